From an optimization exercise on the open Yosys and OpenROAD flow, aimed at small area; shortcuts taken in it are not production practice. Where RTL was checked, it was by simulation tests only, not by an equivalence proof against the original. The runs stand in the order in which they began. Some may have run side by side, so a run need not build on the results above it, and the first need not be the original design. Some runs may be left out. An edit can pass the tests and still lose a function that they never use. Function not checked in runs 5, 6, 8 and 9: the RTL went through the layout flow alone. Power and IR drop assume default switching activity.

## design/flow/design.v

```verilog
module vga_controller
(
	input                clk,
	input                rst,
	input                pix_en,
	output       [10:0]  hcount,
	output       [10:0]  vcount,
	output reg           hs,
	output reg           vs,
	output reg           vblank
);
reg   [10:0] hcounter;
reg   [10:0] vcounter;
reg          video_enable;
reg          blanking;
assign hcount = hcounter;
assign vcount = vcounter;
always @(posedge clk) begin
	if (rst == 1'b1)
		vblank <= 1'b0;
	else if (pix_en == 1'b1)
		vblank <= blanking;
end
always @(posedge clk) begin
	if (rst == 1'b1)
		hcounter <= 11'b0;
	else if (pix_en == 1'b0)
		hcounter <= hcounter;
	else if (hcounter == 11'd800)
		hcounter <= 11'b0;
	else
		hcounter <= hcounter + 1;
end
always @(posedge clk) begin
	if (rst == 1'b1)
		vcounter <= 11'b0;
	else if (pix_en == 1'b1 && hcounter == 11'd800) begin
		if (vcounter == 11'd525)
			vcounter <= 11'b0;
		else
			vcounter <= vcounter + 1;
	end
end
always @(posedge clk) begin
	if (rst == 1'b1)
		hs <= ~1'b0;
	else if (pix_en == 1'b0)
		hs <= hs;
	else if (hcounter >= 11'd648 && hcounter < 11'd744)
		hs <= 1'b0;
	else
		hs <= ~1'b0;
end
always @(posedge clk) begin
	if (rst == 1'b1)
		vs <= ~1'b0;
	else if (pix_en == 1'b0)
		vs <= vs;
	else if (vcounter >= 11'd482 && vcounter < 11'd484)
		vs <= 1'b0;
	else
		vs <= ~1'b0;
end
always @(hcounter or vcounter) begin
	if (hcounter < 11'd640 && vcounter < 11'd480)
		video_enable = 1'b1;
	else
		video_enable = 1'b0;
	if (vcounter >= 11'd480)
		blanking = 1'b1;
	else
		blanking = 1'b0;
end
endmodule
module ball
(
	input               clk,
	input               rst,
	input       [10:0]  hcount,
	input       [10:0]  vcount,
	input       [3:0]   speed,
	input               frame_tick,
	input               change_dir,
	output reg          ball_h_dir,
	output reg  [10:0]  ball_h_init,
	output reg  [10:0]  ball_v_init,
	output reg          pixel_valid
);
reg    [4:0]   ball_speed;
reg            ball_v_dir;
always @(posedge clk) begin
	if (rst == 1'b1)
		ball_speed <= 5'd0;
	else
		ball_speed <= speed;
	if (rst == 1'b1)
		pixel_valid <= 1'b0;
	else if (hcount >= ball_h_init && hcount <= (ball_h_init + 11'd4) &&
	    vcount >= ball_v_init && vcount <= (ball_v_init + 11'd4))
		pixel_valid <= 1'b1;
	else
		pixel_valid <= 1'b0;
end
always @(posedge clk) begin
	if (rst == 1'b1) begin
		ball_h_init <= 11'd310;
		ball_v_init <= 11'd230;
		ball_h_dir <= 1'b0;
		ball_v_dir <= 1'b0;
	end else if (frame_tick == 1'b0) begin
		ball_h_init <= ball_h_init;
	end else if (change_dir == 1'b1) begin
		if (ball_h_dir == 1'b1)
			ball_h_dir <= 1'b0;
		else
			ball_h_dir <= 1'b1;
	end else begin
		if (ball_h_dir == 1'b0) begin
			if ((ball_h_init + 11'd4 + ball_speed) >= 11'd610)
				ball_h_dir <= 1'b1;
			else
				ball_h_init <= ball_h_init + ball_speed;
		end else begin
			if (ball_h_init < (11'd30 + ball_speed))
				ball_h_dir <= 1'b0;
			else
				ball_h_init <= ball_h_init - ball_speed;
		end
		if (ball_v_dir == 1'b0) begin
			if ((ball_v_init + 11'd4 + ball_speed) >= 11'd420)
				ball_v_dir <= 1'b1;
			else
				ball_v_init <= ball_v_init + ball_speed;
		end else begin
			if (ball_v_init < (11'd60 + ball_speed))
				ball_v_dir <= 1'b0;
			else
				ball_v_init <= ball_v_init - ball_speed;
		end
	end
end
endmodule
module background
(
	input               clk,
	input               rst,
	input       [10:0]  hcount,
	input       [10:0]  vcount,
	output              pixel_valid
);
reg   left_valid;
reg   right_valid;
reg   top_valid;
reg   bottom_valid;
always @(posedge clk) begin
	if (rst == 1'b1)
		left_valid <= 1'b0;
	else if (  hcount <= 11'd30 &&
	      hcount >= (11'd30 - 11'd5) &&
	      vcount >= (11'd60 - 11'd5) &&
	      vcount <= (11'd420 + 11'd5)
	   )
		left_valid <= 1'b1;
	else
		left_valid <= 1'b0;
end
always @(posedge clk) begin
	if (rst == 1'b1)
		right_valid <= 1'b0;
	else if (  hcount >= 11'd610 &&
	      hcount <= (11'd610 + 11'd5) &&
	      vcount >= (11'd60 - 11'd5) &&
	      vcount <= (11'd420 + 11'd5)
	   )
		right_valid <= 1'b1;
	else
		right_valid <= 1'b0;
end
always @(posedge clk) begin
	if (rst == 1'b1)
		top_valid <= 1'b0;
	else if (  vcount <= 11'd60 &&
	      vcount >= (11'd60 - 11'd5) &&
	      hcount >= (11'd30 - 11'd5) &&
	      hcount <= (11'd610 + 11'd5)
	   )
		top_valid <= 1'b1;
	else
		top_valid <= 1'b0;
end
always @(posedge clk) begin
	if (rst == 1'b1)
		bottom_valid <= 1'b0;
	else if (  vcount >= 11'd420 &&
	      vcount <= (11'd420 + 11'd5) &&
	      hcount >= (11'd30 - 11'd5) &&
	      hcount <= (11'd610 + 11'd5)
	   )
		bottom_valid <= 1'b1;
	else
		bottom_valid <= 1'b0;
end
assign pixel_valid = left_valid | right_valid | top_valid | bottom_valid;
endmodule
module paddle
(
	input               clk,
	input               rst,
	input       [10:0]  hcount,
	input       [10:0]  vcount,
	input       [10:0]  hpos,
	input               up,
	input               down,
	input               frame_tick,
	output reg  [10:0]  paddle_v_pos,
	output reg          pixel_valid
);
always @(posedge clk) begin
	if (rst == 1'b1)
		pixel_valid <= 1'b0;
	else if
	(
	      vcount >= paddle_v_pos &&
	      vcount <= (paddle_v_pos + 11'd20) &&
	      hcount >= hpos &&
	      hcount <= (hpos + 11'd5)
	)
		pixel_valid <= 1'b1;
	else
		pixel_valid <= 1'b0;
end
always @(posedge clk) begin
	if (rst == 1'b1)
		paddle_v_pos <= 11'd230;  
	else if (frame_tick == 1'b1) begin
	if
	(
	     up == 1'b1 &&
	     paddle_v_pos >= (11'd60 + 11'd5 + 4'd5)
	)
		paddle_v_pos <= paddle_v_pos - 4'd5;
	if
	(
	     down == 1'b1 &&
	     (paddle_v_pos + 11'd20) <= (11'd420 - 11'd5 - 4'd5)
	)
		paddle_v_pos <= paddle_v_pos + 4'd5;
	end
end
endmodule
module colldetect
(
	input               clk,
	input               rst,
	input       [10:0]  left_paddle_pos,
	input       [10:0]  right_paddle_pos,
	input               ball_dir,
	input       [10:0]  ball_h,
	input       [10:0]  ball_v,
	input        [3:0]  ball_speed,
	output reg   [6:0]  seg,
	output reg   [3:0]  an,
	output reg          coll_paddle,
	output reg          coll_wall
);
reg  [15:0]  counter;
reg          update_lcd;
reg  [3:0]   digit;
reg  [3:0]   player1_0;
reg  [3:0]   player1_1;
reg  [3:0]   player2_0;
reg  [3:0]   player2_1;
reg  [1:0]   cnt;
reg          coll_wall_d;
always @(posedge clk) begin
	if (rst == 1'b1) begin
		coll_wall <= 1'b0;
		coll_paddle <= 1'b0;
	end else if (ball_dir == 1'b1) begin
		if ((ball_h - ball_speed) <= 11'd30)
			coll_wall <= 1'b1;
		else begin
			coll_wall <= 1'b0;
			if ((ball_h - ball_speed) <= ((11'd30 + 11'd10) + 11'd5) &&
			    !(ball_v > (left_paddle_pos + 11'd20) ||
			     (ball_v + 11'd4) < left_paddle_pos))
				coll_paddle <= 1'b1;
			else
				coll_paddle <= 1'b0;
		end
	end else begin
		if ((ball_h + 11'd4 + ball_speed) >= 11'd610)
			coll_wall <= 1'b1;
		else begin
			coll_wall <= 1'b0;
			if ((ball_h + 11'd4 + ball_speed) >= (11'd610 - 11'd10 - 11'd5) &&
			    !(ball_v > (right_paddle_pos + 11'd20) ||
			     (ball_v + 11'd4) < right_paddle_pos))
				coll_paddle <= 1'b1;
			else
				coll_paddle <= 1'b0;
		end
	end
	if (rst == 1'b1) begin
		counter <= 16'd0;
		update_lcd <= 1'b0;
	end else begin
		counter <= counter + 16'd1;
		if (counter == 16'd50000) begin
			counter <= 16'd0;
			update_lcd <= 1'b1;
		end else
			update_lcd <= 1'b0;
	end
end
always @(posedge clk) begin
	if (rst == 1'b1) begin
		digit <= 4'd0;
		seg <= 7'b1111111;
		an <= 4'b1111;
		cnt <= 2'b00;
	end else if (update_lcd == 1'b1) begin
		case (cnt)
			2'b00:    digit <= player1_0;
			2'b01:    digit <= player2_1;
			2'b10:    digit <= player2_0;
			default:  digit <= player1_1;
		endcase
		case (digit)
			4'd0:    seg <= 7'b1000000;
			4'd1:    seg <= 7'b1111001;
			4'd2:    seg <= 7'b0100100;
			4'd3:    seg <= 7'b0110000;
			4'd4:    seg <= 7'b0011001;
			4'd5:    seg <= 7'b0010010;
			4'd6:    seg <= 7'b0000010;
			4'd7:    seg <= 7'b1111000;
			4'd8:    seg <= 7'b0000000;
			4'd9:    seg <= 7'b0010000;
			default: seg <= 7'b0001110;
		endcase
		case (cnt)
			2'b00:   an <= 4'b0111;
			2'b01:   an <= 4'b1011;
			2'b10:   an <= 4'b1101;
			default: an <= 4'b1110;
		endcase
		cnt <= cnt + 2'd1;
	end
end
always @(posedge clk) begin
	if (rst == 1'b1) begin
		coll_wall_d <= 1'b0;
		player1_0 <= 4'd0;
		player1_1 <= 4'd0;
		player2_0 <= 4'd0;
		player2_1 <= 4'd0;
	end else begin
		coll_wall_d <= coll_wall;
		if (coll_wall == 1'b1 && coll_wall_d == 1'b0) begin
			if (ball_dir == 1'b1) begin
				if (player1_0 == 4'd9) begin
					if (player1_1 == 4'd9)
						player1_1 <= 4'd0;
					else
						player1_1 <= player1_1 + 4'd1;
					player1_0 <= 4'd0;
				end else
					player1_0 <= player1_0 + 4'd1;
			end else begin
				if (player2_0 == 4'd9) begin
					if (player2_1 == 4'd9)
						player2_1 <= 4'd0;
					else
						player2_1 <= player2_1 + 4'd1;
					player2_0 <= 4'd0;
				end else
					player2_0 <= player2_0 + 4'd1;
			end
		end
	end
end
endmodule
module pong
(
	input             clk,
	input             rst,
	input      [3:0]  sw,
	input      [3:0]  btn,
	output     [2:0]  led,
	output            hs,
	output            vs,
	output     [7:0]  rgb,
	output     [6:0]  seg,
	output     [3:0]  an
);
wire   [10:0]  hcount;
wire   [10:0]  vcount;
reg            clk_2;
reg            color;
wire           vblank;
reg            blank;
reg            blank_d;
wire           frame_tick;
wire           coll_paddle;
wire           coll_wall;
wire           ball_dir;
wire   [10:0]  ball_h;
wire   [10:0]  ball_v;
wire           ball_valid;
wire           bg_valid;
wire   [10:0]  left_paddle_pos;
wire   [10:0]  right_paddle_pos;
wire           left_paddle_valid;
wire           right_paddle_valid;
assign led[0] = coll_paddle;
assign led[2] = 1'b0;
assign rgb[0] = color;
assign rgb[1] = color;
assign rgb[2] = color;
assign rgb[3] = color;
assign rgb[4] = color;
assign rgb[5] = color;
assign rgb[6] = color;
assign rgb[7] = color;
always @(posedge clk) begin
	if (rst == 1'b1)
		clk_2 <= 1'b0;
	else
		clk_2 <= ~clk_2;
end
always @(posedge clk) begin
	if (rst == 1'b1)
		blank_d <= 1'b0;
	else
		blank_d <= blank;
end
assign frame_tick = blank & ~blank_d;
vga_controller vga0
(
	.clk         ( clk     ),
	.rst         ( rst     ),
	.pix_en      ( ~clk_2  ),
	.hcount      ( hcount  ),
	.vcount      ( vcount  ),
	.hs          ( hs      ),
	.vs          ( vs      ),
	.vblank      ( vblank  )
);
ball ball0
(
	.clk          ( clk               ),
	.rst          ( rst               ),
	.hcount       ( hcount            ),
	.vcount       ( vcount            ),
	.speed        ( sw                ),
	.frame_tick   ( frame_tick        ),
	.change_dir   ( coll_paddle       ),
	.ball_h_dir   ( ball_dir          ),
	.ball_h_init  ( ball_h            ),
	.ball_v_init  ( ball_v            ),
	.pixel_valid  ( ball_valid        )
);
background background0
(
	.clk          ( clk              ),
	.rst          ( rst              ),
	.hcount       ( hcount           ),
	.vcount       ( vcount           ),
	.pixel_valid  ( bg_valid         )
);
paddle left_paddle
(
	.clk           ( clk                     ),
	.rst           ( rst                     ),
	.hcount        ( hcount                  ),
	.vcount        ( vcount                  ),
	.hpos          ( (11'd30 + 11'd10)            ),
	.up            ( btn[1]                  ),
	.down          ( btn[0]                  ),
	.frame_tick    ( frame_tick              ),
	.paddle_v_pos  ( left_paddle_pos         ),
	.pixel_valid   ( left_paddle_valid       )
);
paddle right_paddle
(
	.clk           ( clk                     ),
	.rst           ( rst                     ),
	.hcount        ( hcount                  ),
	.vcount        ( vcount                  ),
	.hpos          ( (11'd610 - 11'd10 - 11'd5)           ),
	.up            ( btn[3]                  ),
	.down          ( btn[2]                  ),
	.frame_tick    ( frame_tick              ),
	.paddle_v_pos  ( right_paddle_pos        ),
	.pixel_valid   ( right_paddle_valid      )
);
colldetect colldetect0
(
	.clk               ( clk                     ),
	.rst               ( rst                     ),
	.left_paddle_pos   ( left_paddle_pos         ),
	.right_paddle_pos  ( right_paddle_pos        ),
	.ball_dir          ( ball_dir                ),
	.ball_h            ( ball_h                  ),
	.ball_v            ( ball_v                  ),
	.ball_speed        ( sw                      ),
	.seg               ( seg                     ),
	.an                ( an                      ),
	.coll_paddle       ( coll_paddle             ),
	.coll_wall         ( led[1]                  )
);
always @(posedge clk) begin
	if (rst == 1'b1) begin
		blank <= 1'b0;
		color <= 1'b0;
	end else if (clk_2 == 1'b0) begin
	blank <= vblank;
	if (
	      ball_valid == 1'b1 ||
	      bg_valid == 1'b1 ||
	      left_paddle_valid == 1'b1 ||
	      right_paddle_valid == 1'b1
	   )
	begin
		color <= 1'b1;
	end else begin
		color <= 1'b0;
	end
	end
end
endmodule
```

## design/flow/run.sh

```bash
#!/bin/bash
# synth_recipe.tcl (not shown) runs the flow's synth.tcl, then flattens the netlist and writes it again
# the make line also repeats each setting of config.mk as NAME=value (left out here)
make -C /OpenROAD-flow-scripts/flow DESIGN_CONFIG=/design/flow/config.mk WORK_HOME=/design/flow/orfs CLKGATE_MAP_FILE= SYNTH_SCRIPT=/design/flow/synth_recipe.tcl finish
```

## design/flow/config.mk

```make
export PLATFORM = sky130hd
export DESIGN_NAME = pong
export DESIGN_NICKNAME = pong
export VERILOG_FILES = /design/flow/design.v
export SDC_FILE = /design/flow/constraint.sdc
export NUM_CORES = 4
export LEC_CHECK = 0
export CAP_MARGIN = 20
export CORE_MARGIN = 2
export CORE_UTILIZATION = 40
export SLEW_MARGIN = 20
```

## design/flow/constraint.sdc

```tcl
create_clock -name core_clock -period 10.0 [get_ports {clk}]
set_input_delay 2.0000 -clock core_clock [delete_from_list [all_inputs] [get_ports {clk}]]
set_output_delay 2.0000 -clock core_clock [all_outputs]
set_load 0.01 [all_outputs]
```

==> impl_metrics.env, run 1 <==
export IMPL_synth_distinct_cells=95
export IMPL_hold_viol_final=0
export IMPL_grt_max_degree=49
export IMPL_post_place_ws_ns=4.773
export IMPL_synth_async_reset_ratio_pct=0
export IMPL_startpoint_type="input port"
export IMPL_grt_antenna_before_repair=2
export IMPL_max_slew_margin_pct=46.07
export IMPL_cts_sinks=139
export IMPL_synth_largest_area_cell="dfxtp_1"
export IMPL_avgSynthCellArea_um2=8.093
export IMPL_max_cap_viol_count=0
export IMPL_setup_worst_path_end_class="flop"
export IMPL_num_vias=11508
export IMPL_first_iter_violations=722
export IMPL_drc=0
export IMPL_drive_gt1_share_pct=5.439
export IMPL_period_minus_slack_ns=4.730
export IMPL_fp_dieH_um=184.1
export IMPL_synth_seq_area_share_pct=21.45
export IMPL_final_max_slew_viol_count=0
export IMPL_synth_edff_count=0
export IMPL_vdd_drop_max_mv=0.1148
export IMPL_die_w_um=184.1
export IMPL_grt_overflow_total=0
export IMPL_placed_area_um2=13520
export IMPL_path_class="input port to flop"
export IMPL_dp_hpwl_um=25990
export IMPL_die_area_um2=33890
export IMPL_rows=65
export IMPL_ioPinCount=34
export IMPL_p_total_mw=1.385
export IMPL_via_per_inst=5.694
export IMPL_rrSetupSlack_ns=5.68
export IMPL_synth_flop_cell="dfxtp_1"
export IMPL_whs_path_depth=2
export IMPL_fin_nets=1836
export IMPL_clk_pin_slew_ns=0.07
export IMPL_finalSetupViolCount=0
export IMPL_synth_cells=1603
export IMPL_h_tree_depth=4
export IMPL_drt_first_pass_iters=5
export IMPL_wirelength_um=35390
export IMPL_critical_path_required_ns=10.30
export IMPL_cts_root_buffer="clkbuf_16"
export IMPL_cts_tree="yes"
export IMPL_mostFrequentLayoutCell="ha_1"
export IMPL_ant_nets=0
export IMPL_place_gp_congestion=0.9433
export IMPL_fin_cells=2021
export IMPL_timing_final_ws_setup_ns=5.270
export IMPL_syn2layout_area_growth_pct=8.776
export IMPL_wl_per_cell_um=17.51
export IMPL_hp_class="flop to flop"
export IMPL_p_per_area_nw_per_um2=98.12
export IMPL_placedCellCount=1988
export IMPL_netlist_area_leader_share_pct=21.45
export IMPL_final_core_util_pct=44.49
export IMPL_cts_resized_gates=0
export IMPL_grt_pass1_wl_um=57890
export IMPL_r2r_cells=16
export IMPL_cp_arrival_ns=5.03
export IMPL_hold_worst_slack_ns=0.4723
export IMPL_synth_seq_cells=139
export IMPL_start_util_pct=40.90
export IMPL_p_leak_nw=5.925
export IMPL_netlist_area_um2=12970
export IMPL_max_freq_mhz=211.4
export IMPL_grt_total_usage_pct=21.49
export IMPL_holdBufCountCts=0
export IMPL_worstMarginPinSlew_ns=0.8079
export IMPL_cts_buffers=17
export IMPL_clock_latency_ns=0.44
export IMPL_setup_tns_ns=0
export IMPL_grt_pass1_vias=11005
export IMPL_finalClockSkew_ns=0.01513
export IMPL_port_buffers=32
export IMPL_status="timing/DRC/antenna clean"
export IMPL_cp_max_fo=13
export IMPL_timing_final_crit_share_pct=47.30
export IMPL_final_cell_mix="ha_1, nor2_1, dfxtp_1"
export IMPL_design_area_um2=14110
export IMPL_clockBufferDepth=2
export IMPL_yosysWarnings=6
export IMPL_postCtsSetupRepairBufs=0
export IMPL_rsz0062_at_grt="false"
export IMPL_synth_area_leaders="dfxtp_1, ha_1, nor2_1"
export IMPL_core_area_um2=31720
==> where the power goes <==
part / leakage (nW) / internal (mW) / switching (mW)
clock network: 0.286 / 0.361 / 0.306
logic: 4.52 / 0.0664 / 0.0858
registers: 1.12 / 0.557 / 0.00879
total: 5.93 / 0.984 / 0.401
==> routing by layer <==
metal	vias up	wire length (um)	global-route usage [%]
li1	5801	-	-
met1	5413	17000	28.71
met2	240	16130	35.43
met3	54	1431	3.478
met4	0	829	6.720
met5	-	0	0
==> cell usage after synthesis (10+ instances only) <==
master and instances:
nand4_1 29, o21ai_0 94, and3_1 12, buf_4 12
inv_1 102, nand2_1 95, dfxtp_1 139, nand3b_1 13
ha_1 213, or3_1 17, a21o_1 33, nor4_1 22
a221oi_1 10, mux2i_1 14, a21oi_1 114, o21a_1 12
nor3_1 43, a31oi_1 11, nand3_1 38, nor2b_1 36
or2_2 15, nand2b_1 19, xor2_1 39, xnor2_1 69
nor2_1 161, o211ai_1 28, clkbuf_1 28
==> flip-flops by register name, summed over array words and instances (netlist names), 2 cells and up <==
name,count
colldetect0.player2_0,4
vga0.vcounter,11
colldetect0.an,4
colldetect0.counter,16
left_paddle.paddle_v_pos,11
colldetect0.player1_0,4
ball0.ball_speed,4
right_paddle.paddle_v_pos,11
colldetect0.player1_1,4
vga0.hcounter,11
ball0.ball_h_init,11
colldetect0.cnt,2
colldetect0.seg,7
colldetect0.player2_1,4
ball0.ball_v_init,11
colldetect0.digit,4
==> worst paths after layout <==
check / from / endpoint
max: btn[2] / right_paddle.paddle_v_pos[9]
min: colldetect0.seg[3] / colldetect0.seg[3]
max reg2reg: right_paddle.paddle_v_pos[2] / right_paddle.paddle_v_pos[9]
min reg2reg: colldetect0.seg[3] / colldetect0.seg[3]
==> worst max-delay path, cell delays in order <==
cell             delay, ns
clkdlybuf4s50_1       0.47
nand4_1               0.46
ha_1                  0.49
a21o_1                0.17
a21oi_1               0.20
o21ai_0               0.13
a2111o_1              0.41
o311ai_0              0.14
o21ai_0               0.20
xor2_1                0.17
a21oi_1               0.14
nor2_1                0.05
==> area by class of cell <==
class / count / area [um^2]
flip-flops and latches: 139 / 2783
inverters: 106 / 397.9
diodes: 1 / 2.502
well taps: 402 / 503.0
multi-input cells: 1301 / 9464
fillers: 3146 / 17610
repair buffers: 40 / 375.4
clock buffers: 18 / 439.2
clock inverters: 14 / 147.6
==> cell families (layout without fill, tap and decap cells) <==
logic type | Yosys count | after routing | share of synthesized area, %
DFF | 139 | 139 | 21.45
other | 1 | 2 | 0.02890
and+or+nand+nor | 548 | 548 | 21.55
buffers and inverters | 163 | 178 | 5.603
muxes | 15 | 15 | 1.167
xor gates and xnor gates | 113 | 113 | 8.005
AOI/OAI and AO/OA | 403 | 403 | 20.42
adders and majority gates | 221 | 221 | 21.78
==> inputs of run 2 (changes only) <==
==> design/flow/design.v (replaced) <==
module pong
(
	input             clk,
	input             rst,
	input      [3:0]  sw,
	input      [3:0]  btn,
	output     [2:0]  led,
	output            hs,
	output            vs,
	output     [7:0]  rgb,
	output     [6:0]  seg,
	output     [3:0]  an
);
function automatic lt10(input [9:0] a, input [9:0] b);
	integer i; reg r;
	begin
		r = 1'b0;
		for (i = 0; i < 10; i = i + 1)
			r = (~a[i] & b[i]) | (~(a[i] ^ b[i]) & r);
		lt10 = r;
	end
endfunction
function automatic lt4(input [3:0] a, input [3:0] b);
	integer i; reg r;
	begin
		r = 1'b0;
		for (i = 0; i < 4; i = i + 1)
			r = (~a[i] & b[i]) | (~(a[i] ^ b[i]) & r);
		lt4 = r;
	end
endfunction
function automatic [9:0] add10(input [9:0] a, input [9:0] b, input ci);
	integer i; reg c;
	begin
		c = ci;
		for (i = 0; i < 10; i = i + 1) begin
			add10[i] = a[i] ^ b[i] ^ c;
			c = (a[i] & b[i]) | (a[i] & c) | (b[i] & c);
		end
	end
endfunction
function automatic [10:0] inc11(input [10:0] a);
	integer i; reg c;
	begin
		c = 1'b1;
		for (i = 0; i < 11; i = i + 1) begin
			inc11[i] = a[i] ^ c;
			c = a[i] & c;
		end
	end
endfunction
reg  [10:0] X;
reg  [9:0]  V;
wire [9:0]  P = X[10:1];
wire        xend = X[10] & X[9] & X[6] & X[0];           
wire        vend = V[9] & V[3] & V[2] & V[0];            
wire        ft   = (X == 11'd2) & (V == 10'd480);        
always @(posedge clk) begin
	if (rst)
		X <= 11'd1601;
	else if (xend)
		X <= 11'd0;
	else
		X <= inc11(X);
	if (rst)
		V <= 10'd525;
	else if (xend)
		V <= vend ? 10'd0 : inc11({1'b0, V});
end
assign hs = ~(P >= 10'd648 && P <= 10'd743);
assign vs = ~(V == 10'd482 || V == 10'd483);
reg  [9:0]  bh;          
reg  [8:0]  bv;          
reg         hdir;        
reg         vdir;        
reg  [3:0]  spd;
reg  [8:0]  lp, rp;
reg         cw, cp, cwd;
always @(posedge clk) spd <= sw;
wire        h_r0 = hdir ? (bh <= 10'd45) : (bh >= 10'd591);
wire        h_r1 = hdir ? (bh >= 10'd46 && bh <= 10'd60) : (bh >= 10'd576 && bh <= 10'd590);
wire [3:0]  h_lo = hdir ? (bh[3:0] + 4'd2) : (4'd14 - bh[3:0]);
wire        v_r0 = vdir ? (bv <= 9'd75) : (bv >= 9'd401);
wire [3:0]  v_lo = vdir ? (bv[3:0] + 4'd4) : (4'd0 - bv[3:0]);
wire        w_lt = lt4(h_lo, sw);
wire        w_eq = (h_lo == sw);
wire        wall = h_r0 & (w_lt | w_eq);
wire        padh = h_r0 | (h_r1 & w_lt);
wire [8:0]  pp = hdir ? lp : rp;
wire [9:0]  du = add10({1'b0, bv}, ~{1'b0, pp}, 1'b1);    
wire        ovl = (&du[9:2]) | (du[9:5] == 5'd0 && du[4:0] <= 5'd20);
wire        hf = h_r0 & (lt4(h_lo, spd) | (~hdir & (h_lo == spd)));
wire        vf = v_r0 & (lt4(v_lo, spd) | (~vdir & (v_lo == spd)));
wire [9:0]  spx = hdir ? ~{6'd0, spd} : {6'd0, spd};
wire [9:0]  spy = vdir ? ~{6'd0, spd} : {6'd0, spd};
wire [9:0]  bh_n = add10(bh, spx, hdir);
wire [9:0]  bv_n = add10({1'b0, bv}, spy, vdir);
always @(posedge clk) begin
	if (rst) begin
		bh <= 10'd310;
		bv <= 9'd230;
		hdir <= 1'b0;
		vdir <= 1'b0;
	end else if (ft) begin
		if (cp)
			hdir <= ~hdir;
		else begin
			if (hf) hdir <= ~hdir; else bh <= bh_n;
			if (vf) vdir <= ~vdir; else bv <= bv_n[8:0];
		end
	end
end
always @(posedge clk) begin
	if (rst) begin
		lp <= 9'd230;
		rp <= 9'd230;
	end else if (ft) begin
		if (btn[0] && lp <= 9'd390) lp <= lp + 9'd5;
		else if (btn[1] && lp >= 9'd70) lp <= lp - 9'd5;
		if (btn[2] && rp <= 9'd390) rp <= rp + 9'd5;
		else if (btn[3] && rp >= 9'd70) rp <= rp - 9'd5;
	end
end
always @(posedge clk) begin
	if (rst) begin
		cw <= 1'b0;
		cp <= 1'b0;
	end else begin
		cw <= wall;
		if (!wall) cp <= padh & ovl;
	end
end
assign led = {1'b0, cw, cp};
wire [9:0] dh = add10(P, ~bh, 1'b1);            
wire [9:0] dv = add10(V, ~{1'b0, bv}, 1'b1);    
wire [9:0] dpd = add10(V, ~{1'b0, (P[9] ? rp : lp)}, 1'b1);
wire ball_on = (dh <= 10'd4) & (dv <= 10'd4);
wire lp_on = ((P >= 10'd40 && P <= 10'd45) | (P >= 10'd595 && P <= 10'd600)) & (dpd <= 10'd20);
wire rp_on = 1'b0;
wire bg_v = (V >= 10'd55 && V <= 10'd425);
wire bg_h = (P >= 10'd25 && P <= 10'd615);
wire bg_on = (bg_v & ((P <= 10'd30) | (P >= 10'd610)) & bg_h) |
             (bg_h & ((V <= 10'd60) | (V >= 10'd420)) & bg_v);
wire color = ball_on | lp_on | rp_on | bg_on;
assign rgb = {8{color}};
reg [3:0] p10, p11, p20, p21;
always @(posedge clk) begin
	if (rst) begin
		cwd <= 1'b0;
		p10 <= 4'd0; p11 <= 4'd0; p20 <= 4'd0; p21 <= 4'd0;
	end else begin
		cwd <= cw;
		if (cw & ~cwd) begin
			if (hdir) begin
				if (p10 == 4'd9) begin
					p11 <= (p11 == 4'd9) ? 4'd0 : p11 + 4'd1;
					p10 <= 4'd0;
				end else
					p10 <= p10 + 4'd1;
			end else begin
				if (p20 == 4'd9) begin
					p21 <= (p21 == 4'd9) ? 4'd0 : p21 + 4'd1;
					p20 <= 4'd0;
				end else
					p20 <= p20 + 4'd1;
			end
		end
	end
end
reg  [15:0] lf;
wire        upd = (lf == 16'h44da);
always @(posedge clk) begin
	if (rst)
		lf <= 16'd0;
	else if (upd)
		lf <= 16'd1;
	else
		lf <= {lf[14:0], ~(lf[15] ^ lf[8])};
end
reg [1:0] cnt;
reg [3:0] digit;
reg [3:0] sc;        
always @(posedge clk) begin
	if (rst) begin
		cnt <= 2'd0;
		digit <= 4'd0;
		sc <= 4'd15;
	end else if (upd) begin
		case (cnt)
			2'd0: digit <= p10;
			2'd1: digit <= p21;
			2'd2: digit <= p20;
			default: digit <= p11;
		endcase
		sc <= digit;
		cnt <= cnt + 2'd1;
	end
end
wire [3:0] q = sc;
wire [6:0] sg;
assign sg[0] = (q == 4'd1) | (q == 4'd4) | (q == 4'd15);
assign sg[1] = (q == 4'd5) | (q == 4'd6) | (q == 4'd15);
assign sg[2] = (q == 4'd2) | (q == 4'd15);
assign sg[3] = (q == 4'd1) | (q == 4'd4) | (q == 4'd7) | (q == 4'd15);
assign sg[4] = (q == 4'd1) | (q == 4'd3) | (q == 4'd4) | (q == 4'd5) | (q == 4'd7) | (q == 4'd9) | (q == 4'd15);
assign sg[5] = (q == 4'd1) | (q == 4'd2) | (q == 4'd3) | (q == 4'd7) | (q == 4'd15);
assign sg[6] = (q == 4'd0) | (q == 4'd1) | (q == 4'd7) | (q == 4'd15);
assign seg = sg;
wire blank = (sc == 4'd15);
assign an = blank ? 4'b1111 :
            (cnt == 2'd1) ? 4'b0111 :
            (cnt == 2'd2) ? 4'b1011 :
            (cnt == 2'd3) ? 4'b1101 : 4'b1110;
endmodule
==> run 2 against run 1 <==
Compared with the run above:
- still clean on timing, DRC and antenna
- cell area decreased by 38%
- first-iteration DRC count decreased by 61%
- count of clock-buffer cells in the layout decreased by 9
- synthesized area decreased by 39%
- utilization increased by 0.28 points
- highest routed layer unchanged
==> impl_metrics.env, run 2 <==
export IMPL_status="timing/DRC/antenna clean"
export IMPL_synth_largest_area_cell="dfxtp_1"
export IMPL_rsz0062_at_grt="false"
export IMPL_crit_path_frequent_cell="fa_1"
export IMPL_final_max_slew_viol_count=0
export IMPL_hold_viol_final=0
export IMPL_mostFrequentLayoutCell="dfxtp_1"
export IMPL_vdd_drop_max_mv=0.07406
export IMPL_fillerInstances=1938
export IMPL_clk_pin_slew_ns=0.08
export IMPL_h_tree_depth=3
export IMPL_ioPinCount=34
export IMPL_holdBufCountCts=0
export IMPL_critical_path_required_ns=8.00
export IMPL_timing_final_ws_setup_ns=1.654
export IMPL_die_w_um=144.5
export IMPL_max_freq_mhz=119.8
export IMPL_synth_distinct_cells=70
export IMPL_drc=0
export IMPL_crit_family="adder cells"
export IMPL_place_gp_congestion=0.8331
export IMPL_worstMarginPinSlew_ns=1.077
export IMPL_crit_chain="buf_4, mux2_2, ha_1, fa_1, inv_1, fa_1, fa_1, fa_1, fa_1, fa_1, inv_1, fa_1, inv_1, fa_1, or4b_2, nor3_1, o211ai_1, o21a_1, o221ai_1, clkdlybuf4s50_1"
export IMPL_r2r_cells=15
export IMPL_wirelength_um=16650
export IMPL_rows=51
export IMPL_max_slew_margin_pct=28.05
export IMPL_synth_seq_area_share_pct=27.62
export IMPL_grt_max_degree=50
export IMPL_timing_rr_start="hdir"
export IMPL_final_cell_mix="dfxtp_1, nor2_1, inv_1"
export IMPL_cts_sinks=109
export IMPL_grt_pass1_vias=5605
export IMPL_setup_tns_ns=0
export IMPL_path_class="flop to output pin"
export IMPL_clockBufferDepth=2
export IMPL_synth_flop_cell="dfxtp_1"
export IMPL_postCtsSetupRepairBufs=0
export IMPL_synth_async_reset_ratio_pct=0
export IMPL_finalClockSkew_ns=0.009470
export IMPL_placedCellCount=1130
export IMPL_fp_dieH_um=144.5
export IMPL_synthTopCellsByCount="dfxtp_1, nor2_1, inv_1"
export IMPL_cp_num_buf_inv=5
export IMPL_largestRegisters="lf (16), X (11)"
export IMPL_p_total_uw=994.0
export IMPL_cp_max_fo=18
export IMPL_whs_path_depth=1
export IMPL_post_place_ws_ns=2.048
export IMPL_max_cap_viol_count=0
export IMPL_ant_nets=0
export IMPL_first_iter_violations=285
export IMPL_syn2layout_area_growth_pct=9.930
export IMPL_period_minus_slack_ns=8.346
export IMPL_synth_area_leaders="dfxtp_1, fa_1, ha_1"
export IMPL_port_buffers=32
export IMPL_synth_most_common_cell="dfxtp_1"
export IMPL_hp_class="flop to flop"
export IMPL_fin_cells=1146
export IMPL_setup_worst_path_end_class="output pin"
export IMPL_core_area_um2=19400
export IMPL_regMostFlops="lf"
export IMPL_dp_hpwl_um=12170
export IMPL_cts_buffers=9
export IMPL_startpoint_type="flop"
export IMPL_final_core_util_pct=44.77
export IMPL_grt_overflow_total=0
export IMPL_synth_edff_count=0
export IMPL_worst_r2r_endpoint="cp"
export IMPL_p_leak_nw=3.536
export IMPL_hold_worst_slack_ns=0.4525
export IMPL_yosysWarnings=1
export IMPL_die_area_um2=20890
export IMPL_diodes=0
export IMPL_timing_final_crit_share_pct=83.46
export IMPL_worstHoldStart="X[0]"
export IMPL_clock_latency_ns=0.36
export IMPL_synth_seq_cells=109
export IMPL_cts_resized_gates=0
export IMPL_grt_total_usage_pct=17.05
export IMPL_drt_first_pass_iters=6
export IMPL_critPathSlowestCell="clkdlybuf4s50_1"
export IMPL_rrSetupSlack_ns=4.82
export IMPL_synth_cells=871
export IMPL_drive_gt1_share_pct=5.675
export IMPL_start_util_pct=40.72
export IMPL_wl_per_cell_um=14.53
export IMPL_cp_arrival_ns=6.35
export IMPL_netlist_area_um2=7900
export IMPL_largest_reg_flops=16
export IMPL_p_per_area_nw_per_um2=114.5
export IMPL_grt_antenna_before_repair=0
export IMPL_via_per_inst=5.182
export IMPL_num_vias=5938
export IMPL_placed_area_um2=8353
export IMPL_cts_root_buffer="clkbuf_16"
export IMPL_finalSetupViolCount=0
export IMPL_cts_tree="yes"
export IMPL_avgSynthCellArea_um2=9.070
export IMPL_whs_endpoint="X[0]"
export IMPL_max_stage_delay_ns=0.66
export IMPL_design_area_um2=8685
export IMPL_netlist_area_leader_share_pct=27.62
export IMPL_fin_nets=1003
export IMPL_grt_pass1_wl_um=28620
[run 2: cell types whose count changed after synthesis, moves of 30 or more]
cell and change:
a21oi_1 -52, ha_1 -145, dfxtp_1 -30, nor2_1 -85, xnor2_1 -41, o21ai_0 -55
fa_1 +41, nand2_1 -59
[run 2: where the power goes]
group	internal (mW)	switching [mW]	total (mW)
clock	0.224	0.177	0.400
sequential	0.444	0.0211	0.465
combinational	0.0566	0.0717	0.128
total	0.724	0.270	0.994
[run 2: worst max path at each step]
| stage | from | endpoint | slack (ns) | cells after the start |
|---|---|---|---|---|
| final | X[10] | rgb[6] | 1.65 | 20 |
| after global routing | X[10] | rgb[3] | 1.28 | 20 |
| after CTS | X[10] | rgb[4] | 1.61 | 20 |
| after detailed placement | X[10] | rgb[4] | 2.05 | 20 |
| after global placement | X[10] | rgb[4] | 2.18 | 20 |
| after floorplan | X[10] | rgb[0] | 2.51 | 21 |
[run 2: layout make-up]
class	instances	area [um^2]	area share [%]
clock buffer	9	225.2	2.593
tap	265	331.6	3.818
sequential	109	2182	25.13
timing repair buffer	36	345.3	3.976
inverter	73	274.0	3.155
clock inverter	7	102.6	1.181
multi-input combinational	647	5224	60.15
[run 2: per-layer routing]
metal	vias to the layer above	part of all wire, %	track usage, %
li1	3041	-	-
met2	83	44	26.39
met5	-	0	0
met1	2810	52	24.89
met4	0	0.48	3.015
met3	4	3.4	3.411
[run 2: cells by family (layout without fill, tap and decap cells)]
| family | count (synthesis) | in the layout | share of synthesized area [%] |
|---|---|---|---|
| buffers and inverters | 115 | 125 | 6.303 |
| AND/OR/NAND/NOR | 259 | 259 | 17.71 |
| other | 1 | 1 | 0.04747 |
| adder cells (fa/ha/maj) | 117 | 117 | 23.19 |
| multiplexers | 31 | 31 | 4.118 |
| AO/OA/AOI/OAI | 193 | 193 | 15.92 |
| XOR/XNOR | 46 | 46 | 5.100 |
| flip-flops | 109 | 109 | 27.62 |
==> inputs of run 3 (changes only) <==
==> design/flow/design.v (replaced) <==
function automatic [10:0] f_add(input [10:0] a, input [10:0] b, input ci);
	integer i; reg c;
	begin
		c = ci;
		for (i = 0; i < 11; i = i + 1) begin
			f_add[i] = a[i] ^ b[i] ^ c;
			c = (a[i] & b[i]) | (a[i] & c) | (b[i] & c);
		end
	end
endfunction
function automatic [10:0] f_sub(input [10:0] a, input [10:0] b);
	f_sub = f_add(a, ~b, 1'b1);
endfunction
function automatic f_lt(input [10:0] a, input [10:0] b);
	integer i; reg r;
	begin
		r = 1'b0;
		for (i = 0; i < 11; i = i + 1)
			r = (~a[i] & b[i]) | (~(a[i] ^ b[i]) & r);
		f_lt = r;
	end
endfunction
function automatic [10:0] f_inc(input [10:0] a);
	integer i; reg c;
	begin
		c = 1'b1;
		for (i = 0; i < 11; i = i + 1) begin
			f_inc[i] = a[i] ^ c;
			c = a[i] & c;
		end
	end
endfunction
function automatic f_cmp(input [10:0] a, input [10:0] b, input ci);
	integer i; reg r;
	begin
		r = ci;
		for (i = 0; i < 11; i = i + 1)
			r = (~a[i] & b[i]) | (~(a[i] ^ b[i]) & r);
		f_cmp = r;
	end
endfunction
module pong
(
	input             clk,
	input             rst,
	input      [3:0]  sw,
	input      [3:0]  btn,
	output     [2:0]  led,
	output            hs,
	output            vs,
	output     [7:0]  rgb,
	output     [6:0]  seg,
	output     [3:0]  an
);
function automatic [10:0] f_add(input [10:0] a, input [10:0] b, input ci);
	integer i; reg c;
	begin
		c = ci;
		for (i = 0; i < 11; i = i + 1) begin
			f_add[i] = a[i] ^ b[i] ^ c;
			c = (a[i] & b[i]) | (a[i] & c) | (b[i] & c);
		end
	end
endfunction
function automatic [10:0] f_sub(input [10:0] a, input [10:0] b);
	f_sub = f_add(a, ~b, 1'b1);
endfunction
function automatic f_lt(input [10:0] a, input [10:0] b);
	integer i; reg r;
	begin
		r = 1'b0;
		for (i = 0; i < 11; i = i + 1)
			r = (~a[i] & b[i]) | (~(a[i] ^ b[i]) & r);
		f_lt = r;
	end
endfunction
function automatic [10:0] f_inc(input [10:0] a);
	integer i; reg c;
	begin
		c = 1'b1;
		for (i = 0; i < 11; i = i + 1) begin
			f_inc[i] = a[i] ^ c;
			c = a[i] & c;
		end
	end
endfunction
function automatic f_cmp(input [10:0] a, input [10:0] b, input ci);
	integer i; reg r;
	begin
		r = ci;
		for (i = 0; i < 11; i = i + 1)
			r = (~a[i] & b[i]) | (~(a[i] ^ b[i]) & r);
		f_cmp = r;
	end
endfunction
reg  [10:0] X;
reg  [9:0]  V;
wire [9:0]  P    = X[10:1];
wire        xend = X[10] & X[9] & X[6] & X[0];           
wire        vend = V[9] & V[3] & V[2] & V[0];            
wire        ft   = (X == 11'd2) & (V == 10'd480);
always @(posedge clk) begin
	if (rst)
		X <= 11'd1601;
	else if (xend)
		X <= 11'd0;
	else
		X <= f_inc(X);
	if (rst)
		V <= 10'd525;
	else if (xend & vend)
		V <= 10'd0;
	else
		V <= f_add(V, 11'd0, xend);
end
assign hs = ~(~f_lt(P, 10'd648) & f_lt(P, 10'd744));
assign vs = ~(V[9:1] == 9'd241);                         
reg  [9:0] bh;           
reg  [8:0] bv;           
reg        hdir;         
reg        vdir;         
reg  [3:0] spd;
reg        cw, cp, ovl;
always @(posedge clk) spd <= sw;
wire       h_r0 = hdir ? f_lt(bh, 10'd46) : ~f_lt(bh, 10'd591);
wire       h_r1 = hdir ? (~f_lt(bh, 10'd46) & f_lt(bh, 10'd61)) : (~f_lt(bh, 10'd576) & f_lt(bh, 10'd591));
wire [3:0] h_lo = hdir ? f_add(bh[3:0], 4'd2, 1'b0) : f_sub(4'd14, bh[3:0]);
wire       v_r0 = vdir ? f_lt(bv, 9'd76) : ~f_lt(bv, 9'd401);
wire [3:0] v_lo = vdir ? f_add(bv[3:0], 4'd4, 1'b0) : f_sub(4'd0, bv[3:0]);
wire       hf = h_r0 & f_cmp(h_lo, spd, ~hdir);
wire       vf = v_r0 & f_cmp(v_lo, spd, ~vdir);
wire       mh = ft & ~cp & ~hf;
wire       mv = ft & ~cp & ~vf;
wire [9:0] oh = {{6{mh & hdir}}, {4{mh}} & (spd ^ {4{hdir}})};
wire [8:0] ov = {{5{mv & vdir}}, {4{mv}} & (spd ^ {4{vdir}})};
wire [9:0] bh_n = f_add(bh, oh, mh & hdir);
wire [8:0] bv_n = f_add(bv, ov, mv & vdir);
wire       hdir_n = hdir ^ (ft & (cp | hf));
always @(posedge clk) begin
	if (rst) begin
		bh <= 10'd310;
		bv <= 9'd230;
		hdir <= 1'b0;
		vdir <= 1'b0;
	end else begin
		bh <= bh_n;
		bv <= bv_n;
		hdir <= hdir_n;
		vdir <= vdir ^ (ft & ~cp & vf);
	end
end
reg  [8:0] lp, rp;
wire       l_dn = ft & btn[0] & ~(lp[8] & lp[7] & lp[3]);           
wire       l_up = ft & ~l_dn & btn[1] & (|{lp[8], lp[5:1]});        
wire       r_dn = ft & btn[2] & ~(rp[8] & rp[7] & rp[3]);
wire       r_up = ft & ~r_dn & btn[3] & (|{rp[8], rp[5:1]});
wire [8:0] lp_n = f_add(lp, {{6{l_up}}, l_dn, l_up, l_dn | l_up}, 1'b0);
wire [8:0] rp_n = f_add(rp, {{6{r_up}}, r_dn, r_up, r_dn | r_up}, 1'b0);
always @(posedge clk) begin
	if (rst) begin
		lp <= 9'd230;
		rp <= 9'd230;
	end else begin
		lp <= lp_n;
		rp <= rp_n;
	end
end
wire [8:0] pa = (ft ? ~hdir_n : P[9]) ? rp_n : lp_n;
wire [8:0] ra = ft ? bv_n : V[8:0];
wire [9:0] dd = f_sub(ra, pa);
wire       d_0_20 = (dd[9:5] == 5'd0) & f_lt(dd[4:0], 5'd21);
wire       d_m4_m1 = &dd[9:2];
wire       w_lt = f_lt(h_lo, sw);
wire       wall = h_r0 & f_cmp(h_lo, sw, 1'b1);
wire       padh = h_r0 | (h_r1 & w_lt);
always @(posedge clk) begin
	if (rst) begin
		cw <= 1'b0;
		cp <= 1'b0;
		ovl <= 1'b1;
	end else begin
		cw <= wall;
		if (!wall) cp <= padh & ovl;
		if (ft) ovl <= d_0_20 | d_m4_m1;
	end
end
assign led = {1'b0, cw, cp};
wire [9:0] dh = f_sub(P, bh);
wire [9:0] dv = f_sub(V[8:0], bv);
wire ball_on = f_lt(dh, 10'd5) & f_lt(dv, 10'd5);
wire pad_on = ((~f_lt(P, 10'd40) & f_lt(P, 10'd46)) | (~f_lt(P, 10'd595) & f_lt(P, 10'd601))) & d_0_20;
wire bg_v = ~f_lt(V, 10'd55) & f_lt(V, 10'd426);
wire bg_h = ~f_lt(P, 10'd25) & f_lt(P, 10'd616);
wire bg_on = bg_v & bg_h & (f_lt(P, 10'd31) | ~f_lt(P, 10'd610) | f_lt(V, 10'd61) | ~f_lt(V, 10'd420));
assign rgb = {8{ball_on | pad_on | bg_on}};
reg  [3:0] p10, p11, p20, p21;
reg        cwd;
wire       hit = cw & ~cwd;
wire       e10 = hit & hdir;
wire       e20 = hit & ~hdir;
wire       e11 = e10 & p10[3] & p10[0];        
wire       e21 = e20 & p20[3] & p20[0];
always @(posedge clk) begin
	if (rst) begin
		cwd <= 1'b0;
		p10 <= 4'd0; p11 <= 4'd0; p20 <= 4'd0; p21 <= 4'd0;
	end else begin
		cwd <= cw;
		p10 <= bcd_inc(p10, e10);
		p11 <= bcd_inc(p11, e11);
		p20 <= bcd_inc(p20, e20);
		p21 <= bcd_inc(p21, e21);
	end
end
function automatic [3:0] bcd_inc(input [3:0] d, input e);
	begin
		bcd_inc[0] = d[0] ^ e;
		bcd_inc[1] = d[1] ^ (e & d[0] & ~d[3]);
		bcd_inc[2] = d[2] ^ (e & d[0] & d[1]);
		bcd_inc[3] = d[3] ^ (e & d[0] & (d[3] | (d[1] & d[2])));
	end
endfunction
reg  [15:0] lf;
wire        upd = (lf == 16'h44da);
always @(posedge clk) begin
	if (rst)
		lf <= 16'd0;
	else if (upd)
		lf <= 16'd1;
	else
		lf <= {lf[14:0], ~(lf[15] ^ lf[8])};
end
reg [1:0] cnt;
reg [3:0] digit;
reg [3:0] sc;        
always @(posedge clk) begin
	if (rst) begin
		cnt <= 2'd0;
		digit <= 4'd0;
		sc <= 4'd15;
	end else if (upd) begin
		digit <= cnt[1] ? (cnt[0] ? p11 : p20) : (cnt[0] ? p21 : p10);
		sc <= digit;
		cnt <= {cnt[1] ^ cnt[0], ~cnt[0]};
	end
end
wire [3:0] q = sc;
assign seg[0] = (q == 4'd1) | (q == 4'd4) | (q == 4'd15);
assign seg[1] = (q == 4'd5) | (q == 4'd6) | (q == 4'd15);
assign seg[2] = (q == 4'd2) | (q == 4'd15);
assign seg[3] = (q == 4'd1) | (q == 4'd4) | (q == 4'd7) | (q == 4'd15);
assign seg[4] = (q == 4'd1) | (q == 4'd3) | (q == 4'd4) | (q == 4'd5) | (q == 4'd7) | (q == 4'd9) | (q == 4'd15);
assign seg[5] = (q == 4'd1) | (q == 4'd2) | (q == 4'd3) | (q == 4'd7) | (q == 4'd15);
assign seg[6] = (q == 4'd0) | (q == 4'd1) | (q == 4'd7) | (q == 4'd15);
wire blank = &sc;
assign an = {blank | (cnt != 2'd1), blank | (cnt != 2'd2), blank | (cnt != 2'd3), blank | (cnt != 2'd0)};
endmodule
==> run 3 against run 2 <==
Compared with the run above:
- flip-flop and latch count grew 1
- highest routed layer unchanged
- synthesized area shrank 13%
- total power shrank 0.34%
- wire length shrank 16%
- utilization grew 1.7 points
- largest cell class unchanged
- worst hold slack gained 0.011 ns
- count of clock-buffer cells in the layout grew 1
- first-iteration DRC count shrank 22%
- still clean
- sequential power grew 2%
- non-clock buffer count grew 6
==> impl_metrics.env, run 3 <==
export IMPL_drc=0
export IMPL_setup_worst_path_start="btn[1]"
export IMPL_synth_async_reset_ratio_pct=0
export IMPL_synth_largest_area_cell="dfxtp_1"
export IMPL_fin_cells=927
export IMPL_timing_rr_start="bv[0]"
export IMPL_fin_nets=820
export IMPL_max_freq_mhz=102.7
export IMPL_worstMarginPinSlew_ns=0.8672
export IMPL_grt_antenna_before_repair=0
export IMPL_synth_seq_cells=110
export IMPL_grt_pass1_wl_um=23790
export IMPL_synth_cells=682
export IMPL_hold_viol_final=0
export IMPL_diodes=0
export IMPL_clock_latency_ns=0.36
export IMPL_rsz0062_at_grt="false"
export IMPL_cts_buffers=9
export IMPL_route_met3_wl_um=514
export IMPL_synth_flop_cell="dfxtp_1"
export IMPL_wl_met1_um=6688
export IMPL_die_w_um=135.0
export IMPL_final_max_slew_viol_count=0
export IMPL_hold_worst_slack_ns=0.4633
export IMPL_startpoint_type="input port"
export IMPL_grt_pass1_vias=4830
export IMPL_r2r_cells=26
export IMPL_path_class="input port to output pin"
export IMPL_placedCellCount=911
export IMPL_die_area_um2=18240
export IMPL_cp_arrival_ns=7.73
export IMPL_wl_per_cell_um=15.04
export IMPL_fillerInstances=1547
export IMPL_synth_most_common_cell="dfxtp_1"
export IMPL_regMostFlops="lf"
export IMPL_h_tree_depth=3
export IMPL_wirelength_um=13940
export IMPL_vdd_drop_max_mv=0.1077
export IMPL_ant_nets=0
export IMPL_mostFrequentLayoutCell="dfxtp_1"
export IMPL_port_buffers=32
export IMPL_p_leak_nw=3.140
export IMPL_hp_class="flop to flop"
export IMPL_largestRegisters="lf (16), X (11)"
export IMPL_synth_area_leaders="dfxtp_1, fa_1, ha_1"
export IMPL_rows=47
export IMPL_netlist_area_um2=6869
export IMPL_rrSetupSlack_ns=2.74
export IMPL_place_gp_congestion=0.7905
export IMPL_max_slew_margin_pct=42.19
export IMPL_via_per_inst=5.101
export IMPL_netlist_area_leader_share_pct=32.06
export IMPL_synth_distinct_cells=66
export IMPL_clockBufferDepth=2
export IMPL_timing_final_crit_share_pct=97.34
export IMPL_start_util_pct=41.13
export IMPL_synth_seq_area_share_pct=32.06
export IMPL_worst_r2r_endpoint="ovl"
export IMPL_first_iter_violations=222
export IMPL_grt_total_usage_pct=16.30
export IMPL_wl_met2_um=6587
export IMPL_synthTopCellsByCount="dfxtp_1, fa_1, ha_1"
export IMPL_cp_endpoint="rgb[7]"
export IMPL_drive_gt1_share_pct=12.31
export IMPL_finalClockSkew_ns=0.007602
export IMPL_syn2layout_area_growth_pct=13.01
export IMPL_p_per_area_nw_per_um2=127.6
export IMPL_clk_pin_slew_ns=0.07
export IMPL_largest_reg_flops=16
export IMPL_setup_worst_path_end_class="output pin"
export IMPL_ioPinCount=34
export IMPL_yosysWarnings=1
export IMPL_cp_max_fo=8
export IMPL_finalSetupViolCount=0
export IMPL_num_vias=4729
export IMPL_status="timing/DRC/antenna clean"
export IMPL_synth_edff_count=0
export IMPL_core_area_um2=16700
export IMPL_max_cap_viol_count=0
export IMPL_cts_tree="yes"
export IMPL_final_cell_mix="dfxtp_1, ha_1, fa_1"
export IMPL_top_layer_used="met4"
export IMPL_avgSynthCellArea_um2=10.07
export IMPL_grt_max_degree=86
export IMPL_cts_sinks=110
export IMPL_critical_path_required_ns=8.00
export IMPL_cts_root_buffer="clkbuf_16"
export IMPL_grt_overflow_total=0
export IMPL_drt_first_pass_iters=4
export IMPL_holdBufCountCts=0
export IMPL_period_minus_slack_ns=9.734
export IMPL_fp_dieH_um=135.0
export IMPL_dp_hpwl_um=10610
==> run 3: power by group <==
group	internal (mW)	switching (mW)	total, mW
registers	0.450	0.0240	0.474
logic	0.0520	0.0627	0.115
clock network	0.225	0.177	0.402
==> run 3: cell type report <==
type	instances	area, um^2	area share (%)
well taps	220	275.3	3.546
flip-flops and latches	110	2207	28.43
multi-input cells	492	4370	56.30
clock inverters	6	103.9	1.338
clock buffers	10	229.0	2.950
inverters	47	176.4	2.273
repair buffers	42	400.4	5.158
==> run 3: logic make-up after synthesis <==
group	count (synthesis)	share of synthesized area, %
flops	110	32.06
fa+ha+maj	108	25.68
buf+inv	80	5.191
simple gates	238	19.89
xor+xnor	32	4.080
compound gates	89	8.634
other cells	1	0.05459
mux	24	4.408
==> run 3: what timing repair did <==
item,in CTS,in global routing
cloned,0,0
pin swaps,1,8
buffers inserted,0,0
endpoints found under the setup margin,8,8
resized for setup,14,40
==> run 3: worst min-delay path by stage <==
stage	start	to	cells after the start
2_1_floorplan	X[0]	X[0]	1
3_3_place_gp	X[0]	X[0]	1
3_5_place_dp	X[0]	X[0]	1
4_1_cts	X[0]	X[0]	1
5_1_grt	X[0]	X[0]	1
6_report	X[0]	X[0]	1
==> run 3: metal layers <==
| layer | track usage (%) | vias to the layer above |
|---|---|---|
| li1 | - | 2336 |
| met1 | 21.92 | 2308 |
| met2 | 26.82 | 72 |
| met3 | 3.866 | 13 |
| met4 | 3.588 | 0 |
| met5 | 0 | - |
==> run 3: worst max-delay path, cell delays in order <==
cell and delay [ns]:
clkdlybuf4s50_1 0.42, o31ai_1 0.12, a21oi_1 0.12, ha_1 0.21, fa_1 0.38, fa_1 0.40
fa_1 0.39, fa_1 0.39, fa_1 0.39, fa_1 0.39, fa_1 0.45, mux2_4 0.28
fa_2 0.36, fa_2 0.36, nor4b_2 0.27, o211ai_1 0.21, nor2_1 0.12, o21ai_0 0.11
nand3_2 0.22, buf_6 0.15
==> run 3: through the flow <==
step	total power [mW]	setup TNS [ns]	setup slack, ns	instance area (um^2)	util [%]
floorplan	0.5610	0	0.7594	6869	-
global placement	0.5958	-1.456	-0.1827	7361	44.07
detailed placement	0.5988	-3.072	-0.3902	7361	44.07
CTS	1.002	0	0.02777	7711	46.17
global route	1.039	0	0.008543	7762	46.48
finish	0.9906	0	0.2659	7762	46.48
==> inputs of run 4 (changes only) <==
--- a/design/flow/config.mk
+++ b/design/flow/config.mk
@@ -8,4 +8,5 @@
 export CAP_MARGIN = 20
 export CORE_MARGIN = 2
 export CORE_UTILIZATION = 40
+export CTS_BUF_LIST = sky130_fd_sc_hd__clkbuf_8
 export SLEW_MARGIN = 20
==> run 4 against run 3 <==
Compared with the run above:
- still clean on timing, DRC and antenna
- die area is the same
- maximum frequency up 0.39%
- register-to-register slack improved by 0.04 ns
- synthesized area stayed put
- wire length rose by 0.13%
- synthesized cell count did not move
- clock power down 22%
- critical path depth stayed put
- total power down 9.1%
- clock skew increased by 0.0052 ns
- first-iteration DRC count fell by 3.2%
- highest routed layer unchanged
==> impl_metrics.env, run 4 <==
export IMPL_largestRegisters="lf (16), X (11)"
export IMPL_port_buffers=32
export IMPL_fp_dieH_um=135.0
export IMPL_via_per_inst=5.099
export IMPL_synth_compound_area_share_pct=8.634
export IMPL_max_stage_delay_ns=0.45
export IMPL_die_w_um=135.0
export IMPL_syn2layout_area_growth_pct=11.57
export IMPL_first_iter_violations=215
export IMPL_cp_max_fo=8
export IMPL_drive_gt1_share_pct=12.45
export IMPL_muxShareOfSynthArea_pct=4.408
export IMPL_critPathSlowestCell="fa_1"
export IMPL_finalClockSkew_ns=0.01283
export IMPL_fin_nets=820
export IMPL_cts_tree="yes"
export IMPL_whs_path_depth=1
export IMPL_avgSynthCellArea_um2=10.07
export IMPL_hold_viol_final=0
export IMPL_crit_path_frequent_cell="fa_1"
export IMPL_cp_num_buf_inv=2
export IMPL_max_cap_viol_count=0
export IMPL_synth_async_reset_ratio_pct=0
export IMPL_yosys_area_share_simple_pct=19.89
export IMPL_mostFrequentLayoutCell="dfxtp_1"
export IMPL_synth_cells=682
export IMPL_synth_distinct_cells=66
export IMPL_rows=47
export IMPL_p_per_area_nw_per_um2=117.5
export IMPL_finalSetupViolCount=0
export IMPL_holdBufCountCts=0
export IMPL_clk_pin_slew_ns=0.10
export IMPL_cts_root_buffer="clkbuf_8"
export IMPL_max_freq_mhz=103.1
export IMPL_worstHoldStart="X[0]"
export IMPL_core_area_um2=16700
export IMPL_path_class="input port to output pin"
export IMPL_drc=0
export IMPL_synth_xor_area_share_pct=4.080
export IMPL_h_tree_depth=3
export IMPL_hold_worst_slack_ns=0.4709
export IMPL_wl_per_cell_um=15.06
export IMPL_grt_overflow_total=0
export IMPL_design_area_um2=7664
export IMPL_die_area_um2=18240
export IMPL_dp_hpwl_um=10610
export IMPL_num_vias=4727
export IMPL_postCtsSetupRepairBufs=0
export IMPL_worst_r2r_endpoint="ovl"
export IMPL_whs_endpoint="X[0]"
export IMPL_yosysWarnings=1
export IMPL_synth_area_leaders="dfxtp_1, fa_1, ha_1"
export IMPL_grt_pass1_wl_um=23880
export IMPL_r2r_cells=26
export IMPL_timing_rr_start="bv[0]"
export IMPL_wirelength_um=13960
export IMPL_grt_max_degree=86
export IMPL_clockBufferDepth=2
export IMPL_vdd_drop_max_mv=0.08905
export IMPL_netlist_area_leader_share_pct=32.06
export IMPL_final_cell_mix="dfxtp_1, ha_1, fa_1"
export IMPL_rrSetupSlack_ns=2.78
export IMPL_clock_latency_ns=0.40
export IMPL_grt_pass1_vias=4857
export IMPL_fillerInstances=1556
export IMPL_synth_top_family_by_area="adder cells"
export IMPL_synth_flop_cell="dfxtp_1"
export IMPL_start_util_pct=41.13
export IMPL_place_gp_congestion=0.7905
export IMPL_netlist_area_um2=6869
export IMPL_cts_buffers=9
export IMPL_critical_path_required_ns=8.00
export IMPL_grt_antenna_before_repair=0
export IMPL_synth_seq_cells=110
export IMPL_largest_reg_flops=16
export IMPL_status="timing/DRC/antenna clean"
export IMPL_regMostFlops="lf"
export IMPL_setup_worst_path_end_class="output pin"
export IMPL_final_max_slew_viol_count=0
export IMPL_crit_family="adder cells"
export IMPL_grt_total_usage_pct=16.44
export IMPL_worstMarginPinSlew_ns=0.8648
export IMPL_synthAdderAreaFrac_pct=25.68
export IMPL_crit_chain="clkdlybuf4s50_1, o31ai_1, a21oi_1, ha_1, fa_1, fa_1, fa_1, fa_1, fa_1, fa_1, fa_1, mux2_4, fa_2, fa_2, nor4b_2, o211ai_1, nor2_1, o21ai_0, nand3_2, buf_6"
export IMPL_synth_most_common_cell="dfxtp_1"
export IMPL_timing_final_crit_share_pct=96.96
export IMPL_ant_nets=0
export IMPL_diodes=0
export IMPL_synthTopCellsByCount="dfxtp_1, fa_1, ha_1"
export IMPL_placed_area_um2=7361
export IMPL_synth_edff_count=0
export IMPL_drt_first_pass_iters=5
export IMPL_period_minus_slack_ns=9.696
export IMPL_cts_sinks=110
export IMPL_cp_arrival_ns=7.70
export IMPL_max_slew_margin_pct=42.35
export IMPL_p_leak_nw=3.095
export IMPL_p_total_uw=900.6
export IMPL_synth_largest_area_cell="dfxtp_1"
export IMPL_startpoint_type="input port"
export IMPL_synth_seq_area_share_pct=32.06
export IMPL_ioPinCount=34
export IMPL_hp_class="flop to flop"
==> run 4: changes by cell type in the layout (fill, tap and decap cells not counted) <==
| cell | delta |
|---|---|
| clkbuf_8 | +9 |
| clkbuf_16 | -9 |
| clkbuf_1 | -1 |
| fa_2 | +1 |
| inv_1 | +1 |
| fa_1 | -1 |
==> run 4: per-stage QoR <==
stage | util, % | TNS (ns) | worst slack [ns] | std cells
detailed placement | 44.07 | -3.072 | -0.3902 | 911
finish | 45.89 | 0 | 0.3038 | 927
global route | 45.89 | -0.1554 | -0.02059 | 927
global placement | 44.07 | -1.456 | -0.1827 | 911
CTS | 45.56 | 0 | 0.02575 | 927
floorplan | - | 0 | 0.7594 | 682
==> run 4: repair_timing <==
action / CTS / global route
gates resized for setup: 14 / 41
setup endpoints to repair: 8 / 8
pin swaps: 3 / 7
==> run 4: layout make-up <==
| cell class | instances | area (um^2) | share of cell area (%) |
|---|---|---|---|
| Tap cell | 220 | 275.3 | 3.592 |
| Timing Repair Buffer | 42 | 400.4 | 5.224 |
| Clock buffer | 9 | 123.9 | 1.616 |
| Sequential cell | 110 | 2207 | 28.80 |
| Clock inverter | 7 | 107.6 | 1.404 |
| Inverter | 47 | 176.4 | 2.302 |
| Multi-Input combinational cell | 492 | 4373 | 57.06 |
==> run 4: logic make-up (layout without fill, tap and decap cells) <==
group,after synthesis,after routing
XOR/XNOR,32,32
adder cells (fa/ha/maj),108,108
AO/OA/AOI/OAI,89,89
multiplexers,24,24
AND/OR/NAND/NOR,238,238
buffers and inverters,80,105
flip-flops,110,110
other,1,1
==> run 4: power breakdown <==
part	total [mW]	switching (mW)	leakage (nW)	internal, mW
registers	0.474	0.0238	0.892	0.450
logic	0.115	0.0629	2.09	0.0520
clock network	0.312	0.167	0.116	0.145
==> run 4: worst max path at each step <==
stage                     startpoint  endpoint  cells after the start
final                         btn[1]    rgb[7]                     20
after global placement        btn[1]    rgb[0]                     20
after global routing           bv[1]    rgb[7]                     27
after detailed placement      btn[1]    rgb[6]                     20
after CTS                      bv[0]    rgb[6]                     27
after floorplan                bv[0]    rgb[1]                     27
==> run 4: per-layer routing <==
metal  track usage (%)  vias to the layer above  share of wire [%]
met5                 0                        -                  0
met4             4.398                        0                1.5
met3             3.754                       16                3.4
met2             27.04                       80                 48
met1             21.87                     2301                 48
li1                  -                     2330                  -
==> inputs of run 5 (changes only) <==
--- a/design/flow/design.v
+++ b/design/flow/design.v
@@ -99,6 +99,7 @@
 wire        xend = X[10] & X[9] & X[6] & X[0];           
 wire        vend = V[9] & V[3] & V[2] & V[0];            
 wire        ft   = (X == 11'd2) & (V == 10'd480);
+wire        ft1  = (X == 11'd3) & (V == 10'd480);         
 always @(posedge clk) begin
 	if (rst)
 		X <= 11'd1601;
@@ -165,14 +166,16 @@
 		rp <= rp_n;
 	end
 end
-wire [8:0] pa = (ft ? ~hdir_n : P[9]) ? rp_n : lp_n;
-wire [8:0] ra = ft ? bv_n : V[8:0];
+wire [8:0] pa = (ft1 ? ~hdir : P[9]) ? rp : lp;
+wire [8:0] ra = ft1 ? bv : V[8:0];
 wire [9:0] dd = f_sub(ra, pa);
 wire       d_0_20 = (dd[9:5] == 5'd0) & f_lt(dd[4:0], 5'd21);
 wire       d_m4_m1 = &dd[9:2];
 wire       w_lt = f_lt(h_lo, sw);
 wire       wall = h_r0 & f_cmp(h_lo, sw, 1'b1);
 wire       padh = h_r0 | (h_r1 & w_lt);
+wire       ovl_new = d_0_20 | d_m4_m1;
+wire       ovl_now = ft1 ? ovl_new : ovl;
 always @(posedge clk) begin
 	if (rst) begin
 		cw <= 1'b0;
@@ -180,8 +183,8 @@
 		ovl <= 1'b1;
 	end else begin
 		cw <= wall;
-		if (!wall) cp <= padh & ovl;
-		if (ft) ovl <= d_0_20 | d_m4_m1;
+		if (!wall) cp <= padh & ovl_now;
+		if (ft1) ovl <= ovl_new;
 	end
 end
 assign led = {1'b0, cw, cp};
@@ -200,12 +203,11 @@
 wire       e20 = hit & ~hdir;
 wire       e11 = e10 & p10[3] & p10[0];        
 wire       e21 = e20 & p20[3] & p20[0];
-always @(posedge clk) begin
-	if (rst) begin
-		cwd <= 1'b0;
+always @(posedge clk) cwd <= cw;      
+always @(posedge clk) begin
+	if (rst) begin
 		p10 <= 4'd0; p11 <= 4'd0; p20 <= 4'd0; p21 <= 4'd0;
 	end else begin
-		cwd <= cw;
 		p10 <= bcd_inc(p10, e10);
 		p11 <= bcd_inc(p11, e11);
 		p20 <= bcd_inc(p20, e20);
==> run 5 against run 4 <==
Compared with the run above:
- clock power is 17% lower
- first-iteration DRC count is 26% higher
- non-clock buffer count decreased by 9
- highest routed layer unchanged
- synthesized cell count increased by 2.5%
- cell area decreased by 2.8%
- setup slack gained 0.98 ns
- global-route usage is 0.070 points higher
- still clean
- synthesized area fell by 0.51%
- worst hold slack got worse by 0.024 ns
- count of clock-buffer cells in the layout stayed put
- flip-flop and latch count is the same
==> impl_metrics.env, run 5 <==
export IMPL_setup_tns_ns=0
export IMPL_clock_latency_ns=0.39
export IMPL_p_leak_nw=3.217
export IMPL_cts_buffers=9
export IMPL_synthTopCellsByCount="dfxtp_1, nand2_1, fa_1"
export IMPL_num_vias=4825
export IMPL_hold_worst_slack_ns=0.4470
export IMPL_drt_first_pass_iters=4
export IMPL_avgSynthCellArea_um2=9.777
export IMPL_clockBufferDepth=2
export IMPL_cts_root_buffer="clkbuf_8"
export IMPL_cp_max_fo=14
export IMPL_synth_flop_cell="dfxtp_1"
export IMPL_setup_worst_path_end_class="output pin"
export IMPL_die_w_um=134.7
export IMPL_die_area_um2=18150
export IMPL_netlist_area_um2=6834
export IMPL_synth_area_leaders="dfxtp_1, fa_1, ha_1"
export IMPL_syn2layout_area_growth_pct=8.989
export IMPL_grt_pass1_wl_um=23810
export IMPL_cp_arrival_ns=6.72
export IMPL_max_slew_margin_pct=30.85
export IMPL_path_class="flop to output pin"
export IMPL_holdBufCountCts=0
export IMPL_max_cap_viol_count=0
export IMPL_max_freq_mhz=114.7
export IMPL_rows=47
export IMPL_ioPinCount=34
export IMPL_vdd_drop_max_mv=0.05513
export IMPL_port_buffers=32
export IMPL_diodes=0
export IMPL_synth_cells=699
export IMPL_period_minus_slack_ns=8.716
export IMPL_synth_seq_cells=110
export IMPL_cts_resized_gates=0
export IMPL_clk_pin_slew_ns=0.11
export IMPL_worstMarginPinSlew_ns=1.036
export IMPL_first_iter_violations=270
export IMPL_core_area_um2=16640
export IMPL_synth_async_reset_ratio_pct=0
export IMPL_placedCellCount=920
export IMPL_netlist_area_leader_share_pct=32.22
export IMPL_drive_gt1_share_pct=7.961
export IMPL_fillerInstances=1604
export IMPL_start_util_pct=41.06
export IMPL_grt_overflow_total=0
export IMPL_fp_dieH_um=134.7
export IMPL_finalClockSkew_ns=0.01629
export IMPL_synth_edff_count=0
export IMPL_hold_viol_final=0
export IMPL_wirelength_um=13860
export IMPL_wl_per_cell_um=14.81
export IMPL_synth_seq_area_share_pct=32.22
export IMPL_grt_pass1_vias=4930
export IMPL_h_tree_depth=3
export IMPL_yosysWarnings=1
export IMPL_critical_path_required_ns=8.00
export IMPL_dp_hpwl_um=10730
export IMPL_rsz0062_at_grt="false"
export IMPL_seq_area_um2=2202
export IMPL_status="timing/DRC/antenna clean"
export IMPL_hp_class="flop to flop"
export IMPL_mostFrequentLayoutCell="dfxtp_1"
export IMPL_largest_reg_flops=16
export IMPL_p_per_area_nw_per_um2=114.5
export IMPL_timing_final_crit_share_pct=87.16
export IMPL_finalSetupViolCount=0
export IMPL_post_place_ws_ns=1.721
export IMPL_regMostFlops="lf"
export IMPL_timing_final_ws_setup_ns=1.284
export IMPL_fin_nets=829
export IMPL_grt_max_degree=72
export IMPL_fin_cells=936
export IMPL_via_per_inst=5.155
export IMPL_place_gp_congestion=0.8905
export IMPL_cts_sinks=110
export IMPL_synth_most_common_cell="dfxtp_1"
export IMPL_startpoint_type="flop"
export IMPL_drc=0
export IMPL_multi_input_area_um2=4270
export IMPL_final_max_slew_viol_count=0
export IMPL_largestRegisters="lf (16), X (11)"
export IMPL_ant_nets=0
export IMPL_grt_antenna_before_repair=0
export IMPL_cts_tree="yes"
export IMPL_synth_largest_area_cell="dfxtp_1"
export IMPL_p_total_uw=853.0
export IMPL_final_cell_mix="dfxtp_1, nand2_1, fa_1"
export IMPL_synth_distinct_cells=62
export IMPL_postCtsSetupRepairBufs=0
export IMPL_grt_total_usage_pct=16.51
==> run 5: changes by cell type after synthesis, sizes merged, moves of 3 or more <==
cell / delta
mux2i: +3
nand4: +6
buf: -3
nor2: +7
nor3: +3
nand2: +19
inv: +4
and2: -24
a21o: -8
and3: +25
a211o: -5
==> run 5: final timing paths <==
kind | from | end | slack, ns | depth (start not counted)
worst max-delay path | hdir | rgb[0] | 1.28 | 18
worst min-delay path | X[0] | X[0] | 0.45 | 1
worst min register to register | X[0] | X[0] | 0.45 | 1
worst max register to register | bh[0] | bh[9] | 3.54 | 22
==> run 5: worst max-delay path, cell delays in order, from the launching register on <==
cell and delay (ns):
dfxtp_1 0.66, clkinv_1 0.38, a21oi_2 0.62, mux2_2 0.28
ha_1 0.16, fa_1 0.16, inv_1 0.05, fa_1 0.39
fa_1 0.39, fa_1 0.39, fa_1 0.40, fa_1 0.39
fa_1 0.39, inv_1 0.08, fa_1 0.42, nand4_1 0.16
a211o_1 0.13, nand3_1 0.29, clkdlybuf4s50_1 0.60
==> run 5: area by class of cell <==
class / count / share of cell area (%)
multi-input combinational: 505 / 57.33
sequential: 110 / 29.56
timing repair buffer: 33 / 4.334
tap: 220 / 3.696
inverter: 52 / 2.621
clock buffer: 9 / 1.663
clock inverter: 7 / 0.7895
==> run 5: routing by layer <==
layer  routed length, um  global-route usage (%)  up-vias
met3                 440                   2.477       26
met5                   0                       0        -
li1                    -                       -     2367
met1                6565                   21.73     2332
met2                6456                   27.21      100
met4                 396                   6.842        0
==> run 5: power breakdown <==
part	internal, mW	leakage, nW	switching (mW)
registers	0.450	0.892	0.0221
logic	0.0514	2.23	0.0701
clock network	0.0948	0.0975	0.164
==> run 5: kinds of logic (layout without fill, tap and decap cells) <==
group,after synthesis,after routing,synth area share (%)
flip-flops,110,110,32.22
XOR/XNOR,31,31,3.973
AND/OR/NAND/NOR,266,266,21.33
buffers and inverters,84,101,5.291
multiplexers,28,28,4.925
other,1,1,0.05487
AO/OA/AOI/OAI,71,71,6.390
adder cells (fa/ha/maj),108,108,25.81
==> run 5: metrics by stage <==
| stage | instance area [um^2] | util (%) |
|---|---|---|
| 6_report | 7448 | 44.76 |
| 5_1_grt | 7448 | 44.76 |
| 3_5_place_dp | 7266 | 43.66 |
| 3_3_place_gp | 7266 | 43.66 |
| 2_1_floorplan | 6834 | - |
| 4_1_cts | 7448 | 44.76 |
==> inputs of run 6 (changes only) <==
==> design/flow/flow/run.sh (new file) <==
#!/bin/bash
# The standard layout, with the port buffers made of the smallest buffer
# cell and the buffers that synthesis (ABC) inserted removed at floorplan.
set -euo pipefail
bash standard.sh "BUFFER_PORTS_ARGS=-buffer_cell sky130_fd_sc_hd__buf_1" "REMOVE_ABC_BUFFERS=1" finish > standard.log 2>&1
==> design/flow/standard.sh (new file) <==
#!/bin/bash
# synth_recipe.tcl (not shown) runs the flow's synth.tcl, then flattens the netlist and writes it again
# the make line also repeats each setting of config.mk as NAME=value (left out here)
make -C /OpenROAD-flow-scripts/flow DESIGN_CONFIG=/design/flow/config.mk WORK_HOME=/design/flow/orfs CLKGATE_MAP_FILE= SYNTH_SCRIPT=/design/flow/synth_recipe.tcl "${@:-finish}"
removed: design/flow/run.sh
==> run 6 against run 5 <==
Compared with the run above:
- cell count stayed put
- synthesized area unchanged
- worst hold slack worse by 0.024 ns
- die area did not move
- combinational power hardly changed
- critical endpoint is now rgb[3]
- highest routed layer unchanged
==> impl_metrics.env, run 6 <==
export IMPL_grt_overflow_total=0
export IMPL_mostFrequentLayoutCell="dfxtp_1"
export IMPL_synth_distinct_cells=62
export IMPL_max_freq_mhz=121.9
export IMPL_synthAdderAreaFrac_pct=25.81
export IMPL_p_per_area_nw_per_um2=118.0
export IMPL_synth_edff_count=0
export IMPL_yosys_area_share_simple_pct=21.33
export IMPL_clk_pin_slew_ns=0.11
export IMPL_critPathSlowestCell="dfxtp_1"
export IMPL_place_gp_congestion=0.8885
export IMPL_diodes=0
export IMPL_period_minus_slack_ns=8.203
export IMPL_cts_sinks=110
export IMPL_crit_path_frequent_cell="fa_1"
export IMPL_port_buffers=32
export IMPL_start_util_pct=41.06
export IMPL_h_tree_depth=3
export IMPL_cp_max_fo=14
export IMPL_synthTopCellsByCount="dfxtp_1, nand2_1, fa_1"
export IMPL_holdBufCountCts=0
export IMPL_synth_top_family_by_area="adder cells"
export IMPL_ant_nets=0
export IMPL_postCtsSetupRepairBufs=0
export IMPL_wl_per_cell_um=15.15
export IMPL_cts_buffers=9
export IMPL_cts_resized_gates=0
export IMPL_dp_hpwl_um=10850
export IMPL_grt_pass1_vias=4808
export IMPL_rows=47
export IMPL_vdd_drop_max_mv=0.05756
export IMPL_synth_flop_cell="dfxtp_1"
export IMPL_timing_final_crit_share_pct=82.03
export IMPL_synth_area_leaders="dfxtp_1, fa_1, ha_1"
export IMPL_setup_tns_ns=0
export IMPL_die_w_um=134.7
export IMPL_synth_largest_area_cell="dfxtp_1"
export IMPL_cellInternalPower_uw=600.0
export IMPL_largestRegisters="lf (16), X (11)"
export IMPL_fin_cells=936
export IMPL_final_cell_mix="dfxtp_1, nand2_1, fa_1"
export IMPL_power_switching_uw=256.2
export IMPL_synth_xor_area_share_pct=3.973
export IMPL_grt_max_degree=72
export IMPL_cp_num_buf_inv=4
export IMPL_pwr_share_seq_pct=55.1
export IMPL_max_stage_delay_ns=0.65
export IMPL_regMostFlops="lf"
export IMPL_netlist_area_um2=6834
export IMPL_hp_class="flop to flop"
export IMPL_placedCellCount=920
export IMPL_crit_chain="clkinv_1, a21oi_2, mux2_2, ha_1, fa_1, inv_1, fa_1, fa_1, fa_1, fa_1, fa_1, fa_1, inv_1, fa_1, nand4_1, a211o_1, nand3_1, buf_1"
export IMPL_clockBufferDepth=2
export IMPL_fin_nets=829
export IMPL_finalSetupViolCount=0
export IMPL_max_cap_viol_count=0
export IMPL_hold_viol_final=0
export IMPL_clock_latency_ns=0.39
export IMPL_final_max_slew_viol_count=0
export IMPL_finalClockSkew_ns=0.01450
export IMPL_swShare_pct=29.92
export IMPL_ioPinCount=34
export IMPL_wirelength_um=14180
export IMPL_num_vias=4780
export IMPL_path_class="flop to output pin"
export IMPL_setup_worst_path_end_class="output pin"
export IMPL_cts_tree="yes"
export IMPL_largest_reg_flops=16
export IMPL_yosysWarnings=1
export IMPL_drt_first_pass_iters=4
export IMPL_via_per_inst=5.107
export IMPL_synth_async_reset_ratio_pct=0
export IMPL_clkPwrFrac_pct=30.4
export IMPL_synth_seq_cells=110
export IMPL_cts_root_buffer="clkbuf_8"
export IMPL_muxShareOfSynthArea_pct=4.925
export IMPL_rsz0062_at_grt="false"
export IMPL_grt_antenna_before_repair=0
export IMPL_drive_gt1_share_pct=7.961
export IMPL_synth_most_common_cell="dfxtp_1"
export IMPL_p_leak_nw=3.128
export IMPL_fp_dieH_um=134.7
export IMPL_core_area_um2=16640
export IMPL_worstMarginPinSlew_ns=1.002
export IMPL_status="timing/DRC/antenna clean"
export IMPL_startpoint_type="flop"
export IMPL_cp_arrival_ns=6.20
export IMPL_netlist_area_leader_share_pct=32.22
export IMPL_first_iter_violations=187
export IMPL_synth_cells=699
export IMPL_drc=0
export IMPL_avgSynthCellArea_um2=9.777
export IMPL_crit_family="adder cells"
export IMPL_synth_seq_area_share_pct=32.22
export IMPL_die_area_um2=18150
export IMPL_p_comb_share_pct=14.5
export IMPL_grt_pass1_wl_um=23790
export IMPL_critical_path_required_ns=8.00
export IMPL_grt_total_usage_pct=16.65
export IMPL_synth_compound_area_share_pct=6.390
export IMPL_max_slew_margin_pct=33.11
export IMPL_syn2layout_area_growth_pct=6.170
## run 6: cell types whose count changed in the layout (fill, tap and decap cells not counted)
cell | before | now
clkinv_4 | 3 | 2
clkbuf_8 | 9 | 10
buf_2 | 1 | 0
inv_8 | 1 | 0
clkbuf_2 | 0 | 1
buf_1 | 0 | 31
clkinvlp_4 | 0 | 1
clkdlybuf4s50_1 | 31 | 0
## run 6: layout make-up
| type | instances | area (um^2) |
|---|---|---|
| Multi-Input combinational cell | 505 | 4270 |
| Clock inverter | 6 | 46.29 |
| Tap cell | 220 | 275.3 |
| Clock buffer | 10 | 137.6 |
| Fill cell | 1588 | 9387 |
| Inverter | 52 | 195.2 |
| Sequential cell | 110 | 2202 |
| Timing Repair Buffer | 33 | 128.9 |
## run 6: cell families after synthesis
family                     after synthesis
muxes                                   28
DFF                                    110
adders and majority gates              108
xor gates and xnor gates                31
buffers and inverters                   84
and+or+nand+nor                        266
AOI/OAI and AO/OA                       71
other                                    1
## run 6: power groups by stage
stage          Clock, mW  Combinational, mW  Sequential [mW]
2_1_floorplan          0             0.0838            0.476
3_3_place_gp           0              0.120            0.481
3_5_place_dp           0              0.121            0.482
4_1_cts            0.272              0.125            0.472
5_1_grt            0.288              0.141            0.476
6_report           0.260              0.124            0.472
## run 6: worst paths after layout
check / startpoint / end / slack, ns / cells after the start
max reg2reg: bh[0] / bh[9] / 3.46 / 22
min reg2reg: cw / cwd / 0.42 / 0
min: cw / cwd / 0.42 / 0
max: hdir / rgb[3] / 1.80 / 18
## run 6: through the flow
step | hold WS (ns) | util [%] | power, mW | area (um^2) | setup slack [ns]
2_1_floorplan | 0.3958 | - | 0.5602 | 6668 | 2.595
3_3_place_gp | 0.4158 | 42.49 | 0.6010 | 7072 | 2.485
3_5_place_dp | 0.4092 | 42.49 | 0.6028 | 7072 | 2.253
4_1_cts | 0.4281 | 43.60 | 0.8683 | 7256 | 1.781
5_1_grt | 0.4344 | 43.60 | 0.9042 | 7256 | 1.331
6_report | 0.4230 | 43.60 | 0.8562 | 7256 | 1.797
## run 6: metal layers
layer | track usage, % | share of wire (%) | vias to the layer above
li1 | - | - | 2370
met1 | 21.95 | 47 | 2314
met2 | 27.55 | 47 | 79
met3 | 3.641 | 3.8 | 17
met4 | 4.795 | 1.6 | 0
met5 | 0 | 0 | -
==> inputs of run 7 (changes only) <==
--- a/design/flow/design.v
+++ b/design/flow/design.v
@@ -166,10 +166,13 @@
 		rp <= rp_n;
 	end
 end
-wire [8:0] pa = (ft1 ? ~hdir : P[9]) ? rp : lp;
+wire       bsel = (P[9:4] == 6'd0) & ~ft1;
+wire [8:0] pa = bsel ? bv : ((ft1 ? ~hdir : P[9]) ? rp : lp);
 wire [8:0] ra = ft1 ? bv : V[8:0];
 wire [9:0] dd = f_sub(ra, pa);
 wire       d_0_20 = (dd[9:5] == 5'd0) & f_lt(dd[4:0], 5'd21);
+reg        brow;
+always @(posedge clk) if (bsel) brow <= (dd[9:3] == 7'd0) & f_lt(dd[2:0], 3'd5);
 wire       d_m4_m1 = &dd[9:2];
 wire       w_lt = f_lt(h_lo, sw);
 wire       wall = h_r0 & f_cmp(h_lo, sw, 1'b1);
@@ -189,8 +192,7 @@
 end
 assign led = {1'b0, cw, cp};
 wire [9:0] dh = f_sub(P, bh);
-wire [9:0] dv = f_sub(V[8:0], bv);
-wire ball_on = f_lt(dh, 10'd5) & f_lt(dv, 10'd5);
+wire ball_on = f_lt(dh, 10'd5) & brow;
 wire pad_on = ((~f_lt(P, 10'd40) & f_lt(P, 10'd46)) | (~f_lt(P, 10'd595) & f_lt(P, 10'd601))) & d_0_20;
 wire bg_v = ~f_lt(V, 10'd55) & f_lt(V, 10'd426);
 wire bg_h = ~f_lt(P, 10'd25) & f_lt(P, 10'd616);
==> run 7 against run 6 <==
Compared with the run above:
- clock power rose by 9.6%
- still clean
- die area shrank 0.39%
- highest routed layer unchanged
- global-route usage is 0.64 points higher
- cell area is 0.12% higher
- largest cell class unchanged
==> impl_metrics.env, run 7 <==
export IMPL_synth_largest_area_cell="dfxtp_1"
export IMPL_finalSetupViolCount=0
export IMPL_drt_first_pass_iters=5
export IMPL_grt_total_usage_pct=17.28
export IMPL_cts_tree="yes"
export IMPL_max_cap_viol_count=0
export IMPL_p_per_area_nw_per_um2=121.0
export IMPL_post_place_ws_ns=1.326
export IMPL_cts_sinks=111
export IMPL_postCtsSetupRepairBufs=0
export IMPL_die_area_um2=18080
export IMPL_timing_final_ws_setup_ns=0.8413
export IMPL_die_w_um=134.4
export IMPL_timing_final_crit_share_pct=91.59
export IMPL_startpoint_type="flop"
export IMPL_synth_seq_cells=111
export IMPL_rows=47
export IMPL_ant_nets=0
export IMPL_grt_antenna_before_repair=0
export IMPL_avgSynthCellArea_um2=9.724
export IMPL_grt_overflow_total=0
export IMPL_largest_reg_flops=16
export IMPL_final_cell_mix="dfxtp_1, nor2_1, ha_1"
export IMPL_critical_path_required_ns=8.00
export IMPL_cp_max_fo=14
export IMPL_num_vias=4910
export IMPL_period_minus_slack_ns=9.159
export IMPL_synth_flop_cell="dfxtp_1"
export IMPL_start_util_pct=41.04
export IMPL_crit_path_frequent_cell="fa_1"
export IMPL_mostFrequentLayoutCell="dfxtp_1"
export IMPL_largestRegisters="lf (16), X (11)"
export IMPL_fp_dieH_um=134.4
export IMPL_max_freq_mhz=109.2
export IMPL_port_buffers=32
export IMPL_drive_gt1_share_pct=7.392
export IMPL_dp_hpwl_um=11050
export IMPL_yosysWarnings=1
export IMPL_synth_distinct_cells=67
export IMPL_cts_root_buffer="clkbuf_8"
export IMPL_place_gp_congestion=0.8683
export IMPL_path_class="flop to output pin"
export IMPL_crit_chain="or3_4, or3_4, o21ai_1, nor2_1, a21oi_1, ha_1, inv_1, fa_1, fa_1, fa_1, fa_1, fa_1, fa_1, fa_1, fa_1, nor4_1, nand2_1, nor3_1, a21oi_1, o21ai_0, buf_1"
export IMPL_status="timing/DRC/antenna clean"
export IMPL_h_tree_depth=3
export IMPL_syn2layout_area_growth_pct=6.728
export IMPL_fillerInstances=1634
export IMPL_synth_area_leaders="dfxtp_1, fa_1, ha_1"
export IMPL_hold_worst_slack_ns=0.4033
export IMPL_synth_seq_area_share_pct=32.79
export IMPL_hold_viol_final=0
export IMPL_critPathSlowestCell="o21ai_1"
export IMPL_first_iter_violations=218
export IMPL_netlist_area_leader_share_pct=32.35
export IMPL_clock_latency_ns=0.39
export IMPL_vdd_drop_max_mv=0.08516
export IMPL_netlist_area_um2=6807
export IMPL_wl_per_cell_um=15.52
export IMPL_grt_pass1_wl_um=24880
export IMPL_setup_tns_ns=0
export IMPL_setup_worst_path_end_class="output pin"
export IMPL_max_slew_margin_pct=41.62
export IMPL_clk_pin_slew_ns=0.11
export IMPL_diodes=0
export IMPL_grt_max_degree=87
export IMPL_worstHoldStart="cw"
export IMPL_setup_worst_path_start="V[2]"
export IMPL_finalClockSkew_ns=0.01253
export IMPL_cts_resized_gates=0
export IMPL_regMostFlops="lf"
export IMPL_final_max_slew_viol_count=0
export IMPL_max_stage_delay_ns=0.66
export IMPL_hp_class="flop to flop"
export IMPL_wirelength_um=14550
export IMPL_synthTopCellsByCount="dfxtp_1, nor2_1, ha_1"
export IMPL_multi_input_area_um2=4250
export IMPL_rrSetupSlack_ns=3.06
export IMPL_drc=0
export IMPL_worstMarginPinSlew_ns=0.8757
export IMPL_ioPinCount=34
export IMPL_cp_arrival_ns=7.16
export IMPL_grt_pass1_vias=5096
export IMPL_core_area_um2=16580
export IMPL_rsz0062_at_grt="false"
export IMPL_holdBufCountCts=0
export IMPL_synth_cells=700
export IMPL_p_leak_nw=2.972
export IMPL_fin_nets=821
export IMPL_via_per_inst=5.240
export IMPL_synth_async_reset_ratio_pct=0
export IMPL_synth_edff_count=1
export IMPL_seq_area_um2=2232
export IMPL_p_total_uw=878.9
export IMPL_clockBufferDepth=2
export IMPL_timing_rr_start="hdir"
export IMPL_final_core_util_pct=43.81
export IMPL_cts_buffers=9
export IMPL_synth_most_common_cell="dfxtp_1"
[run 7: cells by family (layout without fill, tap and decap cells)]
family | after synthesis | count (layout) | share of synthesized area [%]
AND/OR/NAND/NOR | 265 | 265 | 21.56
adder cells (fa/ha/maj) | 99 | 99 | 23.38
buffers and inverters | 76 | 93 | 4.761
other | 1 | 1 | 0.05509
XOR/XNOR | 32 | 32 | 4.118
multiplexers | 18 | 18 | 3.456
flip-flops | 111 | 111 | 32.79
AO/OA/AOI/OAI | 98 | 98 | 9.872
[run 7: where the power goes]
part           total, mW  switching [mW]  internal, mW
Sequential         0.476          0.0210         0.455
Combinational      0.119          0.0667        0.0518
Clock              0.285           0.155         0.129
[run 7: final cells by class]
type,count,area share [%]
Clock buffer,11,2.084
Tap cell,220,3.789
Multi-Input combinational cell,513,58.51
Timing Repair Buffer,34,1.877
Inverter,43,2.222
Sequential cell,111,30.73
Clock inverter,5,0.7923
[run 7: final timing paths]
check                           endpoint  cells after the start
worst max-delay path              rgb[3]                     21
worst min-delay path                 cwd                      0
worst max register to register     bh[9]                     22
worst min register to register       cwd                      0
[run 7: stage by stage]
step / instance area (um^2) / cells
after floorplan: 6644 / 667
after global placement: 7056 / 921
after detailed placement: 7056 / 921
after CTS: 7264 / 937
after global routing: 7264 / 937
final: 7264 / 937
[run 7: per-layer routing]
layer / wire (um) / track usage (%)
met3: 604 / 3.515
met5: 0 / 0
met1: 6550 / 21.74
met4: 190 / 5.322
met2: 7201 / 29.88
[run 7: worst max-delay path, delay by kind of cell, from the launching register on]
family                     cells  cell delay (ns)
DFF                            1             0.39
AOI/OAI and AO/OA              4             1.19
adders and majority gates      9             3.38
buffers and inverters          2             0.26
and+or+nand+nor                6             1.55
==> inputs of run 8 (changes only) <==
--- a/design/flow/design.v
+++ b/design/flow/design.v
@@ -150,34 +150,35 @@
 		vdir <= vdir ^ (ft & ~cp & vf);
 	end
 end
-reg  [8:0] lp, rp;
-wire       l_dn = ft & btn[0] & ~(lp[8] & lp[7] & lp[3]);           
-wire       l_up = ft & ~l_dn & btn[1] & (|{lp[8], lp[5:1]});        
-wire       r_dn = ft & btn[2] & ~(rp[8] & rp[7] & rp[3]);
-wire       r_up = ft & ~r_dn & btn[3] & (|{rp[8], rp[5:1]});
-wire [8:0] lp_n = f_add(lp, {{6{l_up}}, l_dn, l_up, l_dn | l_up}, 1'b0);
-wire [8:0] rp_n = f_add(rp, {{6{r_up}}, r_dn, r_up, r_dn | r_up}, 1'b0);
-always @(posedge clk) begin
-	if (rst) begin
-		lp <= 9'd230;
-		rp <= 9'd230;
-	end else begin
-		lp <= lp_n;
-		rp <= rp_n;
+reg  [6:0] lk, rk;
+wire       l_dn = ft & btn[0] & ~(lk[6] & lk[1]);                 
+wire       l_up = ft & ~l_dn & btn[1] & (|lk);                    
+wire       r_dn = ft & btn[2] & ~(rk[6] & rk[1]);
+wire       r_up = ft & ~r_dn & btn[3] & (|rk);
+wire [6:0] lk_n = f_add(lk, {{6{l_up}}, l_dn | l_up}, 1'b0);
+wire [6:0] rk_n = f_add(rk, {{6{r_up}}, r_dn | r_up}, 1'b0);
+always @(posedge clk) begin
+	if (rst) begin
+		lk <= 7'd33;
+		rk <= 7'd33;
+	end else begin
+		lk <= lk_n;
+		rk <= rk_n;
 	end
 end
 wire       bsel = (P[9:4] == 6'd0) & ~ft1;
-wire [8:0] pa = bsel ? bv : ((ft1 ? ~hdir : P[9]) ? rp : lp);
+wire [6:0] ks = (ft1 ? ~hdir : P[9]) ? rk : lk;
+wire [8:0] k5 = f_add({ks, 2'b00}, ks, 1'b0);
+wire [8:0] pa = bsel ? bv : k5;
 wire [8:0] ra = ft1 ? bv : V[8:0];
 wire [9:0] dd = f_sub(ra, pa);
-wire       d_0_20 = (dd[9:5] == 5'd0) & f_lt(dd[4:0], 5'd21);
+wire       d_pad = ~dd[9] & ~f_lt(dd, 10'd65) & f_lt(dd, 10'd86);        
 reg        brow;
 always @(posedge clk) if (bsel) brow <= (dd[9:3] == 7'd0) & f_lt(dd[2:0], 3'd5);
-wire       d_m4_m1 = &dd[9:2];
 wire       w_lt = f_lt(h_lo, sw);
 wire       wall = h_r0 & f_cmp(h_lo, sw, 1'b1);
 wire       padh = h_r0 | (h_r1 & w_lt);
-wire       ovl_new = d_0_20 | d_m4_m1;
+wire       ovl_new = ~dd[9] & ~f_lt(dd, 10'd61) & f_lt(dd, 10'd86);     
 wire       ovl_now = ft1 ? ovl_new : ovl;
 always @(posedge clk) begin
 	if (rst) begin
@@ -193,7 +194,7 @@
 assign led = {1'b0, cw, cp};
 wire [9:0] dh = f_sub(P, bh);
 wire ball_on = f_lt(dh, 10'd5) & brow;
-wire pad_on = ((~f_lt(P, 10'd40) & f_lt(P, 10'd46)) | (~f_lt(P, 10'd595) & f_lt(P, 10'd601))) & d_0_20;
+wire pad_on = ((~f_lt(P, 10'd40) & f_lt(P, 10'd46)) | (~f_lt(P, 10'd595) & f_lt(P, 10'd601))) & d_pad;
 wire bg_v = ~f_lt(V, 10'd55) & f_lt(V, 10'd426);
 wire bg_h = ~f_lt(P, 10'd25) & f_lt(P, 10'd616);
 wire bg_on = bg_v & bg_h & (f_lt(P, 10'd31) | ~f_lt(P, 10'd610) | f_lt(V, 10'd61) | ~f_lt(V, 10'd420));
==> run 8 against run 7 <==
Compared with the run above:
- maximum frequency increased by 2.2%
- synthesized area shrank 1.8%
- first-iteration DRC count fell by 3.2%
- worst hold slack improved by 0.034 ns
- combinational power fell by 11%
- synthesized cell count is 1.4% lower
- non-clock buffer count fell by 1
- global-route usage is 1.3 points lower
- clock skew fell by 0.00054 ns
- largest cell class unchanged
- sequential power fell by 3%
- via count shrank 4.2%
==> impl_metrics.env, run 8 <==
export IMPL_max_stage_delay_ns=0.62
export IMPL_die_w_um=133.3
export IMPL_synth_most_common_cell="dfxtp_1"
export IMPL_start_util_pct=40.60
export IMPL_final_core_util_pct=43.29
export IMPL_postCtsSetupRepairBufs=0
export IMPL_cts_tree="yes"
export IMPL_p_per_area_nw_per_um2=118.0
export IMPL_synthTopCellsByCount="dfxtp_1, nor2_1, ha_1"
export IMPL_synth_distinct_cells=60
export IMPL_clock_latency_ns=0.39
export IMPL_p_leak_nw=2.914
export IMPL_synth_seq_area_share_pct=32.19
export IMPL_grt_overflow_total=0
export IMPL_grt_max_degree=63
export IMPL_num_vias=4705
export IMPL_netlist_area_leader_share_pct=31.74
export IMPL_ioPinCount=34
export IMPL_fin_nets=813
export IMPL_critical_path_required_ns=8.00
export IMPL_placedCellCount=911
export IMPL_via_per_inst=5.076
export IMPL_core_area_um2=16470
export IMPL_dp_hpwl_um=10240
export IMPL_ant_nets=0
export IMPL_cts_sinks=107
export IMPL_clockBufferDepth=2
export IMPL_status="timing/DRC/antenna clean"
export IMPL_rows=47
export IMPL_first_iter_violations=211
export IMPL_hold_viol_final=0
export IMPL_finalSetupViolCount=0
export IMPL_fin_cells=927
export IMPL_final_max_slew_viol_count=0
export IMPL_regMostFlops="lf"
export IMPL_max_slew_margin_pct=50.69
export IMPL_vdd_drop_max_mv=0.09481
export IMPL_fp_dieH_um=133.3
export IMPL_place_gp_congestion=0.8821
export IMPL_wirelength_um=13260
export IMPL_cp_arrival_ns=6.96
export IMPL_grt_pass1_wl_um=22750
export IMPL_avgSynthCellArea_um2=9.689
export IMPL_grt_total_usage_pct=15.99
export IMPL_yosysWarnings=1
export IMPL_placed_area_um2=6928
export IMPL_clk_pin_slew_ns=0.11
export IMPL_syn2layout_area_growth_pct=6.626
export IMPL_cts_buffers=9
export IMPL_cts_resized_gates=0
export IMPL_h_tree_depth=3
export IMPL_final_cell_mix="dfxtp_1, nor2_1, ha_1"
export IMPL_largest_reg_flops=16
export IMPL_design_area_um2=7128
export IMPL_setup_tns_ns=0
export IMPL_rsz0062_at_grt="false"
export IMPL_synth_edff_count=1
export IMPL_timing_final_crit_share_pct=89.60
export IMPL_die_area_um2=17760
export IMPL_rrSetupSlack_ns=3.42
export IMPL_synth_seq_cells=107
export IMPL_period_minus_slack_ns=8.960
export IMPL_synth_largest_area_cell="dfxtp_1"
export IMPL_port_buffers=32
export IMPL_grt_antenna_before_repair=0
export IMPL_synth_area_leaders="dfxtp_1, fa_1, ha_1"
export IMPL_holdBufCountCts=0
export IMPL_largestRegisters="lf (16), X (11)"
export IMPL_cp_max_fo=17
export IMPL_wl_per_cell_um=14.30
export IMPL_post_place_ws_ns=1.529
export IMPL_finalClockSkew_ns=0.01199
export IMPL_netlist_area_um2=6685
export IMPL_whs_path_depth=0
export IMPL_path_class="flop to output pin"
export IMPL_worstMarginPinSlew_ns=0.7374
export IMPL_r2r_cells=22
export IMPL_synth_async_reset_ratio_pct=0
export IMPL_timing_final_ws_setup_ns=1.040
export IMPL_critPathSlowestCell="a2111oi_0"
export IMPL_grt_pass1_vias=4717
export IMPL_synth_cells=690
export IMPL_drt_first_pass_iters=4
export IMPL_cts_root_buffer="clkbuf_8"
export IMPL_crit_path_frequent_cell="fa_1"
export IMPL_synth_flop_cell="dfxtp_1"
export IMPL_diodes=0
export IMPL_drc=0
export IMPL_mostFrequentLayoutCell="dfxtp_1"
export IMPL_setup_worst_path_end_class="output pin"
export IMPL_crit_chain="nor4_1, and4_1, nand3_1, nand4_1, mux2_2, ha_1, fa_1, fa_1, inv_1, fa_1, fa_1, fa_1, inv_1, fa_1, fa_1, fa_1, nand3b_1, a2111oi_0, o211ai_1, nand3_1, buf_1"
export IMPL_max_cap_viol_count=0
export IMPL_hp_class="flop to flop"
export IMPL_drive_gt1_share_pct=7.214
export IMPL_max_freq_mhz=111.6
export IMPL_startpoint_type="flop"
[run 8: path summary, 6_finish.rpt]
check                           from     end
worst max-delay path            X[3]  rgb[6]
worst min-delay path              cw     cwd
worst max register to register  X[3]      cp
worst min register to register    cw     cwd
[run 8: cells by family after synthesis]
group / Yosys count / share of synthesized area (%)
flops: 107 / 32.19
xor+xnor: 31 / 4.061
simple gates: 246 / 20.14
other cells: 1 / 0.05609
fa+ha+maj: 101 / 24.18
compound gates: 99 / 9.733
buf+inv: 81 / 5.166
mux: 24 / 4.473
[run 8: metrics by stage]
| step | hold slack, ns | total power, mW |
|---|---|---|
| floorplan | 0.3962 | 0.5433 |
| finish | 0.4378 | 0.8411 |
| CTS | 0.4259 | 0.8567 |
| detailed placement | 0.4088 | 0.5784 |
| global route | 0.4337 | 0.8892 |
| global placement | 0.4053 | 0.5741 |
[run 8: worst max-delay path: cells and delay by family (launching register included)]
kind | cells | cell delay, ns
compound gates | 2 | 0.83
fa+ha+maj | 9 | 2.77
mux | 1 | 0.41
flops | 1 | 0.37
simple gates | 6 | 1.87
buf+inv | 3 | 0.31
[run 8: final cells by class]
class | instances | area [um^2]
clock buffer | 9 | 123.9
clock inverter | 7 | 76.32
fill | 1608 | 9338
inverter | 49 | 183.9
multi-input combinational | 502 | 4188
sequential | 107 | 2152
tap | 220 | 275.3
timing repair buffer | 33 | 128.9
[run 8: power by group]
group	internal (mW)	leakage (nW)	total (mW)	switching, mW
Combinational	0.0475	1.94	0.106	0.0583
Sequential	0.439	0.870	0.462	0.0229
Clock	0.118	0.107	0.274	0.156
Total	0.604	2.91	0.841	0.237
[run 8: layer usage]
layer | track usage (%) | routed length (um)
met1 | 20.66 | 6201
met2 | 26.43 | 6294
met3 | 3.501 | 469
met4 | 5.792 | 291
met5 | 0 | 0
==> inputs of run 9 (changes only) <==
==> design/flow/flow/run.sh (replaced) <==
#!/bin/bash
# The standard layout, with the port buffers made of the smallest buffer
# cell, the buffers that synthesis (ABC) inserted removed at floorplan, and
# cells with spare slack shrunk after floorplan.
set -euo pipefail
bash standard.sh "BUFFER_PORTS_ARGS=-buffer_cell sky130_fd_sc_hd__buf_1" "REMOVE_ABC_BUFFERS=1" "POST_FLOORPLAN_TCL=$PWD/flow/recover.tcl" finish > standard.log 2>&1
==> design/flow/flow/recover.tcl (new file) <==
# after floorplan: shrink cells that have timing slack to spare
estimate_parasitics -placement
repair_timing -recover_power 100 -setup_margin 0.5
==> run 9 against run 8 <==
Compared with the run above:
- still clean on timing, DRC and antenna
- via count is 1.1% higher
- wire length is 2.2% higher
- sequential share of layout area hardly changed
- utilization hardly changed
- synthesized area stayed put
- die area stayed put
- critical path depth stayed put
==> impl_metrics.env, run 9 <==
export IMPL_setup_worst_path_end_class="output pin"
export IMPL_drc=0
export IMPL_dp_hpwl_um=10340
export IMPL_synth_xor_area_share_pct=4.061
export IMPL_rows=47
export IMPL_grt_max_degree=67
export IMPL_grt_overflow_total=0
export IMPL_synth_compound_area_share_pct=9.732
export IMPL_port_buffers=32
export IMPL_grt_pass1_vias=4875
export IMPL_synth_async_reset_ratio_pct=0
export IMPL_cts_tree="yes"
export IMPL_netlist_area_leader_share_pct=31.74
export IMPL_synth_cells=690
export IMPL_path_class="flop to output pin"
export IMPL_p_total_uw=861.4
export IMPL_final_cell_mix="dfxtp_1, nor2_1, ha_1"
export IMPL_largest_reg_flops=16
export IMPL_regMostFlops="lf"
export IMPL_synth_largest_area_cell="dfxtp_1"
export IMPL_worstMarginPinSlew_ns=0.9205
export IMPL_wl_per_cell_um=14.64
export IMPL_max_freq_mhz=106.1
export IMPL_p_per_area_nw_per_um2=120.9
export IMPL_cts_resized_gates=0
export IMPL_cp_arrival_ns=7.43
export IMPL_setup_tns_ns=0
export IMPL_die_area_um2=17760
export IMPL_synth_edff_count=1
export IMPL_synth_area_leaders="dfxtp_1, fa_1, ha_1"
export IMPL_wirelength_um=13550
export IMPL_critical_path_required_ns=8.00
export IMPL_fp_dieH_um=133.3
export IMPL_synth_top_family_by_area="adder cells"
export IMPL_period_minus_slack_ns=9.429
export IMPL_synth_distinct_cells=60
export IMPL_ant_nets=0
export IMPL_rrSetupSlack_ns=2.85
export IMPL_final_max_slew_viol_count=0
export IMPL_synth_seq_cells=107
export IMPL_placed_area_um2=6913
export IMPL_cts_root_buffer="clkbuf_8"
export IMPL_holdBufCountCts=0
export IMPL_avgSynthCellArea_um2=9.689
export IMPL_largestRegisters="lf (16), X (11)"
export IMPL_cp_max_fo=17
export IMPL_yosys_area_share_simple_pct=20.14
export IMPL_max_cap_viol_count=0
export IMPL_crit_family="adder cells"
export IMPL_mostFrequentLayoutCell="dfxtp_1"
export IMPL_first_iter_violations=199
export IMPL_place_gp_congestion=0.8430
export IMPL_hold_viol_final=0
export IMPL_synth_most_common_cell="dfxtp_1"
export IMPL_h_tree_depth=3
export IMPL_start_util_pct=40.60
export IMPL_hp_class="flop to flop"
export IMPL_finalSetupViolCount=0
export IMPL_grt_antenna_before_repair=0
export IMPL_crit_chain="or3_2, nor3_1, nand3_1, nand4_1, mux2_2, ha_1, fa_1, fa_1, inv_1, fa_1, fa_1, fa_1, inv_1, fa_1, fa_1, fa_1, nand3b_1, a2111oi_0, o211ai_1, nand3_1, buf_1"
export IMPL_core_area_um2=16470
export IMPL_grt_total_usage_pct=16.39
export IMPL_synthTopCellsByCount="dfxtp_1, nor2_1, ha_1"
export IMPL_finalClockSkew_ns=0.01045
export IMPL_drt_first_pass_iters=4
export IMPL_cts_sinks=107
export IMPL_cp_num_buf_inv=3
export IMPL_clockBufferDepth=2
export IMPL_postCtsSetupRepairBufs=0
export IMPL_crit_path_frequent_cell="fa_1"
export IMPL_fillerInstances=1642
export IMPL_via_per_inst=5.136
export IMPL_clock_latency_ns=0.39
export IMPL_yosysWarnings=1
export IMPL_grt_pass1_wl_um=23480
export IMPL_ioPinCount=34
export IMPL_startpoint_type="flop"
export IMPL_num_vias=4756
export IMPL_fin_nets=813
export IMPL_critPathSlowestCell="nor3_1"
export IMPL_diodes=0
export IMPL_muxShareOfSynthArea_pct=4.473
export IMPL_synth_seq_area_share_pct=32.19
export IMPL_syn2layout_area_growth_pct=6.588
export IMPL_timing_final_crit_share_pct=94.29
export IMPL_drive_gt1_share_pct=6.941
export IMPL_synth_flop_cell="dfxtp_1"
export IMPL_rsz0062_at_grt="false"
export IMPL_synthAdderAreaFrac_pct=24.18
export IMPL_netlist_area_um2=6685
export IMPL_max_stage_delay_ns=0.76
export IMPL_seq_area_um2=2152
export IMPL_multi_input_area_um2=4173
export IMPL_p_leak_nw=2.902
export IMPL_clk_pin_slew_ns=0.10
export IMPL_status="timing/DRC/antenna clean"
export IMPL_max_slew_margin_pct=38.16
export IMPL_cts_buffers=9
export IMPL_die_w_um=133.3
export IMPL_vdd_drop_max_mv=0.1128
export IMPL_design_area_um2=7126
run 9: layout make-up:
type / instances / area share (%)
multi-input combinational: 502 / 58.56
sequential: 107 / 30.20
tap: 220 / 3.863
inverter: 49 / 2.581
timing repair buffer: 33 / 1.809
clock buffer: 9 / 1.738
clock inverter: 6 / 1.247
run 9: stage by stage:
stage / util (%) / cells / setup slack, ns / hold slack (ns)
6_report: 43.28 / 926 / 0.5714 / 0.4154
5_1_grt: 43.28 / 926 / 0.07453 / 0.4371
4_1_cts: 43.28 / 926 / 0.5936 / 0.4148
3_5_place_dp: 41.98 / 911 / 1.059 / 0.3991
3_3_place_gp: 41.98 / 911 / 1.234 / 0.4017
2_1_floorplan: - / 658 / 1.977 / 0.3962
run 9: final timing paths:
check | from | end | cells after the start
max | V[2] | rgb[6] | 21
min | cw | cwd | 0
max reg2reg | V[2] | cp | 22
min reg2reg | cw | cwd | 0
run 9: kinds of logic (layout without fill, tap and decap cells):
logic type,Yosys count,in the layout
simple gates,246,246
other cells,1,1
buf+inv,81,97
mux,24,24
fa+ha+maj,101,101
compound gates,99,99
xor+xnor,31,31
flops,107,107
run 9: power by group:
part	internal (mW)	leakage (nW)	switching, mW	total [mW]
clock	0.141	0.113	0.154	0.295
sequential	0.439	0.870	0.0239	0.463
combinational	0.0467	1.92	0.0572	0.104
total	0.627	2.90	0.235	0.861
run 9: per-layer routing:
metal	wire length [um]	part of all wire, %	global-route usage, %
met1	6221	46	21.32
met2	6524	48	27.89
met3	625	4.6	3.158
met4	180	1.3	4.610
met5	0	0	0
==> inputs of run 10 (changes only) <==
--- a/design/flow/design.v
+++ b/design/flow/design.v
@@ -128,7 +128,8 @@
 wire [3:0] h_lo = hdir ? f_add(bh[3:0], 4'd2, 1'b0) : f_sub(4'd14, bh[3:0]);
 wire       v_r0 = vdir ? f_lt(bv, 9'd76) : ~f_lt(bv, 9'd401);
 wire [3:0] v_lo = vdir ? f_add(bv[3:0], 4'd4, 1'b0) : f_sub(4'd0, bv[3:0]);
-wire       hf = h_r0 & f_cmp(h_lo, spd, ~hdir);
+reg        wl;
+wire       hf = hdir ? wl : cw;
 wire       vf = v_r0 & f_cmp(v_lo, spd, ~vdir);
 wire       mh = ft & ~cp & ~hf;
 wire       mv = ft & ~cp & ~vf;
@@ -178,6 +179,7 @@
 wire       w_lt = f_lt(h_lo, sw);
 wire       wall = h_r0 & f_cmp(h_lo, sw, 1'b1);
 wire       padh = h_r0 | (h_r1 & w_lt);
+always @(posedge clk) wl <= h_r0 & w_lt;
 wire       ovl_new = ~dd[9] & ~f_lt(dd, 10'd61) & f_lt(dd, 10'd86);     
 wire       ovl_now = ft1 ? ovl_new : ovl;
 always @(posedge clk) begin
==> design/flow/flow/run.sh (replaced) <==
#!/bin/bash
# The standard layout, with the port buffers made of the smallest buffer
# cell and the buffers that synthesis (ABC) inserted removed at floorplan.
set -euo pipefail
bash standard.sh "BUFFER_PORTS_ARGS=-buffer_cell sky130_fd_sc_hd__buf_1" "REMOVE_ABC_BUFFERS=1" finish > standard.log 2>&1
removed: design/flow/flow/recover.tcl
==> run 10 against run 9 <==
Compared with the run above:
- combinational power about the same
- critical endpoint is now rgb[7]
- via count decreased by 5.2%
- clock power decreased by 2%
- first-iteration DRC count increased by 18%
- setup slack improved by 1.5 ns
- still clean on timing, DRC and antenna
- maximum frequency increased by 18%
- flip-flop and latch count increased by 1
- synthesized area decreased by 1.4%
==> impl_metrics.env, run 10 <==
export IMPL_status="timing/DRC/antenna clean"
export IMPL_cts_buffers=9
export IMPL_h_tree_depth=3
export IMPL_fillerInstances=1603
export IMPL_p_leak_nw=2.855
export IMPL_cts_tree="yes"
export IMPL_wl_per_cell_um=13.77
export IMPL_synth_seq_area_share_pct=32.97
export IMPL_synth_most_common_cell="dfxtp_1"
export IMPL_max_slew_margin_pct=44.89
export IMPL_syn2layout_area_growth_pct=6.703
export IMPL_synth_seq_cells=108
export IMPL_hold_viol_final=0
export IMPL_synth_flop_cell="dfxtp_1"
export IMPL_power_switching_uw=235.1
export IMPL_cp_arrival_ns=5.97
export IMPL_final_max_slew_viol_count=0
export IMPL_clockBufferDepth=2
export IMPL_placedCellCount=893
export IMPL_synth_edff_count=1
export IMPL_timing_final_crit_share_pct=79.74
export IMPL_grt_max_degree=82
export IMPL_clock_latency_ns=0.38
export IMPL_final_cell_mix="dfxtp_1, inv_1, nor2_1"
export IMPL_period_minus_slack_ns=7.974
export IMPL_wirelength_um=12520
export IMPL_p_total_uw=856.5
export IMPL_design_area_um2=7030
export IMPL_clk_pin_slew_ns=0.10
export IMPL_cp_max_fo=8
export IMPL_ioPinCount=34
export IMPL_die_area_um2=17520
export IMPL_cts_resized_gates=0
export IMPL_worstMarginPinSlew_ns=0.8266
export IMPL_fin_cells=909
export IMPL_port_buffers=32
export IMPL_path_class="flop to output pin"
export IMPL_largestRegisters="lf (16), X (11)"
export IMPL_via_per_inst=4.959
export IMPL_swShare_pct=27.44
export IMPL_place_gp_congestion=0.8807
export IMPL_dp_hpwl_um=9587
export IMPL_diodes=0
export IMPL_hp_class="flop to flop"
export IMPL_synth_cells=677
export IMPL_fp_dieH_um=132.3
export IMPL_setup_tns_ns=0
export IMPL_synth_area_leaders="dfxtp_1, fa_1, ha_1"
export IMPL_cellInternalPower_uw=621.4
export IMPL_synth_distinct_cells=61
export IMPL_placed_area_um2=6812
export IMPL_core_area_um2=16000
export IMPL_grt_total_usage_pct=15.33
export IMPL_holdBufCountCts=0
export IMPL_synth_async_reset_ratio_pct=0
export IMPL_netlist_area_leader_share_pct=32.51
export IMPL_p_comb_share_pct=12.0
export IMPL_regMostFlops="lf"
export IMPL_drt_first_pass_iters=4
export IMPL_hold_worst_slack_ns=0.4335
export IMPL_synthTopCellsByCount="dfxtp_1, inv_1, nor2_1"
export IMPL_max_freq_mhz=125.4
export IMPL_vdd_drop_max_mv=0.08766
export IMPL_rows=46
export IMPL_mostFrequentLayoutCell="dfxtp_1"
export IMPL_postCtsSetupRepairBufs=0
export IMPL_rsz0062_at_grt="false"
export IMPL_drive_gt1_share_pct=7.504
export IMPL_start_util_pct=41.18
export IMPL_grt_antenna_before_repair=0
export IMPL_synth_largest_area_cell="dfxtp_1"
export IMPL_finalClockSkew_ns=0.009766
export IMPL_grt_overflow_total=0
export IMPL_num_vias=4508
export IMPL_yosysWarnings=1
export IMPL_p_per_area_nw_per_um2=121.8
export IMPL_max_cap_viol_count=0
export IMPL_setup_worst_path_end_class="output pin"
export IMPL_avgSynthCellArea_um2=9.732
export IMPL_ant_nets=0
export IMPL_grt_pass1_vias=4521
export IMPL_netlist_area_um2=6589
export IMPL_timing_final_ws_setup_ns=2.026
export IMPL_cts_root_buffer="clkbuf_8"
export IMPL_first_iter_violations=234
export IMPL_startpoint_type="flop"
export IMPL_largest_reg_flops=16
export IMPL_die_w_um=132.3
export IMPL_drc=0
export IMPL_cts_sinks=108
export IMPL_pwr_share_seq_pct=54.4
export IMPL_critical_path_required_ns=8.00
export IMPL_post_place_ws_ns=2.415
export IMPL_finalSetupViolCount=0
export IMPL_grt_pass1_wl_um=21850
export IMPL_final_core_util_pct=43.94
export IMPL_fin_nets=795
export IMPL_clkPwrFrac_pct=33.6
-- run 10: worst paths after layout --
path,from,to,slack (ns),depth (start not counted)
worst min-delay path,cw,cwd,0.43,0
worst max-delay path,X[6],rgb[7],2.03,22
worst min register to register,cw,cwd,0.43,0
worst max register to register,bv[1],bv[8],3.98,22
-- run 10: logic make-up after synthesis --
group	Yosys count	synth area share (%)
DFF	108	32.97
other	1	0.05691
adders and majority gates	97	23.78
xor gates and xnor gates	34	4.519
AOI/OAI and AO/OA	87	8.488
and+or+nand+nor	238	19.82
muxes	24	4.558
buffers and inverters	88	5.811
-- run 10: power groups by stage --
stage	Clock (mW)	Sequential (mW)	Combinational, mW
2_1_floorplan	0	0.469	0.0759
5_1_grt	0.317	0.470	0.119
3_3_place_gp	0	0.475	0.100
3_5_place_dp	0	0.476	0.103
6_report	0.288	0.466	0.103
4_1_cts	0.300	0.466	0.104
-- run 10: layout make-up --
| cell class | count | area [um^2] | share of cell area, % |
|---|---|---|---|
| sequential | 108 | 2172 | 30.90 |
| multi-input combinational | 481 | 4034 | 57.38 |
| inverter | 55 | 206.4 | 2.936 |
| timing repair buffer | 33 | 128.9 | 1.833 |
| clock inverter | 5 | 67.56 | 0.9610 |
| tap | 216 | 270.3 | 3.844 |
| clock buffer | 11 | 151.4 | 2.153 |
-- run 10: metal layers --
metal  up-vias  routed length [um]  track usage, %
li1       2280                   -               -
met1      2156                5832           19.76
met2        61                6130           25.79
met3        11                 394           3.191
met4         0                 161           4.839
met5         -                   0               0
-- run 10: worst max-delay path, stage by stage, from the launching register on --
cell      delay [ns]
dfxtp_1         0.39
nor4_1          0.49
nand3_1         0.15
o21bai_2        0.39
mux2_2          0.40
mux2_2          0.26
ha_1            0.19
inv_1           0.06
fa_1            0.16
inv_1           0.05
fa_1            0.35
inv_1           0.07
fa_1            0.18
fa_1            0.18
fa_1            0.17
inv_1           0.05
fa_1            0.37
fa_1            0.38
fa_1            0.49
nand3b_1        0.10
nor2_1          0.18
a311o_1         0.34
buf_1           0.19
==> inputs of run 11 (changes only) <==
--- a/design/flow/config.mk
+++ b/design/flow/config.mk
@@ -8,5 +8,6 @@
 export CAP_MARGIN = 20
 export CORE_MARGIN = 2
 export CORE_UTILIZATION = 40
-export CTS_BUF_LIST = sky130_fd_sc_hd__clkbuf_8
+export CTS_BUF_LIST = sky130_fd_sc_hd__clkbuf_4 sky130_fd_sc_hd__clkbuf_8
+export CTS_CLUSTER_SIZE = 12
 export SLEW_MARGIN = 20
==> run 11 against run 10 <==
Compared with the run above:
- still clean on timing, DRC and antenna
- cell area stayed put
- global-route usage stayed put
- synthesized area unchanged
- synthesized cell count unchanged
- register-to-register slack is essentially flat
- flip-flop and latch count stayed put
==> impl_metrics.env, run 11 <==
export IMPL_status="timing/DRC/antenna clean"
export IMPL_port_buffers=32
export IMPL_via_per_inst=4.959
export IMPL_first_iter_violations=234
export IMPL_start_util_pct=41.18
export IMPL_die_w_um=132.3
export IMPL_cp_max_fo=8
export IMPL_final_cell_mix="dfxtp_1, inv_1, nor2_1"
export IMPL_holdBufCountCts=0
export IMPL_synth_edff_count=1
export IMPL_grt_pass1_vias=4521
export IMPL_max_cap_viol_count=0
export IMPL_clock_latency_ns=0.38
export IMPL_cts_resized_gates=0
export IMPL_hp_class="flop to flop"
export IMPL_synth_area_leaders="dfxtp_1, fa_1, ha_1"
export IMPL_synth_seq_area_share_pct=32.97
export IMPL_avgSynthCellArea_um2=9.732
export IMPL_synth_flop_cell="dfxtp_1"
export IMPL_postCtsSetupRepairBufs=0
export IMPL_r2r_cells=22
export IMPL_fp_dieH_um=132.3
export IMPL_setup_tns_ns=0
export IMPL_worstMarginPinSlew_ns=0.8266
export IMPL_mostFrequentLayoutCell="dfxtp_1"
export IMPL_netlist_area_um2=6589
export IMPL_largest_reg_flops=16
export IMPL_dp_hpwl_um=9587
export IMPL_synth_seq_cells=108
export IMPL_grt_pass1_wl_um=21850
export IMPL_max_slew_margin_pct=44.89
export IMPL_critPathSlowestCell="nor4_1"
export IMPL_grt_total_usage_pct=15.33
export IMPL_grt_antenna_before_repair=0
export IMPL_max_stage_delay_ns=0.49
export IMPL_period_minus_slack_ns=7.974
export IMPL_whs_path_depth=0
export IMPL_clk_pin_slew_ns=0.10
export IMPL_path_class="flop to output pin"
export IMPL_syn2layout_area_growth_pct=6.703
export IMPL_p_leak_nw=2.855
export IMPL_max_freq_mhz=125.4
export IMPL_timing_rr_start="bv[1]"
export IMPL_die_area_um2=17520
export IMPL_finalSetupViolCount=0
export IMPL_synth_distinct_cells=61
export IMPL_h_tree_depth=3
export IMPL_startpoint_type="flop"
export IMPL_rsz0062_at_grt="false"
export IMPL_clockBufferDepth=2
export IMPL_ioPinCount=34
export IMPL_synth_most_common_cell="dfxtp_1"
export IMPL_fin_nets=795
export IMPL_synth_async_reset_ratio_pct=0
export IMPL_num_vias=4508
export IMPL_timing_final_crit_share_pct=79.74
export IMPL_largestRegisters="lf (16), X (11)"
export IMPL_p_per_area_nw_per_um2=121.8
export IMPL_synthTopCellsByCount="dfxtp_1, inv_1, nor2_1"
export IMPL_place_gp_congestion=0.8807
export IMPL_wl_per_cell_um=13.77
export IMPL_drive_gt1_share_pct=7.504
export IMPL_final_max_slew_viol_count=0
export IMPL_cp_arrival_ns=5.97
export IMPL_drt_first_pass_iters=4
export IMPL_ant_nets=0
export IMPL_critical_path_required_ns=8.00
export IMPL_netlist_area_leader_share_pct=32.51
export IMPL_cts_buffers=9
export IMPL_drc=0
export IMPL_worstHoldStart="cw"
export IMPL_whs_endpoint="cwd"
export IMPL_rrSetupSlack_ns=3.98
export IMPL_worst_r2r_endpoint="bv[8]"
export IMPL_yosysWarnings=1
export IMPL_finalClockSkew_ns=0.009766
export IMPL_cts_sinks=108
export IMPL_cts_tree="yes"
export IMPL_final_core_util_pct=43.94
export IMPL_cts_root_buffer="clkbuf_8"
export IMPL_hold_worst_slack_ns=0.4335
export IMPL_grt_max_degree=82
export IMPL_crit_chain="nor4_1, nand3_1, o21bai_2, mux2_2, mux2_2, ha_1, inv_1, fa_1, inv_1, fa_1, inv_1, fa_1, fa_1, fa_1, inv_1, fa_1, fa_1, fa_1, nand3b_1, nor2_1, a311o_1, buf_1"
export IMPL_core_area_um2=16000
export IMPL_setup_worst_path_end_class="output pin"
export IMPL_vdd_drop_max_mv=0.08766
export IMPL_wirelength_um=12520
export IMPL_synth_cells=677
export IMPL_crit_path_frequent_cell="fa_1"
export IMPL_regMostFlops="lf"
export IMPL_diodes=0
export IMPL_grt_overflow_total=0
export IMPL_hold_viol_final=0
export IMPL_synth_largest_area_cell="dfxtp_1"
export IMPL_fillerInstances=1603
export IMPL_rows=46
==> run 11: cell counts in the layout (fill, tap and decap cells not counted) <==
No cell type changed its count.
==> run 11: layer usage <==
layer	vias up	global-route usage [%]	share of wire, %
li1	2280	-	-
met1	2156	19.76	47
met2	61	25.79	49
met3	11	3.191	3.1
met4	0	4.839	1.3
met5	-	0	0
==> run 11: layout make-up <==
| class | instances | area (um^2) | area share (%) |
|---|---|---|---|
| clock inverter | 5 | 67.56 | 0.9610 |
| sequential | 108 | 2172 | 30.90 |
| multi-input combinational | 481 | 4034 | 57.38 |
| tap | 216 | 270.3 | 3.844 |
| clock buffer | 11 | 151.4 | 2.153 |
| timing repair buffer | 33 | 128.9 | 1.833 |
| inverter | 55 | 206.4 | 2.936 |
==> run 11: cell families after synthesis <==
kind of cell / count (synthesis) / share of synthesized area (%)
AND/OR/NAND/NOR: 238 / 19.82
flip-flops: 108 / 32.97
adder cells (fa/ha/maj): 97 / 23.78
buffers and inverters: 88 / 5.811
AO/OA/AOI/OAI: 87 / 8.488
XOR/XNOR: 34 / 4.519
multiplexers: 24 / 4.558
other: 1 / 0.05691
==> run 11: report_power, final <==
group	switching, mW	leakage, nW	total (mW)	internal (mW)
logic	0.0573	1.87	0.103	0.0455
registers	0.0229	0.878	0.466	0.443
clock network	0.155	0.112	0.288	0.133
total	0.235	2.86	0.857	0.621
==> run 11: stage by stage <==
stage               std cells  instance area, um^2  setup slack [ns]  power [mW]
floorplan                 644                 6412             2.610      0.5445
global placement          893                 6812             2.517      0.5756
detailed placement        893                 6812             2.415      0.5791
CTS                       909                 7030             1.978      0.8699
global route              909                 7030             1.543      0.9054
finish                    909                 7030             2.026      0.8565
==> run 11: critical path, delay by kind of cell, from the launching register on <==
| kind | cells | cell delay, ns |
|---|---|---|
| adder cells (fa/ha/maj) | 9 | 2.47 |
| AND/OR/NAND/NOR | 4 | 0.92 |
| AO/OA/AOI/OAI | 2 | 0.73 |
| multiplexers | 2 | 0.66 |
| buffers and inverters | 5 | 0.42 |
| flip-flops | 1 | 0.39 |
==> run 11: worst max path at each step <==
stage | startpoint | end | slack [ns] | cells after the start
2_1_floorplan | X[6] | rgb[0] | 2.61 | 21
3_3_place_gp | X[6] | rgb[0] | 2.52 | 22
3_5_place_dp | X[6] | rgb[7] | 2.42 | 22
4_1_cts | X[6] | rgb[7] | 1.98 | 22
5_1_grt | X[6] | rgb[2] | 1.54 | 22
6_report | X[6] | rgb[7] | 2.03 | 22

## re-timing with driven ports
No port has a modelled driver above. Below, the same layouts with a new extraction and two added sets of constraints. Step 1: set_driving_cell puts a clkbuf_16 on clk and a buf_2 on each other input, an assumption about the parent block. Step 2, shift: input delay + t, output delay - t, t = (earliest + latest rising clock arrival at the registers) / 2. This alone moves slack from input paths to output paths. Three values: ideal ports, drivers, drivers and shift; two values: the first two.
| run | t, ns | setup slack, ns | slew at the worst register clock pin (ns) |
|---|---|---|---|
| run 1 | 0.487 | 5.270 / 5.299 / 4.812 | 0.08 / 0.08 |
| run 2 | 0.399 | 1.654 / 1.609 / 2.008 | 0.08 / 0.08 |
| run 3 | 0.392 | 0.266 / 0.245 / 0.245 | 0.08 / 0.08 |
| run 4 | 0.426 | 0.304 / 0.282 / 0.282 | 0.11 / 0.11 |
| run 5 | 0.418 | 1.284 / 1.248 / 1.666 | 0.11 / 0.11 |
| run 6 | 0.421 | 1.797 / 1.757 / 2.179 | 0.11 / 0.11 |
| run 7 | 0.426 | 0.841 / 0.800 / 1.227 | 0.11 / 0.11 |
| run 8 | 0.425 | 1.040 / 1.003 / 1.428 | 0.11 / 0.11 |
| run 9 | 0.424 | 0.571 / 0.533 / 0.957 | 0.10 / 0.10 |
| run 10 | 0.419 | 2.026 / 1.984 / 2.403 | 0.11 / 0.11 |
| run 11 | 0.419 | 2.026 / 1.984 / 2.403 | 0.11 / 0.11 |
After both steps setup and hold are still met in every run listed. For run 1, which loses most, drivers alone change the setup slack by +0.029 ns; drivers and shift together by -0.458 ns.
